Source: an optimization exercise on an open RTL-to-GDS flow (aim: small area and a short achievable clock period). Production flows keep margins and buffers that such runs may drop. The RTL was checked by simulation tests, not by an equivalence proof against the original design. Runs are listed by start time; runs that overlapped did not see each other's results, and the first one shown may already differ from the original design. The series may have gaps, and a smaller design here may also do less where the tests do not look. Power figures rest on the tool's default switching activity, not on a simulated workload.

[flow/config.mk]
export PLATFORM = sky130hd
export DESIGN_NAME = PipelineMips
export DESIGN_NICKNAME = PipelineMips
export VERILOG_FILES = /design/flow/design.v
export SDC_FILE = /design/flow/constraint.sdc
export NUM_CORES = 4
export LEC_CHECK = 0
export CAP_MARGIN = 20
export CORE_MARGIN = 2
export CORE_UTILIZATION = 30
export SLEW_MARGIN = 20
[flow/constraint.sdc]
create_clock -name core_clock -period 12.0 [get_ports {clk}]
set_input_delay 2.4000 -clock core_clock [delete_from_list [all_inputs] [get_ports {clk}]]
set_output_delay 2.4000 -clock core_clock [all_outputs]
set_load 0.01 [all_outputs]
[flow/design.v]
module Adder(a, b, y);
  input [31:0] a, b;
  output wire [31:0] y;
  wire cout;
  assign {cout, y} = a + b;
endmodule
module ALU(a, b, ALU_Operation, ALU_Result, Zero);
  input [31:0] a, b;
  input [2:0] ALU_Operation;
  output reg[31:0] ALU_Result;
  output wire Zero;
  always@(a, b , ALU_Operation)
  begin
    case(ALU_Operation)
      3'b000:ALU_Result = a & b;
      3'b001:ALU_Result = a | b;
      3'b010:ALU_Result = a + b;
      3'b011:ALU_Result = a - b;
      3'b111:begin if(a < b)
                      ALU_Result = 32'b00000000000000000000000000000001;
                  else
                    ALU_Result = 32'b0;
                  end
      default:ALU_Result = 32'b0;
    endcase
  end
  assign Zero = (ALU_Result == 32'b0) ?
                1'b1 : 1'b0;
endmodule
module AluController(aluOp, func, aluOperation);
  input [1:0] aluOp;
  input [5:0] func;
  output reg [2:0] aluOperation;
  always@ (aluOp or func)
  begin
    aluOperation = 3'b000;
    if(aluOp == 2'b00)
    	aluOperation = 3'b010;
   	else if(aluOp == 2'b01)
    	aluOperation = 3'b011;
    else if(aluOp == 2'b11)
    	aluOperation = 3'b000;
    else if(aluOp == 2'b10)
    begin
    	if(func == 6'b100100)
    		aluOperation = 3'b000;
    	if(func == 6'b100101)
    		aluOperation = 3'b001;
    	if(func == 6'b100000)
    		aluOperation = 3'b010;
    	if(func == 6'b100010)
    		aluOperation = 3'b011;
    	if(func == 6'b101010)
    		aluOperation = 3'b111;
    end
  end
endmodule
module Controller(opcode, EX, MEM, WB, Jump, Branch, BranchNot);
  input [5:0] opcode;
  output reg [1:0] MEM;
  output reg [1:0] WB;
  output reg [3:0] EX;
  output reg Jump,  Branch, BranchNot;
  always @(opcode)
      begin
      {Jump,  Branch, BranchNot} = 3'b000;
      MEM = 2'b00;
      WB = 2'b00;
      EX = 4'b0000;
      case(opcode)
        6'b000000: begin 
          EX = 4'b0101;
          WB = 2'b10;
        end
        6'b001000:begin
          EX = 4'b1000;
          WB = 2'b10;
        end
        6'b001100:begin
          EX = 4'b1110;
          WB = 2'b10;
        end
        6'b100011:begin
          EX = 4'b1000;
          MEM = 2'b10;
          WB = 2'b11;
        end
        6'b101011:begin
          EX = 4'b1000;
          MEM = 2'b01;
          WB = 2'b00;
        end
        6'b000100:begin
          EX = 4'b0010;
          WB = 2'b00;
          Branch = 1'b1;
        end
        6'b000101:begin
          EX = 4'b0010;
          WB = 2'b00;
          BranchNot = 1'b1;
        end
        6'b000010:begin
          EX = 4'b0000;
          WB = 2'b00;
          Jump = 1'b1;
        end
      endcase
  end
endmodule
module Equal(a, b, equal);
  input [31:0] a, b;
  output wire equal;
  assign equal = (a==b) ? 1'b1 : 1'b0;
endmodule
module ForwardingUnit(ID_EX_RegWrite, ID_EX_RegisterRd, ID_EX_RegisterRt, ID_EX_RegisterRs, MEM_WB_RegisterRd, MEM_WB_RegWrite, EX_MEM_RegisterRd, EX_MEM_RegWrite,
instruction, ForwardA, ForwardB, Sel1, Sel2);
  input [31:0]instruction;
  input [4:0] ID_EX_RegisterRd, ID_EX_RegisterRt, ID_EX_RegisterRs, MEM_WB_RegisterRd, EX_MEM_RegisterRd;
  input ID_EX_RegWrite, MEM_WB_RegWrite, EX_MEM_RegWrite;
  output reg [1:0] ForwardA, ForwardB;
  output reg Sel1, Sel2;
  wire tempA, tempB;
  assign tempA = (EX_MEM_RegWrite == 1'b1) & ((EX_MEM_RegisterRd == ID_EX_RegisterRs) || (EX_MEM_RegisterRd == ID_EX_RegisterRt)) & (EX_MEM_RegisterRd != 0); 
  assign tempB = (ID_EX_RegWrite == 1'b1) & ((ID_EX_RegisterRd == instruction[25:21]) ||(ID_EX_RegisterRd == instruction[20:16])) & (ID_EX_RegisterRd != 0);
  always @(instruction or ID_EX_RegWrite or ID_EX_RegisterRd or ID_EX_RegisterRt or ID_EX_RegisterRs or MEM_WB_RegisterRd or MEM_WB_RegWrite or EX_MEM_RegisterRd or EX_MEM_RegWrite)
      begin
          ForwardB = 2'b00;
          ForwardA = 2'b00;
          Sel1 = 1'b0;
          Sel2 = 1'b0;
          if((EX_MEM_RegWrite == 1'b1) && (EX_MEM_RegisterRd == ID_EX_RegisterRs) && (EX_MEM_RegisterRd != 0))
              ForwardA = 2'b01;
          else if((EX_MEM_RegWrite == 1'b1) && (EX_MEM_RegisterRd == ID_EX_RegisterRt) && (EX_MEM_RegisterRd != 0))
              ForwardB = 2'b01;
          else if((MEM_WB_RegWrite == 1'b1) && (MEM_WB_RegisterRd == ID_EX_RegisterRs) && (MEM_WB_RegisterRd != 0) && (!tempA))
              ForwardA = 2'b10;
          else if((MEM_WB_RegWrite == 1'b1) && (MEM_WB_RegisterRd == ID_EX_RegisterRt) && (MEM_WB_RegisterRd != 0) && (!tempA))
              ForwardB = 2'b10;
          else if((EX_MEM_RegWrite == 1'b1) && (EX_MEM_RegisterRd == instruction[25:21]) && (EX_MEM_RegisterRd != 0) && (!tempB))
              Sel1 = 1'b1;
          else if((EX_MEM_RegWrite == 1'b1) && (EX_MEM_RegisterRd == instruction[20:16]) && (EX_MEM_RegisterRd !=0) && (!tempB))
              Sel2 = 1'b1;
      end
endmodule
 module HazardUnit(Rs, Rt, ID_EX_MemRead, ID_EX_RegisterRt, ID_EX_RegisterRd, ID_EX_RegWrite, IF_ID_Write, Sel, PCWrite, EX_MEM_MemRead, Branch, BranchNot, EX_MEM_RegisterRt);
  input [4:0] Rs, Rt, ID_EX_RegisterRt, ID_EX_RegisterRd, EX_MEM_RegisterRt;
  input ID_EX_MemRead, ID_EX_RegWrite, EX_MEM_MemRead, Branch, BranchNot;
  output reg Sel, PCWrite, IF_ID_Write;
  always @(Rs or Rt or ID_EX_MemRead or ID_EX_RegisterRt or ID_EX_RegisterRd or EX_MEM_RegisterRt or ID_EX_RegWrite or EX_MEM_MemRead or Branch or BranchNot)
      begin
          {PCWrite, IF_ID_Write} = 2'b11;
          Sel = 1'b1;
          if((ID_EX_MemRead == 1'b1) && ((ID_EX_RegisterRt == Rs) || (ID_EX_RegisterRt == Rt)) && (ID_EX_RegisterRt !=0))begin
              Sel = 1'b0;
              PCWrite = 1'b0;
              IF_ID_Write = 1'b0;
          end
          else if((EX_MEM_MemRead == 1'b1) && ((Branch == 1'b1) || (BranchNot == 1'b1)) && ((EX_MEM_RegisterRt == Rs) || (EX_MEM_RegisterRt == Rt)) && (EX_MEM_RegisterRt !=0))begin
              Sel = 1'b0;
              PCWrite = 1'b0;
              IF_ID_Write = 1'b0;
          end
          else if((ID_EX_RegWrite == 1'b1) && ((Branch == 1'b1) || (BranchNot == 1'b1)) && ((ID_EX_RegisterRd == Rs) || (ID_EX_RegisterRd == Rt)) && (ID_EX_RegisterRd !=0))begin
              Sel = 1'b0;
              PCWrite = 1'b0;
              IF_ID_Write = 1'b0;
          end
    end
endmodule
module Mux32bits(a, b, sel, y);
  input [31:0] a, b;
  input sel;
  output wire [31:0] y;
  assign y = sel ? a : b;
endmodule
module Mux5bits(a, b, sel, y);
  input [4:0] a, b;
  input sel;
  output wire [4:0] y;
  assign y = sel ? a : b;
endmodule
module Mux3(a, b, c, sel, y);
  input [31:0] a, b, c;
  input [1:0] sel;
  output wire [31:0] y;
  assign y = (sel == 2'b00) ? a:
             (sel == 2'b01) ? b:
             (sel == 2'b10) ? c : a;
endmodule
module Mux8bits(controlSignalStage, zero, controlSel, EX, MEM, WB);
  input [7:0] controlSignalStage, zero;
  input controlSel;
  output wire [1:0] MEM;
  output wire [1:0] WB;
  output wire [3:0] EX;
  assign {MEM,WB,EX} = controlSel ? controlSignalStage : zero;
endmodule
module Shifter26bits(a, y);
  input [25:0] a;
  output wire [27:0] y;
  assign y = {a[25:0], 2'b00};
endmodule
module Shifter32bits(a, y);
  input [31:0] a;
  output wire [31:0] y;
  assign y = {a[29:0], 2'b00};
endmodule
module SignExtender(a, y);
  input [15:0] a;
  output wire [31:0] y;
  assign y = a[15] ? {16'b1111111111111111, a[15:0]} : 
                     {16'b0000000000000000, a[15:0]};
endmodule
module Reg2bits(clk, rst, a, w);
	input [1:0] a;
	input clk, rst;
	output reg [1:0] w;
	always @(posedge clk, posedge rst)
	begin
		if(rst == 1) w = 2'b0;
		else w <= a;
	end
endmodule
module Reg4bits(clk, rst, a, w);
	input [3:0] a;
	input clk, rst;
	output reg [3:0] w;
	always @(posedge clk, posedge rst)
	begin
		if(rst == 1) w = 4'b0;
		else w <= a;
	end
endmodule
module Reg5bits(clk, rst, a, w);
	input [4:0] a;
	input clk, rst;
	output reg [4:0] w;
	always @(posedge clk, posedge rst)
	begin
		if(rst == 1) w = 5'b0;
		else w <= a;
	end
endmodule
module Reg32bits(clk, rst, a, w);
	input [31:0] a;
	input clk, rst;
	output reg [31:0] w;
	always @(posedge clk, posedge rst)
	begin
		if(rst == 1) w = 32'b0;
		else w <= a;
	end
endmodule
module RegisterWithClear(clk, rst, controlSignal, clear, a, w);
  input [31:0] a;
  input clk, rst, controlSignal, clear;
  output reg [31:0] w;
  always @(posedge clk, posedge rst)
  begin
    if(rst == 1'b1)
      w <= 32'b0;
    else if(clear == 1'b1)
      w <= 32'b0;
    else if(controlSignal == 1'b1)
      w <= a;
  end
endmodule
module RegisterWithControl(clk, rst, controlSignal, a, w);
  input [31:0] a;
  input clk, rst, controlSignal;
  output reg [31:0] w;
  always @(posedge clk, posedge rst)
  begin
    if(rst == 1'b1)
      w <= 32'b0;
    else if(controlSignal == 1'b1)
      w <= a;
  end
endmodule
module IfIdReg(clk, rst, IfIdWrite, IfFlush, nextPCIn, instIn, nextPCOut, instOut);
	input clk, rst, IfIdWrite, IfFlush;
	input [31:0]nextPCIn, instIn;
	output wire[31:0]nextPCOut, instOut;
	RegisterWithControl nextPC(clk, rst, IfIdWrite, nextPCIn, nextPCOut);
	RegisterWithClear Inst(clk, rst, IfIdWrite, IfFlush, instIn, instOut);
endmodule
module IdExReg(clk, rst, wbIn, wbOut, mIn, mOut, exIn, exOut, readData1In, readData1Out, readData2In, readData2Out, rtIn, rtOut, rdIn, rdOut, rsIn, rsOut, extendedAdrIn, extendedAdrOut); 
  input clk, rst;
  input [1:0]wbIn, mIn;
  input [3:0]exIn;
  input [31:0]readData1In, readData2In, extendedAdrIn;
  input [4:0]rtIn, rdIn, rsIn;
  output wire[1:0]wbOut, mOut;
  output wire[3:0]exOut;
  output wire[31:0]readData1Out, readData2Out, extendedAdrOut;
  output wire[4:0]rtOut, rdOut, rsOut;
  Reg4bits EX(clk, rst, exIn, exOut);
  Reg2bits WB(clk, rst, wbIn, wbOut);
  Reg2bits M(clk, rst, mIn, mOut);
  Reg32bits ReadData1(clk, rst, readData1In, readData1Out);
  Reg32bits ReadData2(clk, rst, readData2In, readData2Out);
  Reg32bits ExtendedAdr(clk, rst, extendedAdrIn, extendedAdrOut);
  Reg5bits Rt(clk, rst, rtIn, rtOut);
  Reg5bits Rs(clk, rst, rsIn, rsOut);
  Reg5bits Rd(clk, rst, rdIn, rdOut);
endmodule
module ExMemReg(clk, rst, wbIn, wbOut, mIn, mOut, resultIn, resultOut, writeDataIn, writeDataOut, registerRdIn, registerRdOut, registerRtIn, registerRtOut);
input clk, rst;
input [1:0]wbIn, mIn;
input [31:0]resultIn, writeDataIn;
input [4:0]registerRdIn, registerRtIn;
output wire[1:0]wbOut, mOut;
output wire[31:0]resultOut, writeDataOut;
output wire[4:0]registerRdOut, registerRtOut;
Reg2bits WB(clk, rst, wbIn, wbOut);
Reg2bits M(clk, rst, mIn, mOut);
Reg32bits Result(clk, rst, resultIn, resultOut);
Reg32bits WriteData(clk, rst, writeDataIn, writeDataOut);
Reg5bits RegisterRd(clk, rst, registerRdIn, registerRdOut);
Reg5bits RegisterRt(clk, rst, registerRtIn, registerRtOut);
endmodule
module MemWbReg(clk, rst, wbIn, wbOut, readDataIn, readDataOut, resultIn, resultOut, registerRdIn, registerRdOut);
input clk, rst;
input [1:0]wbIn;
input [31:0]readDataIn, resultIn;
input [4:0]registerRdIn;
output wire[1:0]wbOut;
output wire[31:0]readDataOut ,resultOut;
output wire[4:0]registerRdOut;
Reg2bits WB(clk, rst, wbIn, wbOut);
Reg32bits Result(clk, rst, resultIn, resultOut);
Reg32bits ReadData(clk, rst, readDataIn, readDataOut);
Reg5bits RegisterRd(clk, rst, registerRdIn, registerRdOut);
endmodule
module PCRegister_with_control(a, clk, reset, Write, w);
  input [31:0] a;
  input clk, reset;
  input Write;
  output reg [31:0] w;
  wire four;
  assign four = 32'b00000000000000000000000000000100;
  always @(posedge clk, posedge reset)
  begin
    if(reset == 1'b1)
      w <= 32'b0;
    else if(Write == 1'b0)
      w <= a - four;
    else
      w <= a;
    end
endmodule
module RegisterFile(Read_Register1, Read_Register2, Write_Register, Write_Data,
RegWrite, clk, reset, Read_Data1, Read_Data2);
input [4:0] Read_Register1, Read_Register2, Write_Register;
input [31:0] Write_Data;
input clk, reset, RegWrite;
output wire [31:0] Read_Data1, Read_Data2;
reg [31:0] reg_File [0:31];
integer i;
always @(negedge clk, posedge reset)
  begin
    if(reset == 1'b1)begin
      for(i = 0; i < 32; i = i + 1)begin
        reg_File[i] <= 32'b0;
      end
    end
    else if(RegWrite == 1'b1)
            reg_File[Write_Register] <= Write_Data;
    end
assign Read_Data1 = reg_File[Read_Register1];
assign Read_Data2 = reg_File[Read_Register2];
endmodule
module DataPath(clk, reset, controlSignalStage, Jump, func, opcode, ALU_Operation, ALUOp, Branch, BranchNot,
  imem_addr, imem_data, dmem_we, dmem_re, dmem_addr, dmem_wdata, dmem_rdata);
  output wire [31:0] imem_addr;
  input [31:0] imem_data;
  output wire dmem_we, dmem_re;
  output wire [31:0] dmem_addr, dmem_wdata;
  input [31:0] dmem_rdata;
  input clk, reset, Jump, Branch, BranchNot;
  input [7:0] controlSignalStage;
  input [2:0] ALU_Operation;
  output wire [5:0] func, opcode;
  output wire [1:0] ALUOp;
  wire [31:0] Addr, Inst, nextPCIn, nextPCOut, instOut, writeData, readData1, readData2, resultOutEXMEM,
  readData1InIDEX, readData2InIDEX, extendedAdrIn, readData1OutIDEX, readData2OutIDEX, extendedAdrOut, muxA, b,
  resultInEXMEM, writeDataInEXMEM, writeDataOutEXMEM, readData, readDataOutMEMWB, resultOutMEMWB, addOut, shiftAdder,
  y, nextPC, four;
  wire IfIdWriteSignal, IfFlush, PCWrite, Sel1, Sel2, Zero, Sel, equal, PCSrc, c, d, controlSel;
  wire [4:0] rtOutIDEX, rdOutIDEX, rsOutIDEX, registerRdInEXMEM, registerRdOutEXMEM, registerRdOutMEMWB, registerRtOutEXMEM;
  wire [1:0] MEM , WB, wbOutIDEX, mOutIDEX, ForwardA, ForwardB, wbOutMEMWB, wbOutEXMEM, mOutEXMEM;
  wire [3:0] EX, exOutIDEX;
  wire [27:0] z;
  assign four = 32'b00000000000000000000000000000100;
	assign func = instOut[5:0];
	assign opcode = instOut[31:26];
	assign ALUOp = exOutIDEX[2:1];
  assign c = Branch & equal;
  assign d = BranchNot & ~equal;
  assign PCSrc = c | d;
  assign IfFlush = c | d;
  assign imem_addr = Addr;
  assign Inst = imem_data;
  Adder PCAdder(Addr, four, nextPCIn);
  PCRegister_with_control PC(nextPC, clk, reset, PCWrite, Addr);
  Shifter32bits Shifter32bits(extendedAdrIn, shiftAdder);
  Adder Adder(nextPCOut, shiftAdder, addOut);
  Mux32bits AdderMUX(addOut, nextPCOut, PCSrc, y);
  Shifter26bits Shifter26bits(instOut[25:0], z);
  Mux32bits jump({nextPCOut[31:28],z}, y, Jump, nextPC);
  assign controlSel = Sel & ~IfFlush;
  Mux8bits Mux8bits(controlSignalStage, 8'b00000000, controlSel, EX, MEM, WB);
  RegisterFile RegisterFile(instOut[25:21], instOut[20:16], registerRdOutMEMWB, writeData, wbOutMEMWB[1], clk, reset, readData1, readData2);
  Mux32bits MuxRegFile1(resultOutEXMEM, readData1, Sel1, readData1InIDEX);
  Mux32bits MuxRegFile2(resultOutEXMEM, readData2, Sel2, readData2InIDEX);
  Equal Equal(readData1InIDEX, readData2InIDEX, equal);
  IdExReg IdExReg(clk, reset, WB, wbOutIDEX, MEM, mOutIDEX, EX, exOutIDEX, readData1InIDEX, readData1OutIDEX, readData2InIDEX, readData2OutIDEX, instOut[20:16], rtOutIDEX, instOut[15:11], rdOutIDEX, instOut[25:21], rsOutIDEX, extendedAdrIn, extendedAdrOut);
  SignExtender SignExtender(instOut[15:0], extendedAdrIn);
  HazardUnit HazardUnit(instOut[25:21], instOut[20:16], mOutIDEX[1], rtOutIDEX, rdOutIDEX, wbOutIDEX[1], IfIdWriteSignal, Sel, PCWrite, mOutEXMEM[1], Branch, BranchNot, registerRtOutEXMEM);
  IfIdReg IfIdReg(clk, reset, IfIdWriteSignal, IfFlush, nextPCIn, Inst, nextPCOut, instOut);
  Mux3 Mux3_1(readData1OutIDEX, resultOutEXMEM, writeData, ForwardA, muxA);
  Mux3 Mux3_2(readData2OutIDEX, resultOutEXMEM, writeData, ForwardB, writeDataInEXMEM);
  Mux32bits Mux32bits_B (extendedAdrOut, writeDataInEXMEM, exOutIDEX[3], b);
  ALU ALU(muxA, b, ALU_Operation, resultInEXMEM, Zero);
  Mux5bits Mux5bits(rdOutIDEX, rtOutIDEX, exOutIDEX[0], registerRdInEXMEM);
  ExMemReg ExMemReg(clk, reset, wbOutIDEX, wbOutEXMEM, mOutIDEX, mOutEXMEM, resultInEXMEM, resultOutEXMEM, 
  writeDataInEXMEM, writeDataOutEXMEM, registerRdInEXMEM, registerRdOutEXMEM, rtOutIDEX, registerRtOutEXMEM);
  ForwardingUnit ForwardingUnit(wbOutIDEX[1], rdOutIDEX, rtOutIDEX, rsOutIDEX, registerRdOutMEMWB, wbOutMEMWB[1],
  registerRdOutEXMEM, wbOutEXMEM[1], instOut, ForwardA, ForwardB, Sel1, Sel2);
  assign dmem_we = mOutEXMEM[0];
  assign dmem_re = mOutEXMEM[1];
  assign dmem_addr = resultOutEXMEM;
  assign dmem_wdata = writeDataOutEXMEM;
  assign readData = mOutEXMEM[1] ? dmem_rdata : 32'b0;
  MemWbReg MemWbReg(clk, reset, wbOutEXMEM, wbOutMEMWB, readData, readDataOutMEMWB, resultOutEXMEM, resultOutMEMWB, registerRdOutEXMEM, registerRdOutMEMWB);
  Mux32bits Mux32bitsMEMWB(readDataOutMEMWB, resultOutMEMWB, wbOutMEMWB[0], writeData);
endmodule
module PipelineMips(clk, reset, imem_addr, imem_data, dmem_we, dmem_re, dmem_addr, dmem_wdata, dmem_rdata);
  input clk, reset;
  output wire [31:0] imem_addr;
  input [31:0] imem_data;
  output wire dmem_we, dmem_re;
  output wire [31:0] dmem_addr, dmem_wdata;
  input [31:0] dmem_rdata;
  wire [1:0] MEM, WB, ALUOp;
  wire [3:0] EX;
  wire Jump,  Branch, BranchNot;
  wire [5:0] opcode, func;
  wire [7:0] controlSignalStage;
  wire [2:0] ALU_Operation;
  assign controlSignalStage[3:0] = EX;
  assign controlSignalStage[5:4] = WB;
  assign controlSignalStage[7:6] = MEM;
  DataPath DataPath(clk, reset, controlSignalStage, Jump, func, opcode, ALU_Operation, ALUOp, Branch, BranchNot,
    imem_addr, imem_data, dmem_we, dmem_re, dmem_addr, dmem_wdata, dmem_rdata);
  Controller Controller(opcode, EX, MEM, WB, Jump, Branch, BranchNot);
  AluController AluController(ALUOp, func, ALU_Operation);
endmodule
[flow/run.sh]
#!/bin/bash
# synth_recipe.tcl (not shown) runs the flow's synth.tcl, then flattens the netlist and writes it again
# the make line also repeats each setting of config.mk as NAME=value (left out here)
make -C /OpenROAD-flow-scripts/flow DESIGN_CONFIG=/design/flow/config.mk WORK_HOME=/design/flow/orfs CLKGATE_MAP_FILE= SYNTH_SCRIPT=/design/flow/synth_recipe.tcl finish
==> qor.yml, run 1 <==
first_pass_iters: 19
fin_skew_ns: 0.0984
ys_top_cells_by_area: "dfrtn_1, dfrtp_1, a21oi_1"
dp_hpwl_um: 233000
nets: 8204
core_um2: 238000
numCtsBuffers: 152
h-tree-depth: 4
gp_congestion: 1.00
start_kind: "flop"
layout_common_cells: "dfrtn_1, nor2_1, a21oi_1, nand2_1, o21ai_0"
regMostFlops: "DataPath.RegisterFile.reg_File"
hp-class: "flop to flop"
final_common_cell: "dfrtn_1"
synth_top_area_frac: 0.357
finalHoldViolCount: 0
ys_types: 99
place_area_um2: 77800
cts.path.max_buffers: 3
grt_antenna_before_repair: 42
powerDensity_nw_per_um2: 162
grtUsageMet1: 0.387
cts_tree: "done"
vias_per_cell: 6.41
cp_slowest_cell: "o22ai_1"
ys_ff_latch: 1367
grt_setup_unrepaired: "false"
use_met3: 0.119
cts_resized: 0
worstPathCellList: "and3_1, a2111oi_0, nand3_1, or3_1, o22ai_1, a221oi_1, o22ai_1, o21ai_1, nor4b_4, a21oi_1, nor2_4, o221ai_1"
die_h_um: 493
crit_type: "flop to flop"
finalSetupViolations: 0
fp.dieW_um: 493
status: "timing/DRC/antenna clean"
first_iter_violations: 13600
overflow: 0
gr-usage-all-layers: 0.299
layout-drive-gt1-share: 0.0964
clock-root-buffer: "clkbuf_16"
top_usage_layer: "met2"
crit_path_end_kind: "flop"
row_count: 179
maxCapViolations: 0
synth_ff_type: "dfrtn_1"
io_pins: 164
clk-insertion-delay-late_ns: 0.83
synth_edf_count: 0
max_slew_margin: 0.118
area_growth_pct: 16.4
netlist_area_um2: 71800
initial_core_util: 0.302
cts_setup_buffers: 0
clk_pin_slew_ns: 0.06
grt_use_met2: 0.406
synth_cells: 8112
worstMarginPinSlew_ns: 1.31
crit_required_ns: 12.66
largest_reg_flops: 1024
critPathMaxStageDelay_ns: 0.91
vias: 72600
crit_fanout: 18
timing.setup.tns_ns: 0
synth.avg_cell_area_um2: 8.85
async_flop_share: 1.00
seq_area_frac_synth: 0.476
ir_worst_vdd_mv: 0.128
detail-route-antenna-nets: 0
grt_pass1_wl_um: 525000
yosysWarningCount: 14
cts.sinks: 1367
io_buffer_count: 163
drc: 0
p_leak_nw: 37.8
die_area_um2: 243000
slew_viol_final: 0
grt_pass1_vias: 68800
path_common_cell: "o22ai_1"
crit_arrival_ns: 11.68
hold_buffers: 0
total_power_w: 0.0136
wirelength_um: 375000
avgRoutedWirePerCell_um: 33.1
grt_max_degree: 120
netlist.top_cell.by_area: "dfrtn_1"
final_area_um2: 83600
-- cells by family after synthesis --
group,after synthesis,synth area share
xor gates and xnor gates,153,0.0187
DFF,1367,0.476
adders and majority gates,141,0.0249
and+or+nand+nor,3050,0.204
AOI/OAI and AO/OA,2405,0.211
buffers and inverters,880,0.0483
muxes,116,0.0167
-- cell type report --
type | count | area, um^2
repair buffers | 451 | 4240
multi-input cells | 5865 | 35100
well taps | 3167 | 3960
inverters | 160 | 604
diodes | 34 | 85.1
fillers | 24200 | 154000
clock inverters | 65 | 983
flip-flops and latches | 1367 | 34200
clock buffers | 213 | 4420
-- worst max-delay path, delay by kind of cell (launching register included) --
| family | cells | cell delay [ns] |
|---|---|---|
| AO/OA/AOI/OAI | 7 | 2.62 |
| AND/OR/NAND/NOR | 5 | 1.94 |
| flip-flops | 1 | 0.35 |
-- through the flow --
step / util / cells / setup WS [ns] / hold slack, ns
floorplan: - / 8112 / -14.82 / 0.331
global placement: 0.327 / 11000 / 1.21 / 0.331
detailed placement: 0.327 / 11000 / 1.17 / 0.354
CTS: 0.350 / 11300 / 1.22 / 0.359
global route: 0.351 / 11300 / 0.668 / 0.372
finish: 0.351 / 11300 / 0.978 / 0.362
-- synthesized netlist by cell type, types with 89 or more instances --
cell type  instances
a221oi_1         108
clkbuf_1         610
and3_1           405
dfrtp_1          343
ha_1             138
inv_1            160
a2111oi_0        111
nand4_1          206
mux2i_1           89
a22oi_1          371
nand3_1          397
nand2_1          658
nor2_1          1004
dfrtn_1         1024
a21oi_1          861
o21ai_0          536
-- report_power, final --
| group | switching, W | internal [W] | total [W] |
|---|---|---|---|
| clock network | 0.00215 | 0.00302 | 0.00517 |
| registers | 0.000533 | 0.00510 | 0.00564 |
| logic | 0.00180 | 0.000962 | 0.00277 |
-- routing by layer --
| layer | wire length, um | vias up |
|---|---|---|
| li1 | - | 29100 |
| met5 | 153 | - |
| met2 | 147000 | 6319 |
| met4 | 31000 | 24 |
| met1 | 139000 | 35300 |
| met3 | 57100 | 1823 |
-- worst paths after layout --
check / cells after the start / slack, ns / from / to
setup / recovery: 12 / 0.98 / DataPath.RegisterFile.reg_File[6][11] / DataPath.PC.w[20]
hold / removal: 0 / 0.36 / DataPath.ExMemReg.WB.w[0] / DataPath.MemWbReg.WB.w[0]
setup reg to reg: 12 / 0.98 / DataPath.RegisterFile.reg_File[6][11] / DataPath.PC.w[20]
hold reg to reg: 0 / 0.36 / DataPath.ExMemReg.WB.w[0] / DataPath.MemWbReg.WB.w[0]
max in group asynchronous: 4 / 2.62 / reset / DataPath.RegisterFile.reg_File[0][13]
min in group asynchronous: 4 / 2.84 / reset / DataPath.IdExReg.ReadData1.w[24]
==> run 2: changes to the inputs <==
==> flow/design.v (replaced) <==
module PipelineMips(clk, reset, imem_addr, imem_data, dmem_we, dmem_re, dmem_addr, dmem_wdata, dmem_rdata);
  input clk, reset;
  output wire [31:0] imem_addr;
  input [31:0] imem_data;
  output wire dmem_we, dmem_re;
  output wire [31:0] dmem_addr, dmem_wdata;
  input [31:0] dmem_rdata;
  integer i;
  reg [31:0] pc;
  reg [31:0] if_pc4, if_inst;                
  reg        ex_alusrc, ex_regdst;           
  reg [1:0]  ex_aluop;
  reg        ex_mr, ex_mw, ex_rw;
  reg [31:0] ex_a, ex_b;                     
  reg [15:0] ex_imm;
  reg [4:0]  ex_rt;
  reg        fa_mem, fa_wb, fb_mem, fb_wb, f_any;  
  reg        mem_mr, mem_mw, mem_rw;         
  reg [31:0] mem_res, mem_wd;                
  reg [4:0]  mem_rd;
  reg        wb_rw;                          
  reg [31:0] wb_wd;
  reg [4:0]  wb_rd;
  reg [31:0] rf [0:31];
  reg [31:0] rf_v;
  wire [5:0] opcode = if_inst[31:26];
  wire [5:0] func   = if_inst[5:0];
  wire [4:0] rs     = if_inst[25:21];
  wire [4:0] rt     = if_inst[20:16];
  wire [15:0] imm   = if_inst[15:0];
  wire op_r    = (opcode == 6'b000000);
  wire op_addi = (opcode == 6'b001000);
  wire op_andi = (opcode == 6'b001100);
  wire op_lw   = (opcode == 6'b100011);
  wire op_sw   = (opcode == 6'b101011);
  wire op_beq  = (opcode == 6'b000100);
  wire op_bne  = (opcode == 6'b000101);
  wire op_j    = (opcode == 6'b000010);
  wire c_alusrc = op_addi | op_andi | op_lw | op_sw;
  wire c_aluop1 = op_r | op_andi;
  wire c_aluop0 = op_andi | op_beq | op_bne;
  wire c_regdst = op_r;
  wire c_mr     = op_lw;
  wire c_mw     = op_sw;
  wire c_rw     = op_r | op_addi | op_andi | op_lw;
  wire br       = op_beq | op_bne;
  wire [4:0] ex_rdf = ex_imm[15:11];         
  wire hz1 = ex_mr & ((ex_rt == rs) | (ex_rt == rt)) & (ex_rt != 5'd0);
  wire hz2 = mem_mr & br & ((mem_rd == rs) | (mem_rd == rt)) & (mem_rd != 5'd0);
  wire hz3 = ex_rw & br & ((ex_rdf == rs) | (ex_rdf == rt)) & (ex_rdf != 5'd0);
  wire stall = hz1 | hz2 | hz3;
  wire tempB = ex_rw & ((ex_rdf == rs) | (ex_rdf == rt)) & (ex_rdf != 5'd0);
  wire mem_ok = mem_rw & (mem_rd != 5'd0) & ~tempB & ~f_any;
  wire sel1 = mem_ok & (mem_rd == rs);
  wire sel2 = mem_ok & (mem_rd == rt) & ~(mem_rd == rs);
  wire byp1 = wb_rw & (wb_rd == rs);
  wire byp2 = wb_rw & (wb_rd == rt);
  reg [31:0] rd1, rd2;
  always @* begin
    rd1 = 32'd0;
    rd2 = 32'd0;
    for (i = 0; i < 32; i = i + 1) begin
      rd1 = rd1 | ({32{rf_v[i] & (rs == i)}} & rf[i]);
      rd2 = rd2 | ({32{rf_v[i] & (rt == i)}} & rf[i]);
    end
  end
  wire [31:0] op1 = sel1 ? mem_res : (byp1 ? wb_wd : rd1);
  wire [31:0] op2 = sel2 ? mem_res : (byp2 ? wb_wd : rd2);
  wire equal = (op1 == op2);
  wire pcsrc = (op_beq & equal) | (op_bne & ~equal);
  wire csel  = ~stall & ~pcsrc;
  wire [31:0] jt   = {if_pc4[31:28], if_inst[25:0], 2'b00};
  wire [31:0] bt   = if_pc4 + {{14{imm[15]}}, imm, 2'b00};
  wire [31:0] pc_next = op_j ? jt : (pcsrc ? bt : if_pc4);
  wire [4:0] n_exmem_rd = ex_regdst ? ex_rdf : ex_rt;
  wire c1 = ex_rw & (n_exmem_rd != 5'd0) & (n_exmem_rd == rs);
  wire c2 = ex_rw & (n_exmem_rd != 5'd0) & (n_exmem_rd == rt);
  wire c3 = mem_rw & (mem_rd != 5'd0) & (mem_rd == rs);
  wire c4 = mem_rw & (mem_rd != 5'd0) & (mem_rd == rt);
  reg [2:0] aluctl;
  always @* begin
    case (ex_aluop)
      2'b00: aluctl = 3'b010;
      2'b01: aluctl = 3'b011;
      2'b11: aluctl = 3'b000;
      default: case (func)
        6'b100101: aluctl = 3'b001;
        6'b100000: aluctl = 3'b010;
        6'b100010: aluctl = 3'b011;
        6'b101010: aluctl = 3'b111;
        default:   aluctl = 3'b000;
      endcase
    endcase
  end
  wire [31:0] fwd_a = fa_mem ? mem_res : (fa_wb ? wb_wd : ex_a);
  wire [31:0] fwd_b = fb_mem ? mem_res : (fb_wb ? wb_wd : ex_b);
  wire [31:0] alu_b = ex_alusrc ? {{16{ex_imm[15]}}, ex_imm} : fwd_b;
  wire sub = aluctl[0];
  wire [31:0] bx = alu_b ^ {32{sub}};
  wire [33:0] sum = {1'b0, fwd_a, 1'b1} + {1'b0, bx, sub};
  wire ltu = ~sum[33];
  reg [31:0] alu_res;
  always @* begin
    case (aluctl)
      3'b000: alu_res = fwd_a & alu_b;
      3'b001: alu_res = fwd_a | alu_b;
      3'b010: alu_res = sum[32:1];
      3'b011: alu_res = sum[32:1];
      3'b111: alu_res = {31'd0, ltu};
      default: alu_res = 32'd0;
    endcase
  end
  assign imem_addr  = pc;
  assign dmem_we    = mem_mw;
  assign dmem_re    = mem_mr;
  assign dmem_addr  = mem_res;
  assign dmem_wdata = mem_wd;
  always @(posedge clk or posedge reset) begin
    if (reset) begin
      pc <= 32'd0;
      if_pc4 <= 32'd0;
      if_inst <= 32'd0;
      ex_alusrc <= 1'b0; ex_regdst <= 1'b0; ex_aluop <= 2'b00;
      ex_mr <= 1'b0; ex_mw <= 1'b0; ex_rw <= 1'b0;
      fa_mem <= 1'b0; fa_wb <= 1'b0; fb_mem <= 1'b0; fb_wb <= 1'b0; f_any <= 1'b0;
      mem_mr <= 1'b0; mem_mw <= 1'b0; mem_rw <= 1'b0;
      wb_rw <= 1'b0;
      rf_v <= 32'd0;
    end else begin
      pc <= pc_next;
      if (~stall) if_pc4 <= pc + 32'd4;
      if (pcsrc) if_inst <= 32'd0;
      else if (~stall) if_inst <= imem_data;
      ex_alusrc <= csel & c_alusrc;
      ex_regdst <= csel & c_regdst;
      ex_aluop  <= {csel & c_aluop1, csel & c_aluop0};
      ex_mr <= csel & c_mr;
      ex_mw <= csel & c_mw;
      ex_rw <= csel & c_rw;
      fa_mem <= c1;
      fb_mem <= ~c1 & c2;
      fa_wb  <= ~c1 & ~c2 & c3;
      fb_wb  <= ~c1 & ~c2 & ~c3 & c4;
      f_any  <= c1 | c2 | c3 | c4;
      mem_mr <= ex_mr; mem_mw <= ex_mw; mem_rw <= ex_rw;
      wb_rw <= mem_rw;
      if (wb_rw) rf_v[wb_rd] <= 1'b1;
    end
  end
  always @(posedge clk) begin
    ex_a <= op1;
    ex_b <= op2;
    ex_imm <= imm;
    ex_rt <= rt;
    mem_res <= alu_res;
    mem_wd <= fwd_b;
    mem_rd <= n_exmem_rd;
    wb_wd <= mem_mr ? dmem_rdata : mem_res;
    wb_rd <= mem_rd;
    if (wb_rw) rf[wb_rd] <= wb_wd;
  end
endmodule
==> run 2 against run 1 <==
- the layout now fails its checks (max-capacitance violations, max-slew violations)
- setup slack improved by 3.0 ns
- sequential power grew 5.1%
- total power grew 3.0%
- synthesized area fell by 7.4%
- via count shrank 3.4%
- global-route usage rose by 13 points
- die area decreased by 7.3%
- worst hold slack lost 0.0075 ns
- utilization up 0.80 points
- routed wire length rose by 33%
- largest power group unchanged
==> qor.yml, run 2 <==
status: "failed layout checks"  # was timing/DRC/antenna clean
violations: "max-capacitance violations, max-slew violations"
die_area_um2: 225000  # was 243000 um^2
grt_pass1_wl_um: 633000  # was 525000 um
overflow: 0  # unchanged
nets: 6262  # was 8204
start_kind: "flop"  # unchanged
synth_top_area_frac: 0.463  # was 0.357
ys_types: 105  # was 99
wirelength_um: 499000  # was 375000 um
avgRoutedWirePerCell_um: 53.2  # was 33.1 um
min_from: "ex_mw"  # was DataPath.ExMemReg.WB.w[0]
timing.setup.tns_ns: 0  # unchanged
drc: 0  # unchanged
maxCapViolations: 1  # was 0
hold_path_depth: 0  # unchanged
max_slew_margin: -0.0322  # was 0.118
use_met3: 0.263  # was 0.119
total_power_w: 0.0140  # was 0.0136 W
worst_slack_ns: 3.98  # was 0.978 ns
cts.path.max_buffers: 3  # unchanged
dp_hpwl_um: 319000  # was 233000 um
finalSetupViolations: 0  # unchanged
area_growth_pct: 18.9  # was 16.4%
min_period_over_period: 0.668
ys_top_cells_by_area: "edfxtp_1, dfxtp_1, dfrtp_1"  # was dfrtn_1, dfrtp_1, a21oi_1
period_needed_ns: 8.02
grt_max_degree: 79  # was 120
cts.sinks: 1359  # was 1367
die_h_um: 475  # was 493 um
io_pins: 164  # unchanged
io_buffer_count: 163  # unchanged
grt_antenna_before_repair: 109  # was 42
switchingPower_w: 0.00469  # was 0.00448 W
async_flop_share: 0.106  # was 1.00
gp_congestion: 1.15  # was 1.00
crit_arrival_ns: 8.82  # was 11.68 ns
worstMarginPinSlew_ns: 1.51  # was 1.31 ns
layout_common_cells: "edfxtp_1, nand2_1, buf_4, nand3_1, nand4_1"  # was dfrtn_1, nor2_1, a21oi_1, nand2_1, o21ai_0
worst_r2r_path_depth: 15  # was 12
synth.avg_cell_area_um2: 11.3  # was 8.85 um^2
vias_per_cell: 7.48  # was 6.41
slew_viol_final: 2  # was 0
final_area_um2: 79100  # was 83600 um^2
clk-insertion-delay-late_ns: 0.92  # was 0.83 ns
powerDensity_nw_per_um2: 177  # was 162 nW/um^2
synth_ff_type: "edfxtp_1"  # was dfrtn_1
crit_type: "flop to flop"  # unchanged
clk_pin_slew_ns: 0.06  # about the same
dp_slack_ns: 4.65  # was 1.17 ns
largest_reg_flops: 1024  # unchanged
fin_skew_ns: 0.0627  # was 0.0984 ns
first_pass_iters: 12  # was 19
core_um2: 220000  # was 238000 um^2
crit_path_end_kind: "flop"  # unchanged
worstReg2RegEnd: "pc[24]"  # was DataPath.PC.w[20]
netlist.top_cell.by_area: "edfxtp_1"  # was dfrtn_1
hold_end: "mem_mw"  # was DataPath.MemWbReg.WB.w[0]
yosysMostFrequentCell: "edfxtp_1"  # was dfrtn_1
cts_tree: "done"  # unchanged
grt_setup_unrepaired: "false"  # unchanged
ys_top_cells_by_count: "edfxtp_1, nand2_1, nand3_1"  # was dfrtn_1, nor2_1, a21oi_1
r2r-start: "if_inst[24]"  # was DataPath.RegisterFile.reg_File[6][11]
p_int_w: 0.00929  # was 0.00909 W
ys_ff_latch: 1359  # was 1367
grt_pass1_vias: 60400  # was 68800
holdWs_ns: 0.355  # was 0.362 ns
p_leak_nw: 26.5  # was 37.8 nW
clkPwrFrac: 0.365  # was 0.381
top_usage_layer: "met2"  # unchanged
ff2ff_setup_slack_ns: 3.98  # was 0.98 ns
regMostFlops: "rf"  # was DataPath.RegisterFile.reg_File
max_freq_ghz: 0.125
ir_worst_vdd_mv: 0.144  # was 0.128 mV
netlist_area_um2: 66500  # was 71800 um^2
place_area_um2: 73200  # was 77800 um^2
crit_required_ns: 12.80  # was 12.66 ns
cts_resized: 0  # unchanged
detail-route-antenna-nets: 0  # unchanged
crit_fanout: 27  # was 18
seq_area_frac_synth: 0.574  # was 0.476
clock-root-buffer: "clkbuf_16"  # unchanged
final_common_cell: "edfxtp_1"  # was dfrtn_1
hold_buffers: 0  # unchanged
p_seq_frac: 0.424  # was 0.415
vias: 70100  # was 72600
synth_edf_count: 1024  # was 0
grt_use_met2: 0.559  # was 0.406
grtUsageMet1: 0.509  # was 0.387
first_iter_violations: 17000  # was 13600
fp.dieW_um: 475  # was 493 um
row_count: 172  # was 179
layout-drive-gt1-share: 0.135  # was 0.0964
yosysWarningCount: 1  # was 14
combPwrFrac: 0.211  # was 0.204
numCtsBuffers: 156  # was 152
synth_cells: 5904  # was 8112
cts_setup_buffers: 0  # unchanged
gr-usage-all-layers: 0.431  # was 0.299
p_sw_frac: 0.336  # was 0.330
h-tree-depth: 4  # unchanged
initial_core_util: 0.302  # about the same
hp-class: "flop to flop"  # unchanged
finalHoldViolCount: 0  # unchanged
==> run 2: cell types whose count changed after synthesis, sizes merged, moves of 199 or more <==
cell,change
dfrtn,-1024
edfxtp,+1024
a21oi,-757
nor2,-754
o21ai,-369
clkbuf,-329
and3,-246
a22oi,-207
dfrtp,-199
==> run 2: cell type report <==
class / instances / area [um^2]
Fill cell: 21600 / 141000
Sequential cell: 1359 / 38200
Multi-Input combinational cell: 4015 / 26800
Timing Repair Buffer: 518 / 4410
Clock buffer: 198 / 4300
Tap cell: 2958 / 3700
Clock inverter: 86 / 973
Antenna cell: 160 / 400
Inverter: 79 / 302
==> run 2: kinds of logic after synthesis <==
logic type / share of synthesized area
buffers and inverters: 0.0334
AO/OA/AOI/OAI: 0.151
multiplexers: 0.0275
flip-flops: 0.574
AND/OR/NAND/NOR: 0.171
adder cells (fa/ha/maj): 0.0174
XOR/XNOR: 0.0256
==> run 2: per-layer routing <==
layer	vias to the layer above	part of all wire
met5	-	0.0019
met4	40	0.10
met3	2808	0.17
met2	8708	0.37
met1	34800	0.35
li1	23800	-
==> run 2: worst max-delay path by stage <==
stage,to,from
final,pc[24],if_inst[24]
after floorplan,ex_aluop[0],reset
after global routing,pc[16],if_inst[24]
after CTS,pc[24],if_inst[24]
after global placement,pc[14],if_inst[24]
after detailed placement,pc[26],if_inst[24]
==> run 2: worst max-delay path: stages (launching register included) <==
cell,delay (ns)
dfrtp_1,1.12
nor3b_2,0.11
buf_4,0.31
buf_4,0.31
nand2_1,0.93
o2111ai_1,0.28
a2111oi_0,0.59
nand3_1,0.16
o32ai_1,1.02
a221oi_1,0.26
o22ai_1,0.42
nand4_1,0.24
nor4_4,0.50
a21boi_1,0.36
nor3_2,0.97
a221o_1,0.29
==> run 2: power by group through the flow <==
stage / logic, W / clock network, W / registers (W)
2_1_floorplan: 0.00114 / 0 / 0.00603
3_3_place_gp: 0.00270 / 0 / 0.00601
3_5_place_dp: 0.00272 / 0 / 0.00601
4_1_cts: 0.00273 / 0.00507 / 0.00591
5_1_grt: 0.00293 / 0.00525 / 0.00594
6_report: 0.00295 / 0.00510 / 0.00593
==> run 2: metrics by stage <==
stage,util,instances
6_report,0.359,9373
5_1_grt,0.358,9235
4_1_cts,0.357,9208
3_5_place_dp,0.333,8924
3_3_place_gp,0.332,8919
2_1_floorplan,-,5904
==> run 3: changes to the inputs <==
==> flow/design.v (replaced) <==
module PipelineMips(clk, reset, imem_addr, imem_data, dmem_we, dmem_re, dmem_addr, dmem_wdata, dmem_rdata);
  input clk, reset;
  output wire [31:0] imem_addr;
  input [31:0] imem_data;
  output wire dmem_we, dmem_re;
  output wire [31:0] dmem_addr, dmem_wdata;
  input [31:0] dmem_rdata;
  integer i;
  reg [31:2] pc;                             
  reg [31:2] if_pc4;                         
  reg [31:0] if_inst;
  reg        if_z;                           
  reg [31:0] if_g1, if_g2;                   
  reg        ex_regdst;                      
  reg        ex_sub, ex_r_and, ex_r_or, ex_r_sum, ex_r_slt;  
  reg        ex_mr, ex_mw, ex_rw;
  reg [31:0] ex_a, ex_b;                     
  reg [15:0] ex_imm;
  reg [4:0]  ex_rt;
  reg        as_mem, as_wb, as_reg;          
  reg        bs_imm, bs_mem, bs_wb, bs_reg;  
  reg        fb_mem, fb_wb;                  
  reg        id_sel1, id_sel2, id_byp1, id_byp2;  
  reg        id_byp0;                        
  reg        mem_mr, mem_mw, mem_rw;         
  reg        mem_mr2;
  reg [31:0] mem_res, mem_wd;                
  reg [4:0]  mem_rd;
  reg        wb_rw;                          
  reg [31:0] wb_wd;
  reg [4:0]  wb_rd;
  reg [31:0] rf [0:31];
  reg [31:0] rf_v;
  wire [31:0] inst  = if_inst & {32{~if_z}};
  wire [5:0] opcode = inst[31:26];
  wire [5:0] func   = inst[5:0];
  wire [4:0] rs     = inst[25:21];
  wire [4:0] rt     = inst[20:16];
  wire [15:0] imm   = inst[15:0];
  wire op_r    = (opcode == 6'b000000);
  wire op_addi = (opcode == 6'b001000);
  wire op_andi = (opcode == 6'b001100);
  wire op_lw   = (opcode == 6'b100011);
  wire op_sw   = (opcode == 6'b101011);
  wire op_beq  = (opcode == 6'b000100);
  wire op_bne  = (opcode == 6'b000101);
  wire op_j    = (opcode == 6'b000010);
  wire c_alusrc = op_addi | op_andi | op_lw | op_sw;
  wire c_aluop1 = op_r | op_andi;
  wire c_aluop0 = op_andi | op_beq | op_bne;
  wire c_regdst = op_r;
  wire c_mr     = op_lw;
  wire c_mw     = op_sw;
  wire c_rw     = op_r | op_addi | op_andi | op_lw;
  wire br       = op_beq | op_bne;
  wire [4:0] ex_rdf = ex_imm[15:11];         
  wire hz1 = ex_mr & ((ex_rt == rs) | (ex_rt == rt)) & (ex_rt != 5'd0);
  wire hz2 = mem_mr & br & ((mem_rd == rs) | (mem_rd == rt)) & (mem_rd != 5'd0);
  wire hz3 = ex_rw & br & ((ex_rdf == rs) | (ex_rdf == rt)) & (ex_rdf != 5'd0);
  wire stall = hz1 | hz2 | hz3;
  reg [31:0] rd1, rd2;
  always @* begin
    rd1 = 32'd0;
    rd2 = 32'd0;
    for (i = 0; i < 32; i = i + 1) begin
      rd1 = rd1 | ({32{if_g1[i]}} & rf[i]);
      rd2 = rd2 | ({32{if_g2[i]}} & rf[i]);
    end
  end
  wire byp0  = id_byp0;
  wire [31:0] rf0 = {32{rf_v[0]}} & rf[0];
  wire s1_mem = ~if_z & id_sel1;
  wire s1_wb  = if_z ? byp0 : (~id_sel1 & id_byp1);
  wire s1_r0  = if_z & ~byp0;
  wire s1_rf  = ~if_z & ~id_sel1 & ~id_byp1;
  wire s2_mem = ~if_z & id_sel2;
  wire s2_wb  = if_z ? byp0 : (~id_sel2 & id_byp2);
  wire s2_rf  = ~if_z & ~id_sel2 & ~id_byp2;
  wire [31:0] op1 = ({32{s1_mem}} & mem_res) | ({32{s1_wb}} & wb_wd) | ({32{s1_r0}} & rf0) | ({32{s1_rf}} & rd1);
  wire [31:0] op2 = ({32{s2_mem}} & mem_res) | ({32{s2_wb}} & wb_wd) | ({32{s1_r0}} & rf0) | ({32{s2_rf}} & rd2);
  wire equal = (op1 == op2);
  wire pcsrc = (op_beq & equal) | (op_bne & ~equal);
  wire csel  = ~stall & ~pcsrc;
  wire [31:0] rf_w = {31'd0, wb_rw} << wb_rd;
  wire [31:0] rf_vn = rf_v | rf_w;
  wire [4:0] h_rs = stall ? rs : imem_data[25:21];
  wire [4:0] h_rt = stall ? rt : imem_data[20:16];
  wire [31:0] g1_next = (32'd1 << h_rs) & rf_vn;
  wire [31:0] g2_next = (32'd1 << h_rt) & rf_vn;
  wire [31:2] jt   = {if_pc4[31:28], inst[25:0]};
  wire [31:2] bt   = if_pc4 + {{14{imm[15]}}, imm};
  wire [31:2] pc_nt = op_j ? jt : if_pc4;
  wire [31:2] pc_next = pcsrc ? bt : pc_nt;
  wire [4:0] n_exmem_rd = ex_regdst ? ex_rdf : ex_rt;
  wire c1 = ex_rw & (n_exmem_rd != 5'd0) & (n_exmem_rd == rs);
  wire c2 = ex_rw & (n_exmem_rd != 5'd0) & (n_exmem_rd == rt);
  wire c3 = mem_rw & (mem_rd != 5'd0) & (mem_rd == rs);
  wire c4 = mem_rw & (mem_rd != 5'd0) & (mem_rd == rt);
  wire n_fa_mem = c1;
  wire n_fb_mem = ~c1 & c2;
  wire n_fa_wb  = ~c1 & ~c2 & c3;
  wire n_fb_wb  = ~c1 & ~c2 & ~c3 & c4;
  wire [5:0] n_func = imem_data[5:0];
  reg [2:0] n_ctl;
  always @* begin
    case ({c_aluop1, c_aluop0})
      2'b00: n_ctl = 3'b010;
      2'b01: n_ctl = 3'b011;
      2'b11: n_ctl = 3'b000;
      default: case (n_func)
        6'b100101: n_ctl = 3'b001;
        6'b100000: n_ctl = 3'b010;
        6'b100010: n_ctl = 3'b011;
        6'b101010: n_ctl = 3'b111;
        default:   n_ctl = 3'b000;
      endcase
    endcase
  end
  wire [4:0] f_rs = imem_data[25:21];
  wire [4:0] f_rt = imem_data[20:16];
  wire [4:0] rdf  = inst[15:11];
  wire n_fany  = c1 | c2 | c3 | c4;
  wire nmem_ok = ex_rw & (n_exmem_rd != 5'd0) & ~n_fany;
  wire tempB_n = c_rw & ((rdf == f_rs) | (rdf == f_rt)) & (rdf != 5'd0);
  wire sel1_n = nmem_ok & ~tempB_n & (n_exmem_rd == f_rs);
  wire sel2_n = nmem_ok & ~tempB_n & (n_exmem_rd == f_rt) & ~(n_exmem_rd == f_rs);
  wire byp1_n = mem_rw & (mem_rd == f_rs);
  wire byp2_n = mem_rw & (mem_rd == f_rt);
  wire sel1_s = nmem_ok & (n_exmem_rd == rs);
  wire sel2_s = nmem_ok & (n_exmem_rd == rt) & ~(n_exmem_rd == rs);
  wire byp1_s = mem_rw & (mem_rd == rs);
  wire byp2_s = mem_rw & (mem_rd == rt);
  wire sel1_ns = stall ? sel1_s : sel1_n;
  wire sel2_ns = stall ? sel2_s : sel2_n;
  wire byp1_ns = stall ? byp1_s : byp1_n;
  wire byp2_ns = stall ? byp2_s : byp2_n;
  wire [31:0] ext = {{16{ex_imm[15]}}, ex_imm};
  wire [31:0] alu_a = ({32{as_mem}} & mem_res) | ({32{as_wb}} & wb_wd) | ({32{as_reg}} & ex_a);
  wire [31:0] alu_b = ({32{bs_imm}} & ext) | ({32{bs_mem}} & mem_res) | ({32{bs_wb}} & wb_wd) | ({32{bs_reg}} & ex_b);
  wire [31:0] fwd_b = fb_mem ? mem_res : (fb_wb ? wb_wd : ex_b);
  wire [31:0] bx = alu_b ^ {32{ex_sub}};
  wire [33:0] sum = {1'b0, alu_a, 1'b1} + {1'b0, bx, ex_sub};
  wire ltu = ~sum[33];
  wire [31:0] alu_res = ({32{ex_r_and}} & (alu_a & alu_b)) | ({32{ex_r_or}} & (alu_a | alu_b)) |
                        ({32{ex_r_sum}} & sum[32:1]) | {31'd0, ex_r_slt & ltu};
  assign imem_addr  = {pc, 2'b00};
  assign dmem_we    = mem_mw;
  assign dmem_re    = mem_mr;              
  assign dmem_addr  = mem_res;
  assign dmem_wdata = mem_wd;
  always @(posedge clk or posedge reset) begin
    if (reset) begin
      pc <= 30'd0;
      if_pc4 <= 30'd0;
      mem_mr2 <= 1'b0;
      if_z <= 1'b1;
      id_byp0 <= 1'b0;
      ex_mr <= 1'b0; ex_mw <= 1'b0; ex_rw <= 1'b0;
      mem_mr <= 1'b0; mem_mw <= 1'b0; mem_rw <= 1'b0;
      wb_rw <= 1'b0;
      rf_v <= 32'd0;
    end else begin
      pc <= pc_next;
      if (~stall) if_pc4 <= pc + 30'd1;
      mem_mr2 <= ex_mr;
      if_z <= pcsrc | (stall & if_z);
      id_byp0 <= mem_rw & (mem_rd == 5'd0);
      ex_mr <= csel & c_mr;
      ex_mw <= csel & c_mw;
      ex_rw <= csel & c_rw;
      mem_mr <= ex_mr; mem_mw <= ex_mw; mem_rw <= ex_rw;
      wb_rw <= mem_rw;
      rf_v <= rf_vn;
    end
  end
  always @(posedge clk) begin
    if (~stall) if_inst <= imem_data;
    if_g1 <= g1_next;
    if_g2 <= g2_next;
    id_sel1 <= sel1_ns;
    id_sel2 <= sel2_ns;
    id_byp1 <= byp1_ns;
    id_byp2 <= byp2_ns;
    ex_regdst <= csel & c_regdst;
    ex_a <= op1;
    ex_b <= op2;
    ex_imm <= imm;
    ex_rt <= rt;
    as_mem <= n_fa_mem;
    as_wb  <= n_fa_wb;
    as_reg <= ~(n_fa_mem | n_fa_wb);
    bs_imm <= c_alusrc;
    bs_mem <= ~c_alusrc & n_fb_mem;
    bs_wb  <= ~c_alusrc & n_fb_wb;
    bs_reg <= ~c_alusrc & ~(n_fb_mem | n_fb_wb);
    ex_sub   <= n_ctl[0];
    ex_r_and <= (n_ctl == 3'b000);
    ex_r_or  <= (n_ctl == 3'b001);
    ex_r_sum <= (n_ctl[2:1] == 2'b01);
    ex_r_slt <= n_ctl[2];
    fb_mem <= n_fb_mem;
    fb_wb  <= n_fb_wb;
    mem_res <= alu_res;
    mem_wd <= fwd_b;
    mem_rd <= n_exmem_rd;
    wb_wd <= mem_mr2 ? dmem_rdata : mem_res;
    wb_rd <= mem_rd;
    for (i = 0; i < 32; i = i + 1)
      if (rf_w[i]) rf[i] <= wb_wd;
  end
endmodule
==> flow/flow/run.sh (new file) <==
#!/bin/bash
# Layout flow: the standard ORFS flow (standard.sh) with
#  - plain buf_2 port buffers instead of delay buffers;
#  - a clock tree of clkbuf_16 with larger clusters and no dummy loads.
# The make output goes to flow.log here; ORFS writes each step's log under orfs/logs.
set -euo pipefail
export SETUP_SLACK_MARGIN=8.5
export TNS_END_PERCENT=10
export BUFFER_PORTS_ARGS="-buffer_cell sky130_fd_sc_hd__buf_2"
export CTS_ARGS="-sink_clustering_enable -repair_clock_nets -dont_use_dummy_load -buf_list sky130_fd_sc_hd__clkbuf_16 -sink_clustering_size 25 -sink_clustering_max_diameter 70"
bash standard.sh > flow.log 2>&1
==> flow/standard.sh (new file) <==
#!/bin/bash
# synth_recipe.tcl (not shown) runs the flow's synth.tcl, then flattens the netlist and writes it again
# the make line also repeats each setting of config.mk as NAME=value (left out here)
make -C /OpenROAD-flow-scripts/flow DESIGN_CONFIG=/design/flow/config.mk WORK_HOME=/design/flow/orfs CLKGATE_MAP_FILE= SYNTH_SCRIPT=/design/flow/synth_recipe.tcl "${@:-finish}"
==> flow/config.mk (replaced) <==
export PLATFORM = sky130hd
export DESIGN_NAME = PipelineMips
export DESIGN_NICKNAME = PipelineMips
export VERILOG_FILES = /design/flow/design.v
export SDC_FILE = /design/flow/constraint.sdc
export NUM_CORES = 4
export LEC_CHECK = 0
export CAP_MARGIN = 30
export CORE_MARGIN = 2
export CORE_UTILIZATION = 50
export SLEW_MARGIN = 30
removed: flow/run.sh
==> run 3 against run 2 <==
- now clean on timing, DRC and antenna
- synthesized area is 7.0% lower
- synthesized cell count is 18% lower
- register-to-register slack better by 3.6 ns
- combinational power is 44% lower
- total power is 24% lower
- non-clock buffer count is 84 lower
- worst hold slack worse by 0.019 ns
- routed wire length is 42% lower
- count of clock-buffer cells in the layout is 107 lower
- clock skew is 0.011 ns higher
- clock power is 42% lower
==> qor.yml, run 3 <==
first_pass_iters: 19  # was 12
area_growth_pct: 14.4  # was 18.9%
maxCapViolations: 0  # was 1
synth_cells: 4836  # was 5904
layout-drive-gt1-share: 0.171  # was 0.135
crit_path_end_kind: "flop"  # unchanged
ys_top_cells_by_area: "edfxtp_1, a22oi_1, dfxtp_1"  # was edfxtp_1, dfxtp_1, dfrtp_1
regMostFlops: "rf"  # unchanged
overflow: 0  # unchanged
io_pins: 164  # unchanged
vias: 52700  # was 70100
crit_arrival_ns: 5.03  # was 8.82 ns
crit_required_ns: 12.63  # was 12.80 ns
cts_tree: "done"  # unchanged
first_iter_violations: 14100  # was 17000
grt_pass1_vias: 49100  # was 60400
hold_buffers: 0  # unchanged
max_freq_ghz: 0.227  # was 0.125 GHz
timing.setup.tns_ns: 0  # unchanged
hp-class: "flop to flop"  # unchanged
h-tree-depth: 3  # was 4
largest_reg_flops: 1024  # unchanged
drc: 0  # unchanged
worstMarginPinSlew_ns: 1.11  # was 1.51 ns
ys_top_cells_by_count: "a22oi_1, edfxtp_1, dfxtp_1"  # was edfxtp_1, nand2_1, nand3_1
clock-root-buffer: "clkbuf_16"  # unchanged
die_h_um: 356  # was 475 um
grt_setup_unrepaired: "true"  # was false
yosysMostFrequentCell: "a22oi_1"  # was edfxtp_1
fp.dieW_um: 356  # was 475 um
die_area_um2: 126000  # was 225000 um^2
io_buffer_count: 161  # was 163
p_leak_nw: 24.2  # was 26.5 nW
ir_worst_vdd_mv: 0.157  # was 0.144 mV
powerDensity_nw_per_um2: 151  # was 177 nW/um^2
synth_edf_count: 1056  # was 1024
netlist_area_um2: 61800  # was 66500 um^2
fin_skew_ns: 0.0736  # was 0.0627 ns
period_needed_ns: 4.40  # was 8.02 ns
dp_hpwl_um: 164000  # was 319000 um
layout_common_cells: "a22oi_1, edfxtp_1, nand4_1, nand2_1, dfxtp_1"  # was edfxtp_1, nand2_1, buf_4, nand3_1, nand4_1
final_common_cell: "a22oi_1"  # was edfxtp_1
nets: 5171  # was 6262
synth_top_area_frac: 0.513  # was 0.463
crit_fanout: 24  # was 27
worst_slack_ns: 7.60  # was 3.98 ns
slew_viol_final: 0  # was 2
grt_pass1_wl_um: 389000  # was 633000 um
crit_type: "flop to flop"  # unchanged
initial_core_util: 0.506  # was 0.302
detail-route-antenna-nets: 0  # unchanged
seq_area_frac_synth: 0.643  # was 0.574
grt_max_degree: 65  # was 79
start_kind: "flop"  # unchanged
status: "timing/DRC/antenna clean"  # was failed layout checks
numCtsBuffers: 91  # was 156
yosysWarningCount: 2  # was 1
ys_types: 80  # was 105
grt_antenna_before_repair: 7  # was 109
core_um2: 122000  # was 220000 um^2
max_slew_margin: 0.258  # was -0.0322
async_flop_share: 0.0706  # was 0.106
finalHoldViolCount: 0  # unchanged
avgRoutedWirePerCell_um: 43.3  # was 53.2 um
synth.avg_cell_area_um2: 12.8  # was 11.3 um^2
vias_per_cell: 7.90  # was 7.48
netlist.top_cell.by_area: "edfxtp_1"  # unchanged
wirelength_um: 289000  # was 499000 um
num-fill-cells: 9760  # was 21600
clk-insertion-delay-late_ns: 0.76  # was 0.92 ns
clk_pin_slew_ns: 0.08  # was 0.06 ns
dp_slack_ns: 6.57  # was 4.65 ns
gr-usage-all-layers: 0.443  # was 0.431
ys_ff_latch: 1431  # was 1359
synth_ff_type: "edfxtp_1"  # unchanged
cts.sinks: 1431  # was 1359
row_count: 128  # was 172
gp_congestion: 1.05  # was 1.15
min_period_over_period: 0.367  # was 0.668
cts.path.max_buffers: 3  # unchanged
finalSetupViolations: 0  # unchanged
## run 3: cell count changes after synthesis, sizes merged, moves of 86 or more
cell	delta
nor2	-114
and3	-146
nand2	-413
nand3	-247
a22oi	+924
o22ai	-170
o2111ai	-86
buf	-89
## run 3: path summary, 6_finish.rpt
check / start / end / slack, ns / cells past startpoint
worst max-delay path: if_g1[10] / pc[6] / 7.60 / 16
worst min-delay path: ex_mw / mem_mw / 0.34 / 0
worst max register to register: if_g1[10] / pc[6] / 7.60 / 16
worst min register to register: ex_mw / mem_mw / 0.34 / 0
max in group asynchronous: reset / if_pc4[25] / 8.94 / 4
min in group asynchronous: reset / rf_v[6] / 1.90 / 3
## run 3: where the power goes
group	leakage (nW)	internal (W)	switching [W]
combinational	9.71	0.000578	0.00107
sequential	13.3	0.00575	0.000331
clock	1.12	0.00134	0.00162
## run 3: metal layers
metal / GRT usage / up-vias / wire [um]
li1: - / 19800 / -
met1: 0.570 / 25400 / 97900
met2: 0.604 / 5862 / 114000
met3: 0.205 / 1620 / 50700
met4: 0.276 / 17 / 26300
met5: 0.00302 / - / 274
## run 3: per-stage QoR
stage / utilization / power, W / instances / area (um^2) / hold slack [ns]
after floorplan: - / 0.00698 / 4837 / 61900 / 0.329
after CTS: 0.570 / 0.0106 / 6613 / 69600 / 0.337
after global routing: 0.579 / 0.0110 / 6665 / 70700 / 0.346
final: 0.579 / 0.0107 / 6670 / 70700 / 0.336
after detailed placement: 0.535 / 0.00767 / 6478 / 65400 / 0.340
after global placement: 0.534 / 0.00766 / 6478 / 65300 / 0.359
## run 3: worst max-delay path, cell delays in order (launching register included)
cell and delay (ns):
dfxtp_2 0.46, buf_8 0.29, a22oi_1 0.23, nand4_1 0.19, nor4_4 0.79, o21ai_1 0.22
xor2_1 0.23, nor4_1 0.32, nand4_1 0.20, nor3_4 0.38, mux2i_4 0.32, buf_12 0.16
buf_12 0.13, buf_12 0.10, buf_16 0.13, nand2_2 0.04, o21ai_1 0.07
## run 3: cells by family after synthesis
family          after synthesis  share of synthesized area
xor+xnor                    203                     0.0288
other cells                   1                  0.0000607
mux                         107                     0.0181
fa+ha+maj                    63                     0.0129
compound gates             1583                      0.185
flops                      1431                      0.643
simple gates               1056                     0.0880
buf+inv                     392                     0.0245
## run 3: layout make-up
class                      count  area (um^2)  share of cell area
antenna                        5         12.5            0.000177
clock buffer                  91         2280              0.0322
inverter                      67          259             0.00366
multi-input combinational   3016        22200               0.314
sequential                  1431        39900               0.564
tap                         1625         2030              0.0287
timing repair buffer         434         4030              0.0570
timing repair inverter         1         5.00           0.0000708
## run 3: what timing repair did
item,4_1_cts,5_1_grt
endpoints found under the setup margin,281,243
pin swaps,43,42
cloned,13,6
setup buffers,31,46
gates resized for setup,323,129
==> run 4: changes to the inputs <==
--- a/flow/design.v
+++ b/flow/design.v
@@ -79,8 +79,8 @@
   wire [31:0] op1 = ({32{s1_mem}} & mem_res) | ({32{s1_wb}} & wb_wd) | ({32{s1_r0}} & rf0) | ({32{s1_rf}} & rd1);
   wire [31:0] op2 = ({32{s2_mem}} & mem_res) | ({32{s2_wb}} & wb_wd) | ({32{s1_r0}} & rf0) | ({32{s2_rf}} & rd2);
   wire equal = (op1 == op2);
-  wire pcsrc = (op_beq & equal) | (op_bne & ~equal);
-  wire csel  = ~stall & ~pcsrc;
+  wire csel_eq = ~stall & ~op_beq;
+  wire csel_ne = ~stall & ~op_bne;
   wire [31:0] rf_w = {31'd0, wb_rw} << wb_rd;
   wire [31:0] rf_vn = rf_v | rf_w;
   wire [4:0] h_rs = stall ? rs : imem_data[25:21];
@@ -90,7 +90,11 @@
   wire [31:2] jt   = {if_pc4[31:28], inst[25:0]};
   wire [31:2] bt   = if_pc4 + {{14{imm[15]}}, imm};
   wire [31:2] pc_nt = op_j ? jt : if_pc4;
-  wire [31:2] pc_next = pcsrc ? bt : pc_nt;
+  wire [31:2] pc_eq = op_beq ? bt : pc_nt;
+  wire [31:2] pc_ne = op_bne ? bt : pc_nt;
+  wire [31:2] pc_next = equal ? pc_eq : pc_ne;
+  wire z_hold = stall & if_z;
+  wire z_next = equal ? (op_beq | z_hold) : (op_bne | z_hold);
   wire [4:0] n_exmem_rd = ex_regdst ? ex_rdf : ex_rt;
   wire c1 = ex_rw & (n_exmem_rd != 5'd0) & (n_exmem_rd == rs);
   wire c2 = ex_rw & (n_exmem_rd != 5'd0) & (n_exmem_rd == rt);
@@ -163,11 +167,11 @@
       pc <= pc_next;
       if (~stall) if_pc4 <= pc + 30'd1;
       mem_mr2 <= ex_mr;
-      if_z <= pcsrc | (stall & if_z);
+      if_z <= z_next;
       id_byp0 <= mem_rw & (mem_rd == 5'd0);
-      ex_mr <= csel & c_mr;
-      ex_mw <= csel & c_mw;
-      ex_rw <= csel & c_rw;
+      ex_mr <= equal ? (csel_eq & c_mr) : (csel_ne & c_mr);
+      ex_mw <= equal ? (csel_eq & c_mw) : (csel_ne & c_mw);
+      ex_rw <= equal ? (csel_eq & c_rw) : (csel_ne & c_rw);
       mem_mr <= ex_mr; mem_mw <= ex_mw; mem_rw <= ex_rw;
       wb_rw <= mem_rw;
       rf_v <= rf_vn;
@@ -181,7 +185,7 @@
     id_sel2 <= sel2_ns;
     id_byp1 <= byp1_ns;
     id_byp2 <= byp2_ns;
-    ex_regdst <= csel & c_regdst;
+    ex_regdst <= equal ? (csel_eq & c_regdst) : (csel_ne & c_regdst);
     ex_a <= op1;
     ex_b <= op2;
     ex_imm <= imm;
--- a/flow/config.mk
+++ b/flow/config.mk
@@ -7,5 +7,5 @@
 export LEC_CHECK = 0
 export CAP_MARGIN = 30
 export CORE_MARGIN = 2
-export CORE_UTILIZATION = 50
+export CORE_UTILIZATION = 55
 export SLEW_MARGIN = 30
==> run 4 against run 3 <==
- worst hold slack better by 0.0078 ns
- utilization up 5.8 points
- die area down 8.9%
- final area up 0.82%
- clock skew down 0.0047 ns
- largest power group unchanged
- cell count down 0.97%
- fmax up 4.0%
- critical endpoint is now pc[12]
- count of clock-buffer cells in the layout down 1
- global-route usage up 4.9 points
- synthesized area up 0.15%
- combinational power about the same
==> qor.yml, run 4 <==
p_leak_nw: 24.6  # was 24.2 nW
h-tree-depth: 3  # unchanged
gr-usage-all-layers: 0.493  # was 0.443
crit_fanout: 32  # was 24
ys_ff_latch: 1431  # unchanged
synth_edf_count: 1056  # unchanged
numCtsBuffers: 90  # was 91
finalHoldViolCount: 0  # unchanged
combPwrFrac: 0.152  # was 0.154
synth-adder-area-share: 0.0129  # about the same
layout-drive-gt1-share: 0.188  # was 0.171
fin_util: 0.636  # was 0.579
num-fill-cells: 8562  # was 9760
io_pins: 164  # unchanged
die_area_um2: 115000  # was 126000 um^2
max_slew_margin: 0.243  # was 0.258
overflow: 0  # unchanged
cts.sinks: 1431  # unchanged
p_seq_frac: 0.569  # about the same
first_iter_violations: 13400  # was 14100
synth_ff_type: "edfxtp_1"  # unchanged
synth.area.mux_share: 0.0153  # was 0.0181
gp_congestion: 0.966  # was 1.05
multi_input_area_um2: 22200  # about the same
clk-insertion-delay-late_ns: 0.74  # was 0.76 ns
vias_per_cell: 8.08  # was 7.90
wirelength_um: 294000  # was 289000 um
switchingPower_w: 0.00299  # was 0.00302 W
clock-root-buffer: "clkbuf_16"  # unchanged
synth_cells: 4842  # was 4836
cp_slowest_cell: "nor4_4"  # unchanged
io_buffer_count: 161  # unchanged
hp-class: "flop to flop"  # unchanged
max_freq_ghz: 0.236  # was 0.227 GHz
ys_top_cells_by_count: "a22oi_1, edfxtp_1, clkbuf_1"  # was a22oi_1, edfxtp_1, dfxtp_1
regArea_um2: 39900  # about the same
vias: 53300  # was 52700
first_pass_iters: 21  # was 19
powerDensity_nw_per_um2: 149  # was 151 nW/um^2
dp_hpwl_um: 155000  # was 164000 um
timing.setup.tns_ns: 0  # unchanged
synth_top_family_by_area: "compound AO/OA/AOI/OAI gates"  # unchanged
netlist_area_um2: 61900  # was 61800 um^2
grt_setup_unrepaired: "true"  # unchanged
row_count: 123  # was 128
worstPathCellList: "buf_6, a22oi_1, nand4_1, nor4_4, o21ai_2, xor2_1, nor4_2, nand4_1, buf_4, or3_4, a21o_4, buf_6, buf_6, buf_16, a21oi_2"  # was buf_8, a22oi_1, nand4_1, nor4_4, o21ai_1, xor2_1, nor4_1, nand4_1, nor3_4, mux2i_4, buf_12, buf_12, buf_12, buf_16, nand2_2, o21ai_1
finalSetupViolations: 0  # unchanged
die_h_um: 339  # was 356 um
p_sw_frac: 0.281  # was 0.282
avgRoutedWirePerCell_um: 44.4  # was 43.3 um
clk_pin_slew_ns: 0.10  # was 0.08 ns
netlist.top_cell.by_area: "edfxtp_1"  # unchanged
synth.avg_cell_area_um2: 12.8  # about the same
start_kind: "flop"  # unchanged
layout_common_cells: "a22oi_1, edfxtp_1, nand4_1, buf_4, nand2_1"  # was a22oi_1, edfxtp_1, nand4_1, nand2_1, dfxtp_1
status: "timing/DRC/antenna clean"  # unchanged
maxCapViolations: 0  # unchanged
hold_buffers: 0  # unchanged
worstMarginPinSlew_ns: 1.14  # was 1.11 ns
yosysMostFrequentCell: "a22oi_1"  # unchanged
cts.path.max_buffers: 3  # unchanged
path_common_cell: "buf_6"  # was buf_12
yosysWarningCount: 2  # unchanged
slew_viol_final: 0  # unchanged
nets: 5225  # was 5171
cts_tree: "done"  # unchanged
ir_worst_vdd_mv: 0.138  # was 0.157 mV
initial_core_util: 0.552  # was 0.506
crit_type: "flop to flop"  # unchanged
regMostFlops: "rf"  # unchanged
crit_arrival_ns: 4.85  # was 5.03 ns
grt_antenna_before_repair: 13  # was 7
ys_types: 83  # was 80
async_flop_share: 0.0706  # unchanged
fp.dieW_um: 339  # was 356 um
p_int_w: 0.00763  # was 0.00767 W
fin_skew_ns: 0.0689  # was 0.0736 ns
ys_top_cells_by_area: "edfxtp_1, a22oi_1, dfxtp_1"  # unchanged
min_period_over_period: 0.353  # was 0.367
grt_max_degree: 87  # was 65
drc: 0  # unchanged
crit_path_end_kind: "flop"  # unchanged
synth_compound_area_frac: 0.187  # was 0.185
crit_family: "simple AND/OR/NAND/NOR gates"  # unchanged
period_needed_ns: 4.23  # was 4.40 ns
final_common_cell: "a22oi_1"  # unchanged
clkPwrFrac: 0.278  # was 0.277
worst-path-buf-inv: 5  # unchanged
largest_reg_flops: 1024  # unchanged
grt_pass1_vias: 49000  # was 49100
grt_pass1_wl_um: 394000  # was 389000 um
synth_xor_area_frac: 0.0283  # was 0.0288
seq_area_frac_synth: 0.642  # was 0.643
area_growth_pct: 15.2  # was 14.4%
synth_top_area_frac: 0.512  # was 0.513
synth-simple-area-share: 0.0878  # was 0.0880
critPathMaxStageDelay_ns: 0.75  # was 0.79 ns
detail-route-antenna-nets: 0  # unchanged
crit_required_ns: 12.62  # was 12.63 ns
core_um2: 112000  # was 122000 um^2
[run 4: layer usage]
metal  track usage  vias up  wire, um
li1              -    20000         -
met1         0.642    25800     98600
met2         0.673     5944    116000
met3         0.217     1559     53300
met4         0.306        8     25900
met5       0.00654        -        52
[run 4: timing repair]
item                                    CTS  global route
gates cloned                             24             6
buffers inserted                         93            39
gates resized for setup                 407            99
pin swaps                                50            40
endpoints found under the setup margin  281           278
[run 4: path summary, 6_finish.rpt]
| path | from | slack, ns | cells after the start | endpoint |
|---|---|---|---|---|
| worst max-delay path | if_g2[26] | 7.77 | 15 | pc[12] |
| worst min-delay path | ex_mw | 0.34 | 0 | mem_mw |
| worst max register to register | if_g2[26] | 7.77 | 15 | pc[12] |
| worst min register to register | ex_mw | 0.34 | 0 | mem_mw |
| max in group asynchronous | reset | 9.15 | 3 | pc[8] |
| min in group asynchronous | reset | 1.70 | 2 | rf_v[8] |
[run 4: area by class of cell]
type | instances | share of cell area
flip-flops and latches | 1431 | 0.560
multi-input cells | 3002 | 0.312
repair buffers | 482 | 0.0649
clock buffers | 90 | 0.0316
well taps | 1500 | 0.0263
inverters | 89 | 0.00497
diodes | 11 | 0.000386
[run 4: kinds of logic (layout without fill, tap and decap cells)]
kind of cell / count (synthesis) / after routing
AO/OA/AOI/OAI: 1598 / 1600
XOR/XNOR: 200 / 200
adder cells (fa/ha/maj): 63 / 63
buffers and inverters: 420 / 661
flip-flops: 1431 / 1431
multiplexers: 90 / 90
other: 1 / 13
AND/OR/NAND/NOR: 1039 / 1047
[run 4: through the flow]
stage | instances | worst slack [ns] | cell area [um^2] | hold slack (ns) | power, W
4_1_cts | 6549 | 8.12 | 70400 | 0.350 | 0.0104
2_1_floorplan | 4843 | 7.52 | 61900 | 0.329 | 0.00688
3_3_place_gp | 6339 | 6.96 | 65000 | 0.368 | 0.00751
5_1_grt | 6594 | 7.87 | 71300 | 0.344 | 0.0109
6_report | 6605 | 7.77 | 71300 | 0.343 | 0.0106
3_5_place_dp | 6342 | 6.91 | 65100 | 0.358 | 0.00753
[run 4: power by group through the flow]
stage               Sequential (W)  Combinational, W  Clock [W]
finish                     0.00604           0.00162    0.00295
global route               0.00605           0.00170    0.00310
CTS                        0.00603           0.00149    0.00293
detailed placement         0.00614           0.00140          0
global placement           0.00613           0.00138          0
floorplan                  0.00615          0.000723          0
==> run 5: changes to the inputs <==
--- a/flow/design.v
+++ b/flow/design.v
@@ -53,11 +53,14 @@
   wire c_mw     = op_sw;
   wire c_rw     = op_r | op_addi | op_andi | op_lw;
   wire br       = op_beq | op_bne;
+  wire [4:0] rs_r = if_inst[25:21];
+  wire [4:0] rt_r = if_inst[20:16];
+  wire br_r = (if_inst[31:27] == 5'b00010);    
   wire [4:0] ex_rdf = ex_imm[15:11];         
-  wire hz1 = ex_mr & ((ex_rt == rs) | (ex_rt == rt)) & (ex_rt != 5'd0);
-  wire hz2 = mem_mr & br & ((mem_rd == rs) | (mem_rd == rt)) & (mem_rd != 5'd0);
-  wire hz3 = ex_rw & br & ((ex_rdf == rs) | (ex_rdf == rt)) & (ex_rdf != 5'd0);
-  wire stall = hz1 | hz2 | hz3;
+  wire hz1 = ex_mr & ((ex_rt == rs_r) | (ex_rt == rt_r)) & (ex_rt != 5'd0);
+  wire hz2 = mem_mr & br_r & ((mem_rd == rs_r) | (mem_rd == rt_r)) & (mem_rd != 5'd0);
+  wire hz3 = ex_rw & br_r & ((ex_rdf == rs_r) | (ex_rdf == rt_r)) & (ex_rdf != 5'd0);
+  wire stall = ~if_z & (hz1 | hz2 | hz3);
   reg [31:0] rd1, rd2;
   always @* begin
     rd1 = 32'd0;
@@ -83,8 +86,8 @@
   wire csel_ne = ~stall & ~op_bne;
   wire [31:0] rf_w = {31'd0, wb_rw} << wb_rd;
   wire [31:0] rf_vn = rf_v | rf_w;
-  wire [4:0] h_rs = stall ? rs : imem_data[25:21];
-  wire [4:0] h_rt = stall ? rt : imem_data[20:16];
+  wire [4:0] h_rs = stall ? rs_r : imem_data[25:21];
+  wire [4:0] h_rt = stall ? rt_r : imem_data[20:16];
   wire [31:0] g1_next = (32'd1 << h_rs) & rf_vn;
   wire [31:0] g2_next = (32'd1 << h_rt) & rf_vn;
   wire [31:2] jt   = {if_pc4[31:28], inst[25:0]};
@@ -93,13 +96,12 @@
   wire [31:2] pc_eq = op_beq ? bt : pc_nt;
   wire [31:2] pc_ne = op_bne ? bt : pc_nt;
   wire [31:2] pc_next = equal ? pc_eq : pc_ne;
-  wire z_hold = stall & if_z;
-  wire z_next = equal ? (op_beq | z_hold) : (op_bne | z_hold);
+  wire z_next = equal ? op_beq : op_bne;     
   wire [4:0] n_exmem_rd = ex_regdst ? ex_rdf : ex_rt;
-  wire c1 = ex_rw & (n_exmem_rd != 5'd0) & (n_exmem_rd == rs);
-  wire c2 = ex_rw & (n_exmem_rd != 5'd0) & (n_exmem_rd == rt);
-  wire c3 = mem_rw & (mem_rd != 5'd0) & (mem_rd == rs);
-  wire c4 = mem_rw & (mem_rd != 5'd0) & (mem_rd == rt);
+  wire c1 = ~if_z & ex_rw & (n_exmem_rd != 5'd0) & (n_exmem_rd == rs_r);
+  wire c2 = ~if_z & ex_rw & (n_exmem_rd != 5'd0) & (n_exmem_rd == rt_r);
+  wire c3 = ~if_z & mem_rw & (mem_rd != 5'd0) & (mem_rd == rs_r);
+  wire c4 = ~if_z & mem_rw & (mem_rd != 5'd0) & (mem_rd == rt_r);
   wire n_fa_mem = c1;
   wire n_fb_mem = ~c1 & c2;
   wire n_fa_wb  = ~c1 & ~c2 & c3;
@@ -130,10 +132,10 @@
   wire sel2_n = nmem_ok & ~tempB_n & (n_exmem_rd == f_rt) & ~(n_exmem_rd == f_rs);
   wire byp1_n = mem_rw & (mem_rd == f_rs);
   wire byp2_n = mem_rw & (mem_rd == f_rt);
-  wire sel1_s = nmem_ok & (n_exmem_rd == rs);
-  wire sel2_s = nmem_ok & (n_exmem_rd == rt) & ~(n_exmem_rd == rs);
-  wire byp1_s = mem_rw & (mem_rd == rs);
-  wire byp2_s = mem_rw & (mem_rd == rt);
+  wire sel1_s = nmem_ok & (n_exmem_rd == rs_r);
+  wire sel2_s = nmem_ok & (n_exmem_rd == rt_r) & ~(n_exmem_rd == rs_r);
+  wire byp1_s = mem_rw & (mem_rd == rs_r);
+  wire byp2_s = mem_rw & (mem_rd == rt_r);
   wire sel1_ns = stall ? sel1_s : sel1_n;
   wire sel2_ns = stall ? sel2_s : sel2_n;
   wire byp1_ns = stall ? byp1_s : byp1_n;
==> run 5 against run 4 <==
- still clean
- fmax up 2.9%
- sequential power up 1%
- synthesized area down 0.38%
- clock power down 4%
- utilization up 1.4 points
- total power down 0.34%
- flip-flop and latch count unchanged
==> qor.yml, run 5 <==
crit_type: "flop to flop"  # unchanged
finalHoldViolCount: 0  # unchanged
min_from: "ex_mw"  # unchanged
largest_reg_flops: 1024  # unchanged
grt_pass1_wl_um: 382000  # was 394000 um
synth.avg_cell_area_um2: 12.9  # was 12.8 um^2
cts.path.max_buffers: 3  # unchanged
start_kind: "flop"  # unchanged
hold_path_depth: 0  # unchanged
io_buffer_count: 161  # unchanged
p_leak_nw: 25.1  # was 24.6 nW
vias: 54100  # was 53300
wirelength_um: 298000  # was 294000 um
synth_edf_count: 1056  # unchanged
row_count: 122  # was 123
io_pins: 164  # unchanged
crit_arrival_ns: 4.72  # was 4.85 ns
seq_area_frac_synth: 0.644  # was 0.642
cp_slowest_cell: "nor4_4"  # unchanged
placed_cells_incl_taps: 6263  # was 6342
layout_common_cells: "edfxtp_1, a22oi_1, nand4_1, buf_4, nand2_1"  # was a22oi_1, edfxtp_1, nand4_1, buf_4, nand2_1
holdWs_ns: 0.408  # was 0.343 ns
period_needed_ns: 4.11  # was 4.23 ns
grt_max_degree: 65  # was 87
synth_cells: 4763  # was 4842
h-tree-depth: 3  # unchanged
worst-path-buf-inv: 3  # was 5
clk-insertion-delay-late_ns: 0.73  # was 0.74 ns
dr_wl_met2_um: 115000  # was 116000 um
routed.top_layer: "met5"  # unchanged
first_iter_violations: 13000  # was 13400
drc: 0  # unchanged
clk_pin_slew_ns: 0.10  # about the same
overflow: 0  # unchanged
hold_end: "mem_mw"  # unchanged
synth_top_area_frac: 0.514  # was 0.512
min_period_over_period: 0.343  # was 0.353
netlist.top_cell.by_area: "edfxtp_1"  # unchanged
gp_congestion: 1.00  # was 0.966
detail-route-antenna-nets: 0  # unchanged
worstMarginPinSlew_ns: 1.17  # was 1.14 ns
place_area_um2: 65000  # was 65100 um^2
hp-class: "flop to flop"  # unchanged
max_slew_margin: 0.217  # was 0.243
worst_slack_ns: 7.89  # was 7.77 ns
ys_top_cells_by_area: "edfxtp_1, a22oi_1, dfxtp_1"  # unchanged
first_pass_iters: 15  # was 21
worst-path-stages: 13  # was 15
numCtsBuffers: 83  # was 90
vias_per_cell: 8.18  # was 8.08
avgRoutedWirePerCell_um: 45.1  # was 44.4 um
grt_antenna_before_repair: 17  # was 13
ys_top_cells_by_count: "a22oi_1, edfxtp_1, clkbuf_1"  # unchanged
ff2ff_setup_slack_ns: 7.89  # was 7.77 ns
powerDensity_nw_per_um2: 147  # was 149 nW/um^2
met1_length_um: 98200  # was 98600 um
ir_worst_vdd_mv: 0.129  # was 0.138 mV
finalSetupViolations: 0  # unchanged
max_freq_ghz: 0.243  # was 0.236 GHz
regMostFlops: "rf"  # unchanged
fp.dieW_um: 339  # about the same
crit_required_ns: 12.61  # was 12.62 ns
ys_ff_latch: 1431  # unchanged
cts.sinks: 1431  # unchanged
layout-drive-gt1-share: 0.199  # was 0.188
crit_fanout: 8  # was 32
final_common_cell: "edfxtp_1"  # was a22oi_1
die_area_um2: 115000  # about the same
final_area_um2: 72200  # was 71300 um^2
ys_types: 70  # was 83
async_flop_share: 0.0706  # unchanged
fin_skew_ns: 0.0823  # was 0.0689 ns
netlist_area_um2: 61700  # was 61900 um^2
worstPathCellList: "buf_8, a22oi_2, nand4_1, nor4_4, o21ai_2, xor2_1, nor4_2, nand4_1, or3_4, a21oi_4, buf_12, buf_12, mux2i_2"  # was buf_6, a22oi_1, nand4_1, nor4_4, o21ai_2, xor2_1, nor4_2, nand4_1, buf_4, or3_4, a21o_4, buf_6, buf_6, buf_16, a21oi_2
dp_hpwl_um: 159000  # was 155000 um
synth_ff_type: "edfxtp_1"  # unchanged
critPathMaxStageDelay_ns: 0.74  # was 0.75 ns
gr-usage-all-layers: 0.478  # was 0.493
worst_r2r_path_depth: 13  # was 15
core_um2: 111000  # was 112000 um^2
crit_path_end_kind: "flop"  # unchanged
slew_viol_final: 0  # unchanged
timing.setup.tns_ns: 0  # unchanged
grt_pass1_vias: 48400  # was 49000
area_growth_pct: 17.1  # was 15.2%
nets: 5226  # was 5225
clock-root-buffer: "clkbuf_16"  # unchanged
dp_slack_ns: 7.03  # was 6.91 ns
grt_setup_unrepaired: "true"  # unchanged
r2r-start: "if_g2[3]"  # was if_g2[26]
maxCapViolations: 0  # unchanged
finalNonFillerCells: 6609  # was 6605
worstReg2RegEnd: "pc[10]"  # was pc[12]
status: "timing/DRC/antenna clean"  # unchanged
yosysWarningCount: 2  # unchanged
initial_core_util: 0.556  # was 0.552
wl_met3_um: 55000  # was 53300 um
die_h_um: 339  # about the same
crit_path_start: "if_g2[3]"  # was if_g2[26]
crit_family: "simple AND/OR/NAND/NOR gates"  # unchanged
cts_tree: "done"  # unchanged
yosysMostFrequentCell: "a22oi_1"  # unchanged
==> run 5: changes by cell type in the layout (fill, tap and decap cells not counted), sizes merged, moves of 13 or more <==
| cell | before | now |
|---|---|---|
| buf | 471 | 527 |
| mux2i | 54 | 95 |
| a21oi | 100 | 61 |
| nor2 | 161 | 126 |
| xor2 | 103 | 136 |
| xnor2 | 97 | 77 |
| clkbuf | 96 | 114 |
| a31oi | 29 | 12 |
| nand2b | 36 | 19 |
| diode | 11 | 26 |
| nand3 | 74 | 87 |
==> run 5: repair_timing <==
item                       in CTS  in global routing
pin swaps                      55                 57
setup endpoints to repair     194                184
cloned                          8                 30
hold buffers                    0                  0
resized for setup             342                150
buffers inserted              105                 93
==> run 5: per-stage QoR <==
| step | power, W | util |
|---|---|---|
| after global placement | 0.00766 | 0.584 |
| after CTS | 0.0104 | 0.629 |
| after global routing | 0.0108 | 0.650 |
| after floorplan | 0.00697 | - |
| final | 0.0106 | 0.650 |
| after detailed placement | 0.00768 | 0.586 |
==> run 5: layout make-up <==
cell class | count | area [um^2]
inverters | 75 | 285
repair buffers | 564 | 5920
flip-flops and latches | 1431 | 40000
fillers | 8241 | 38800
diodes | 26 | 65.1
well taps | 1488 | 1860
clock buffers | 83 | 2080
multi-input cells | 2942 | 21900
==> run 5: report_power, final <==
part / switching [W] / leakage, nW / internal (W)
registers: 0.000363 / 13.4 / 0.00577
clock network: 0.00159 / 1.02 / 0.00123
logic: 0.00103 / 10.8 / 0.000588
==> run 5: per-layer routing <==
layer / up-vias / global-route usage
met5: - / 0.00625
met4: 36 / 0.312
met3: 1884 / 0.203
met2: 6393 / 0.650
met1: 25900 / 0.622
li1: 19900 / -
==> run 5: worst max path at each step <==
| stage | slack [ns] | end |
|---|---|---|
| detailed placement | 7.03 | pc[30] |
| global placement | 7.05 | pc[30] |
| CTS | 8.23 | mem_res[31] |
| global route | 7.94 | pc[20] |
| finish | 7.89 | pc[10] |
| floorplan | 8.40 | ex_mr |
==> run 5: logic make-up after synthesis <==
logic type,after synthesis,synth area share
AOI/OAI and AO/OA,1544,0.182
muxes,134,0.0225
other,1,0.0000608
adders and majority gates,63,0.0129
buffers and inverters,391,0.0244
DFF,1431,0.644
xor gates and xnor gates,213,0.0303
and+or+nand+nor,986,0.0835
==> run 6: changes to the inputs <==
--- a/flow/design.v
+++ b/flow/design.v
@@ -18,7 +18,7 @@
   reg [15:0] ex_imm;
   reg [4:0]  ex_rt;
   reg        as_mem, as_wb, as_reg;          
-  reg        bs_imm, bs_mem, bs_wb, bs_reg;  
+  reg        bsp_imm, bsn_imm, bsp_mem, bsn_mem, bsp_wb, bsn_wb, bs_reg;
   reg        fb_mem, fb_wb;                  
   reg        id_sel1, id_sel2, id_byp1, id_byp2;  
   reg        id_byp0;                        
@@ -122,6 +122,7 @@
       endcase
     endcase
   end
+  wire n_sub = n_ctl[1] & n_ctl[0];          
   wire [4:0] f_rs = imem_data[25:21];
   wire [4:0] f_rt = imem_data[20:16];
   wire [4:0] rdf  = inst[15:11];
@@ -142,12 +143,13 @@
   wire byp2_ns = stall ? byp2_s : byp2_n;
   wire [31:0] ext = {{16{ex_imm[15]}}, ex_imm};
   wire [31:0] alu_a = ({32{as_mem}} & mem_res) | ({32{as_wb}} & wb_wd) | ({32{as_reg}} & ex_a);
-  wire [31:0] alu_b = ({32{bs_imm}} & ext) | ({32{bs_mem}} & mem_res) | ({32{bs_wb}} & wb_wd) | ({32{bs_reg}} & ex_b);
-  wire [31:0] fwd_b = fb_mem ? mem_res : (fb_wb ? wb_wd : ex_b);
-  wire [31:0] bx = alu_b ^ {32{ex_sub}};
+  wire [31:0] bx = ({32{bsp_imm}} & ext) | ({32{bsn_imm}} & ~ext) |
+                   ({32{bsp_mem}} & mem_res) | ({32{bsn_mem}} & ~mem_res) |
+                   ({32{bsp_wb}} & wb_wd) | ({32{bsn_wb}} & ~wb_wd) | ({32{bs_reg}} & ex_b);
+  wire [31:0] fwd_b = fb_mem ? mem_res : (fb_wb ? wb_wd : (ex_b ^ {32{ex_sub}}));
   wire [33:0] sum = {1'b0, alu_a, 1'b1} + {1'b0, bx, ex_sub};
   wire ltu = ~sum[33];
-  wire [31:0] alu_res = ({32{ex_r_and}} & (alu_a & alu_b)) | ({32{ex_r_or}} & (alu_a | alu_b)) |
+  wire [31:0] alu_res = ({32{ex_r_and}} & (alu_a & bx)) | ({32{ex_r_or}} & (alu_a | bx)) |
                         ({32{ex_r_sum}} & sum[32:1]) | {31'd0, ex_r_slt & ltu};
   assign imem_addr  = {pc, 2'b00};
   assign dmem_we    = mem_mw;
@@ -189,17 +191,20 @@
     id_byp2 <= byp2_ns;
     ex_regdst <= equal ? (csel_eq & c_regdst) : (csel_ne & c_regdst);
     ex_a <= op1;
-    ex_b <= op2;
+    ex_b <= op2 ^ {32{n_sub}};
     ex_imm <= imm;
     ex_rt <= rt;
     as_mem <= n_fa_mem;
     as_wb  <= n_fa_wb;
     as_reg <= ~(n_fa_mem | n_fa_wb);
-    bs_imm <= c_alusrc;
-    bs_mem <= ~c_alusrc & n_fb_mem;
-    bs_wb  <= ~c_alusrc & n_fb_wb;
+    bsp_imm <= c_alusrc & ~n_sub;
+    bsn_imm <= c_alusrc & n_sub;
+    bsp_mem <= ~c_alusrc & n_fb_mem & ~n_sub;
+    bsn_mem <= ~c_alusrc & n_fb_mem & n_sub;
+    bsp_wb  <= ~c_alusrc & n_fb_wb & ~n_sub;
+    bsn_wb  <= ~c_alusrc & n_fb_wb & n_sub;
     bs_reg <= ~c_alusrc & ~(n_fb_mem | n_fb_wb);
-    ex_sub   <= n_ctl[0];
+    ex_sub   <= n_sub;
     ex_r_and <= (n_ctl == 3'b000);
     ex_r_or  <= (n_ctl == 3'b001);
     ex_r_sum <= (n_ctl[2:1] == 2'b01);
==> run 6 against run 5 <==
- utilization down 1.3 points
- non-clock buffer count fell by 63
- highest routed layer unchanged
- synthesized area rose by 2.1%
- register-to-register slack worse by 0.27 ns
==> qor.yml, run 6 <==
status: "timing/DRC/antenna clean"  # unchanged
yosysMostFrequentCell: "edfxtp_1"  # was a22oi_1
regMostFlops: "rf"  # unchanged
synth_ff_type: "edfxtp_1"  # unchanged
largest_reg_flops: 1024  # unchanged
synth_top_area_frac: 0.504  # was 0.514
ys_top_cells_by_area: "edfxtp_1, dfxtp_1, a22oi_1"  # was edfxtp_1, a22oi_1, dfxtp_1
drc: 0  # unchanged
async_flop_share: 0.0704  # was 0.0706
maxCapViolations: 0  # unchanged
grt_use_met2: 0.685  # was 0.650
wirelength_um: 306000  # was 298000 um
h-tree-depth: 3  # unchanged
grt_antenna_before_repair: 10  # was 17
detail-route-antenna-nets: 0  # unchanged
synth_edf_count: 1056  # unchanged
io_pins: 164  # unchanged
crit_required_ns: 12.62  # was 12.61 ns
worstMarginPinSlew_ns: 1.17  # about the same
hp-class: "flop to flop"  # unchanged
first_iter_violations: 13000  # about the same
grtUsageMet1: 0.630  # was 0.622
clk_pin_slew_ns: 0.09  # was 0.10 ns
worstPathCellList: "a222oi_1, inv_1, fa_2, a21o_1, a211o_1, a21o_1, a2111o_1, a31oi_4, o31ai_4, nor4b_4, o21ai_1, buf_4, o21ai_4, o21ai_2, nand2_2, a21o_1, a21oi_2, xor2_1, o21ai_1"  # was buf_8, a22oi_2, nand4_1, nor4_4, o21ai_2, xor2_1, nor4_2, nand4_1, or3_4, a21oi_4, buf_12, buf_12, mux2i_2
ys_top_cells_by_count: "edfxtp_1, a22oi_1, dfxtp_1"  # was a22oi_1, edfxtp_1, clkbuf_1
max_freq_ghz: 0.228  # was 0.243 GHz
synth_top_family_by_area: "compound AO/OA/AOI/OAI gates"  # unchanged
netlist.top_cell.by_area: "edfxtp_1"  # unchanged
core_um2: 114000  # was 111000 um^2
start_kind: "flop"  # unchanged
max_slew_margin: 0.223  # was 0.217
vias_per_cell: 8.11  # was 8.18
finalSetupViolations: 0  # unchanged
vias: 53900  # was 54100
ir_worst_vdd_mv: 0.183  # was 0.129 mV
dp_hpwl_um: 164000  # was 159000 um
row_count: 124  # was 122
p_leak_nw: 25.3  # was 25.1 nW
timing.setup.tns_ns: 0  # unchanged
finalHoldViolCount: 0  # unchanged
cp_slowest_cell: "a222oi_1"  # was nor4_4
area_growth_pct: 15.3  # was 17.1%
cts.sinks: 1434  # was 1431
r2r-start: "mem_res[0]"  # was if_g2[3]
top_usage_layer: "met2"  # unchanged
min_period_over_period: 0.365  # was 0.343
crit_type: "flop to flop"  # unchanged
synth.area.mux_share: 0.0154  # was 0.0225
grt_max_degree: 65  # unchanged
crit_fanout: 8  # unchanged
final_area_um2: 72500  # was 72200 um^2
first_pass_iters: 17  # was 15
synth_cells: 4869  # was 4763
synth_xor_area_frac: 0.0338  # was 0.0303
netlist_area_um2: 62900  # was 61700 um^2
path_common_cell: "a21o_1"
numCtsBuffers: 90  # was 83
layout_common_cells: "edfxtp_1, a22oi_1, nand4_1, buf_4, dfxtp_1"  # was edfxtp_1, a22oi_1, nand4_1, buf_4, nand2_1
grt_pass1_wl_um: 408000  # was 382000 um
ys_types: 73  # was 70
gp_congestion: 0.998  # was 1.00
layout-drive-gt1-share: 0.189  # was 0.199
cts.path.max_buffers: 3  # unchanged
clk-insertion-delay-late_ns: 0.74  # was 0.73 ns
avgRoutedWirePerCell_um: 46.1  # was 45.1 um
initial_core_util: 0.553  # was 0.556
critPathMaxStageDelay_ns: 0.44  # was 0.74 ns
die_h_um: 342  # was 339 um
crit_path_start: "mem_res[0]"  # was if_g2[3]
synth_compound_area_frac: 0.189  # was 0.182
synth.avg_cell_area_um2: 12.9  # about the same
synth-adder-area-share: 0.0193  # was 0.0129
period_needed_ns: 4.38  # was 4.11 ns
crit_arrival_ns: 5.00  # was 4.72 ns
dp_slack_ns: 6.29  # was 7.03 ns
grt_setup_unrepaired: "true"  # unchanged
hold_buffers: 0  # unchanged
cts_tree: "done"  # unchanged
use_met3: 0.257  # was 0.203
seq_area_frac_synth: 0.632  # was 0.644
num-fill-cells: 8676  # was 8241
nets: 5294  # was 5226
die_area_um2: 117000  # was 115000 um^2
yosysWarningCount: 2  # unchanged
clock-root-buffer: "clkbuf_16"  # unchanged
powerDensity_nw_per_um2: 150  # was 147 nW/um^2
grt_pass1_vias: 50300  # was 48400
min_from: "ex_mw"  # unchanged
fin_skew_ns: 0.0548  # was 0.0823 ns
synth-simple-area-share: 0.0787  # was 0.0835
gr-usage-all-layers: 0.509  # was 0.478
final_common_cell: "edfxtp_1"  # unchanged
ys_ff_latch: 1434  # was 1431
fp.dieW_um: 342  # was 339 um
overflow: 0  # unchanged
io_buffer_count: 161  # unchanged
slew_viol_final: 0  # unchanged
place_area_um2: 66000  # was 65000 um^2
crit_path_end_kind: "flop"  # unchanged
worst_slack_ns: 7.62  # was 7.89 ns
## run 6: cell types whose count changed in the layout (fill, tap and decap cells not counted), sizes merged, moves of 33 or more
cell | before | now
a21oi | 61 | 94
a221oi | 6 | 205
a22o | 12 | 179
a22oi | 1084 | 677
buf | 527 | 488
inv | 74 | 142
mux2i | 95 | 62
nor3 | 98 | 135
nor4 | 81 | 26
xnor2 | 77 | 137
## run 6: power breakdown
group	internal (W)	switching (W)	total, W
Clock	0.00133	0.00165	0.00298
Combinational	0.000682	0.00113	0.00181
Sequential	0.00575	0.000325	0.00608
## run 6: final cells by class
cell class              count  area (um^2)  share of cell area
clock buffers              90         2250              0.0310
repair buffers            501         4830              0.0666
diodes                      6         15.0            0.000207
well taps                1512         1890              0.0261
flip-flops and latches   1434        40000               0.551
multi-input cells        2961        23000               0.317
inverters                 144          564             0.00778
## run 6: worst max-delay path, delay by kind of cell, from the launching register on
kind            cells  cell delay, ns
fa+ha+maj           1            0.39
xor+xnor            1            0.17
flops               1            0.42
buf+inv             2            0.31
simple gates        2            0.29
compound gates     13            2.70
## run 6: layer usage
| metal | routed length, um | vias up |
|---|---|---|
| li1 | - | 20000 |
| met1 | 98800 | 25900 |
| met2 | 119000 | 6140 |
| met3 | 56800 | 1857 |
| met4 | 31100 | 26 |
| met5 | 460 | - |
## run 6: cell families (layout without fill, tap and decap cells)
logic type / after synthesis / count (layout)
other: 1 / 9
buffers and inverters: 480 / 735
AOI/OAI and AO/OA: 1564 / 1567
xor gates and xnor gates: 243 / 243
DFF: 1434 / 1434
adders and majority gates: 96 / 96
and+or+nand+nor: 958 / 959
muxes: 93 / 93
## run 6: final timing paths
check | slack, ns | depth (start not counted) | endpoint
worst max-delay path | 7.62 | 19 | mem_res[31]
worst min-delay path | 0.39 | 0 | mem_mw
worst max register to register | 7.62 | 19 | mem_res[31]
worst min register to register | 0.39 | 0 | mem_mw
max in group asynchronous | 9.12 | 5 | if_z
min in group asynchronous | 1.68 | 2 | pc[30]
## run 6: stage by stage
stage	instances	total power [W]	utilization	hold slack (ns)
2_1_floorplan	4871	0.00701	-	0.329
3_3_place_gp	6370	0.00768	0.579	0.358
3_5_place_dp	6371	0.00770	0.579	0.342
4_1_cts	6573	0.0107	0.626	0.381
5_1_grt	6643	0.0111	0.637	0.389
6_report	6648	0.0109	0.637	0.385
## run 6: timing repair
item | in CTS | in global routing
hold endpoints to repair | 0 | 0
gates cloned | 18 | 5
setup buffers | 94 | 59
endpoints found under the setup margin | 284 | 282
pin swaps | 86 | 48
gates resized for setup | 413 | 126
==> run 7: changes to the inputs <==
--- a/flow/flow/run.sh
+++ b/flow/flow/run.sh
@@ -4,7 +4,7 @@
 #  - a clock tree of clkbuf_16 with larger clusters and no dummy loads.
 # The make output goes to flow.log here; ORFS writes each step's log under orfs/logs.
 set -euo pipefail
-export SETUP_SLACK_MARGIN=8.5
+export SETUP_SLACK_MARGIN=8
 export TNS_END_PERCENT=10
 export BUFFER_PORTS_ARGS="-buffer_cell sky130_fd_sc_hd__buf_2"
 export CTS_ARGS="-sink_clustering_enable -repair_clock_nets -dont_use_dummy_load -buf_list sky130_fd_sc_hd__clkbuf_16 -sink_clustering_size 25 -sink_clustering_max_diameter 70"
==> run 7 against run 6 <==
- still clean on timing, DRC and antenna
- cell count increased by 0.15%
- flip-flop and latch count unchanged
- routed wire length increased by 0.18%
- synthesized area unchanged
- fmax decreased by 1.2%
- first-iteration DRC count increased by 10%
- combinational power about the same
- largest cell class unchanged
==> qor.yml, run 7 <==
status: "timing/DRC/antenna clean"  # unchanged
area_growth_pct: 15.1  # was 15.3%
first_iter_violations: 14300  # was 13000
multi_input_area_um2: 22700  # was 23000 um^2
die_area_um2: 117000  # unchanged
slew_viol_final: 0  # unchanged
crit_fanout: 19  # was 8
dr_wl_met2_um: 119000  # about the same
seq_area_frac_synth: 0.632  # unchanged
wirelength_um: 307000  # was 306000 um
p_int_w: 0.00777  # was 0.00776 W
powerDensity_nw_per_um2: 149  # was 150 nW/um^2
nets: 5296  # was 5294
wl_met3_um: 58000  # was 56800 um
row_count: 124  # unchanged
synth_cells: 4869  # unchanged
dp_hpwl_um: 167000  # was 164000 um
period_needed_ns: 4.44  # was 4.38 ns
min_from: "ex_mw"  # unchanged
synth_ff_type: "edfxtp_1"  # unchanged
fin_util: 0.636  # was 0.637
clk-insertion-delay-late_ns: 0.72  # was 0.74 ns
clock-root-buffer: "clkbuf_16"  # unchanged
total_power_w: 0.0108  # was 0.0109 W
crit_path_end_kind: "flop"  # unchanged
critPathMaxStageDelay_ns: 0.45  # was 0.44 ns
die_h_um: 342  # unchanged
io_buffer_count: 161  # unchanged
core_um2: 114000  # unchanged
yosysMostFrequentCell: "edfxtp_1"  # unchanged
vias: 54300  # was 53900
fin_skew_ns: 0.0741  # was 0.0548 ns
netlist_area_um2: 62900  # unchanged
layout_common_cells: "edfxtp_1, a22oi_1, nand4_1, buf_4, dfxtp_1"  # unchanged
async_flop_share: 0.0704  # unchanged
min_period_over_period: 0.370  # was 0.365
grt_pass1_vias: 49600  # was 50300
crit_arrival_ns: 5.04  # was 5.00 ns
cts.sinks: 1434  # unchanged
cts_tree: "done"  # unchanged
routed.top_layer: "met5"  # unchanged
largest_reg_flops: 1024  # unchanged
synth_top_area_frac: 0.504  # unchanged
worst-path-stages: 18  # was 19
switchingPower_w: 0.00305  # was 0.00310 W
num-fill-cells: 8621  # was 8676
regMostFlops: "rf"  # unchanged
yosysWarningCount: 2  # unchanged
ys_ff_latch: 1434  # unchanged
hp-class: "flop to flop"  # unchanged
numCtsBuffers: 90  # unchanged
worst_r2r_path_depth: 18  # was 19
layout-drive-gt1-share: 0.183  # was 0.189
final_area_um2: 72500  # about the same
vias_per_cell: 8.16  # was 8.11
max_slew_margin: 0.231  # was 0.223
dp_slack_ns: 6.55  # was 6.29 ns
worst-path-buf-inv: 5  # was 2
clk_pin_slew_ns: 0.09  # about the same
ys_top_cells_by_area: "edfxtp_1, dfxtp_1, a22oi_1"  # unchanged
gr-usage-all-layers: 0.509  # about the same
worstMarginPinSlew_ns: 1.15  # was 1.17 ns
h-tree-depth: 3  # unchanged
synth.avg_cell_area_um2: 12.9  # unchanged
grt_pass1_wl_um: 407000  # was 408000 um
regArea_um2: 40000  # about the same
worstReg2RegEnd: "pc[20]"  # was mem_res[31]
drc: 0  # unchanged
p_sw_frac: 0.282  # was 0.285
max_freq_ghz: 0.225  # was 0.228 GHz
synth_edf_count: 1056  # unchanged
hold_path_depth: 0  # unchanged
hold_end: "mem_mw"  # unchanged
timing.setup.tns_ns: 0  # unchanged
grt_setup_unrepaired: "true"  # unchanged
first_pass_iters: 22  # was 17
final_common_cell: "edfxtp_1"  # unchanged
worstPathCellList: "buf_4, buf_8, a22o_1, a221oi_1, nand4_1, nor3_1, o21ai_1, xor2_1, o21ai_0, nor2_1, and4_4, nand2_4, a21oi_4, buf_12, clkinv_16, buf_4, nor3_1, o21bai_1"  # was a222oi_1, inv_1, fa_2, a21o_1, a211o_1, a21o_1, a2111o_1, a31oi_4, o31ai_4, nor4b_4, o21ai_1, buf_4, o21ai_4, o21ai_2, nand2_2, a21o_1, a21oi_2, xor2_1, o21ai_1
worst_slack_ns: 7.56  # was 7.62 ns
ys_top_cells_by_count: "edfxtp_1, a22oi_1, dfxtp_1"  # unchanged
fp.dieW_um: 342  # unchanged
p_leak_nw: 25.2  # was 25.3 nW
combPwrFrac: 0.165  # was 0.166
clkPwrFrac: 0.272  # was 0.274
ff2ff_setup_slack_ns: 7.56  # was 7.62 ns
finalSetupViolations: 0  # unchanged
ir_worst_vdd_mv: 0.159  # was 0.183 mV
ys_types: 73  # unchanged
overflow: 0  # unchanged
finalHoldViolCount: 0  # unchanged
crit_required_ns: 12.61  # was 12.62 ns
maxCapViolations: 0  # unchanged
cts.path.max_buffers: 3  # unchanged
crit_type: "flop to flop"  # unchanged
initial_core_util: 0.553  # unchanged
start_kind: "flop"  # unchanged
gp_congestion: 1.02  # was 0.998
avgRoutedWirePerCell_um: 46.1  # about the same
grt_antenna_before_repair: 20  # was 10
hold_buffers: 0  # unchanged
detail-route-antenna-nets: 0  # unchanged
r2r-start: "if_g1[26]"  # was mem_res[0]
io_pins: 164  # unchanged
grt_max_degree: 65  # unchanged
met1_length_um: 99300  # was 98800 um
place_area_um2: 66000  # about the same
netlist.top_cell.by_area: "edfxtp_1"  # unchanged
crit_family: "simple AND/OR/NAND/NOR gates"  # was compound AO/OA/AOI/OAI gates
cp_slowest_cell: "xor2_1"  # was a222oi_1
p_seq_frac: 0.564  # was 0.559
==> run 7: cell counts after synthesis <==
No cell type changed its count.
==> run 7: cells by family after synthesis <==
| logic type | share of synthesized area |
|---|---|
| compound gates | 0.189 |
| xor+xnor | 0.0338 |
| fa+ha+maj | 0.0193 |
| buf+inv | 0.0315 |
| flops | 0.632 |
| mux | 0.0154 |
| other cells | 0.0000596 |
| simple gates | 0.0787 |
==> run 7: worst max-delay path by stage <==
stage | from | slack (ns) | endpoint
after global routing | bsp_wb | 7.53 | mem_res[31]
final | if_g1[26] | 7.56 | pc[20]
after CTS | as_mem | 7.72 | mem_res[31]
after floorplan | if_z | 7.62 | pc[31]
after detailed placement | if_g2[31] | 6.55 | pc[31]
after global placement | if_g2[21] | 6.51 | pc[31]
==> run 7: power groups by stage <==
stage	clock network [W]	registers, W	logic [W]
4_1_cts	0.00291	0.00608	0.00165
3_3_place_gp	0	0.00619	0.00149
5_1_grt	0.00308	0.00612	0.00189
6_report	0.00294	0.00610	0.00178
3_5_place_dp	0	0.00619	0.00150
2_1_floorplan	0	0.00621	0.000790
==> run 7: worst reg2reg max path, delay by kind of cell (launching register included) <==
kind / cells / cell delay (ns)
compound gates: 6 / 1.26
xor+xnor: 1 / 0.45
buf+inv: 5 / 1.02
flops: 1 / 0.32
simple gates: 6 / 1.27
==> run 7: final cells by class <==
class,count,area share
clock buffers,90,0.0311
flip-flops and latches,1434,0.552
repair buffers,507,0.0691
inverters,144,0.00793
diodes,14,0.000484
multi-input cells,2957,0.313
well taps,1512,0.0261
==> run 7: repair_timing <==
action / in CTS / in global routing
pin swaps: 84 / 60
buffers inserted: 96 / 34
endpoints found under the setup margin: 70 / 129
gates resized for setup: 402 / 113
gates cloned: 21 / 6
==> run 7: stage by stage <==
step / std cells / hold WS [ns]
floorplan: 4871 / 0.329
global placement: 6395 / 0.337
detailed placement: 6395 / 0.335
CTS: 6602 / 0.356
global route: 6646 / 0.393
finish: 6658 / 0.356
==> run 7: metal layers <==
metal  global-route usage  vias to the layer above
li1                     -                    20000
met1                0.642                    26000
met2                0.684                     6342
met3                0.251                     1891
met4                0.341                       22
met5               0.0135                        -
==> run 8: changes to the inputs <==
==> flow/design.v: back to that of run 4 <==
==> run 8 against run 7 <==
- largest power group unchanged
- highest routed layer unchanged
- sequential power fell by 0.8%
- die area decreased by 1.6%
- total power decreased by 4.0%
- synthesized area decreased by 1.7%
- still clean on timing, DRC and antenna
- via count shrank 2.7%
- global-route usage decreased by 2.8 points
- synthesized cell count is 0.55% lower
- critical path type unchanged
- worst hold slack gained 0.0056 ns
- register-to-register slack better by 0.25 ns
==> qor.yml, run 8 <==
synth_top_area_frac: 0.512  # was 0.504
holdWs_ns: 0.361  # was 0.356 ns
synth.avg_cell_area_um2: 12.8  # was 12.9 um^2
row_count: 123  # was 124
final_common_cell: "a22oi_1"  # was edfxtp_1
die_area_um2: 115000  # was 117000 um^2
max_freq_ghz: 0.239  # was 0.225 GHz
status: "timing/DRC/antenna clean"  # unchanged
initial_core_util: 0.552  # was 0.553
synth_edf_count: 1056  # unchanged
critPathMaxStageDelay_ns: 0.40  # was 0.45 ns
overflow: 0  # unchanged
synth_ff_type: "edfxtp_1"  # unchanged
regMostFlops: "rf"  # unchanged
clk-insertion-delay-late_ns: 0.74  # was 0.72 ns
yosysWarningCount: 2  # unchanged
ir_worst_vdd_mv: 0.157  # was 0.159 mV
cts.path.max_buffers: 3  # unchanged
h-tree-depth: 3  # unchanged
vias: 52900  # was 54300
detail-route-antenna-nets: 0  # unchanged
grt_pass1_wl_um: 384000  # was 407000 um
fin_skew_ns: 0.0776  # was 0.0741 ns
cts.sinks: 1431  # was 1434
netlist_area_um2: 61900  # was 62900 um^2
layout-drive-gt1-share: 0.156  # was 0.183
vias_per_cell: 8.10  # was 8.16
nets: 5138  # was 5296
synth_top_family_by_area: "compound AO/OA/AOI/OAI gates"  # unchanged
numCtsBuffers: 85  # was 90
yosysMostFrequentCell: "a22oi_1"  # was edfxtp_1
worstMarginPinSlew_ns: 1.10  # was 1.15 ns
hp-class: "flop to flop"  # unchanged
cts_tree: "done"  # unchanged
first_iter_violations: 12600  # was 14300
ys_ff_latch: 1431  # was 1434
grt_setup_unrepaired: "true"  # unchanged
synth_xor_area_frac: 0.0283  # was 0.0338
min_period_over_period: 0.349  # was 0.370
finalHoldViolCount: 0  # unchanged
crit_path_start: "bs_wb"  # was if_g1[26]
cp-endpoint: "mem_res[30]"  # was pc[20]
crit_arrival_ns: 4.79  # was 5.04 ns
layout_common_cells: "a22oi_1, edfxtp_1, nand4_1, dfxtp_1, nand2_1"  # was edfxtp_1, a22oi_1, nand4_1, buf_4, dfxtp_1
crit_path_end_kind: "flop"  # unchanged
ys_top_cells_by_area: "edfxtp_1, a22oi_1, dfxtp_1"  # was edfxtp_1, dfxtp_1, a22oi_1
synth-simple-area-share: 0.0878  # was 0.0787
synth_cells: 4842  # was 4869
slew_viol_final: 0  # unchanged
period_needed_ns: 4.19  # was 4.44 ns
gp_congestion: 0.989  # was 1.02
total_power_w: 0.0104  # was 0.0108 W
core_um2: 112000  # was 114000 um^2
netlist.top_cell.by_area: "edfxtp_1"  # unchanged
synth.area.mux_share: 0.0153  # was 0.0154
worstReg2RegEnd: "mem_res[30]"  # was pc[20]
die_h_um: 339  # was 342 um
seq_area_frac_synth: 0.642  # was 0.632
worst_r2r_path_depth: 16  # was 18
grt_max_degree: 82  # was 65
avgRoutedWirePerCell_um: 44.5  # was 46.1 um
grt_antenna_before_repair: 16  # was 20
wirelength_um: 290000  # was 307000 um
io_pins: 164  # unchanged
r2r-start: "bs_wb"  # was if_g1[26]
powerDensity_nw_per_um2: 149  # about the same
gr-usage-all-layers: 0.480  # was 0.509
io_buffer_count: 161  # unchanged
grt_pass1_vias: 47800  # was 49600
clk_pin_slew_ns: 0.08  # was 0.09 ns
async_flop_share: 0.0706  # was 0.0704
clock-root-buffer: "clkbuf_16"  # unchanged
maxCapViolations: 0  # unchanged
first_pass_iters: 14  # was 22
fp.dieW_um: 339  # was 342 um
dp_hpwl_um: 158000  # was 167000 um
p_leak_nw: 24.0  # was 25.2 nW
ys_types: 83  # was 73
cp_slowest_cell: "a311o_1"  # was xor2_1
synth_compound_area_frac: 0.187  # was 0.189
hold_buffers: 0  # unchanged
max_slew_margin: 0.267  # was 0.231
drc: 0  # unchanged
largest_reg_flops: 1024  # unchanged
crit_type: "flop to flop"  # unchanged
finalSetupViolations: 0  # unchanged
ff2ff_setup_slack_ns: 7.81  # was 7.56 ns
area_growth_pct: 12.6  # was 15.1%
timing.setup.tns_ns: 0  # unchanged
crit_fanout: 32  # was 19
ys_top_cells_by_count: "a22oi_1, edfxtp_1, clkbuf_1"  # was edfxtp_1, a22oi_1, dfxtp_1
start_kind: "flop"  # unchanged
worstPathCellList: "buf_6, a22oi_2, nand2_2, xor2_1, ha_1, a21o_1, a21oi_1, nor2b_1, o21ai_2, a211oi_1, or2_2, a31o_2, a311o_1, a21oi_2, mux2_2, o21ai_0"  # was buf_4, buf_8, a22o_1, a221oi_1, nand4_1, nor3_1, o21ai_1, xor2_1, o21ai_0, nor2_1, and4_4, nand2_4, a21oi_4, buf_12, clkinv_16, buf_4, nor3_1, o21bai_1
crit_required_ns: 12.60  # was 12.61 ns
synth-adder-area-share: 0.0129  # was 0.0193
-- run 8: cell count changes after synthesis, sizes merged, moves of 40 or more --
cell and change:
a22oi +414, nor4 +66, a221oi -199, xnor2 -40
a22o -169, clkbuf +98, buf -103, inv -58
-- run 8: how the worst min path moves through the flow --
stage	start	endpoint	slack (ns)	cells after the start
3_3_place_gp	ex_mw	mem_mw	0.34	0
4_1_cts	ex_mw	mem_mw	0.36	0
2_1_floorplan	mem_rd[0]	wb_rd[0]	0.33	0
6_report	ex_mw	mem_mw	0.36	0
5_1_grt	ex_mw	mem_mw	0.37	0
3_5_place_dp	ex_mw	mem_mw	0.34	0
-- run 8: through the flow --
step	area [um^2]	std cells	util	setup slack, ns
final	69700	6526	0.622	7.81
after floorplan	61900	4843	-	7.38
after detailed placement	65100	6339	0.581	7.27
after global placement	65000	6336	0.580	7.07
after global routing	69700	6510	0.622	7.67
after CTS	68100	6437	0.608	7.92
-- run 8: per-layer routing --
| metal | GRT usage | part of all wire |
|---|---|---|
| met5 | 0.00368 | 0.00098 |
| met4 | 0.294 | 0.090 |
| met3 | 0.193 | 0.18 |
| met2 | 0.663 | 0.40 |
| met1 | 0.633 | 0.34 |
-- run 8: what timing repair did --
item	in CTS	in global routing
gates resized for setup	145	186
cloned	1	15
pin swaps	22	33
setup buffers	12	51
setup endpoints to repair	118	108
-- run 8: worst max-delay path, delay by kind of cell (launching register included) --
| kind | cells | cell delay [ns] |
|---|---|---|
| adders and majority gates | 1 | 0.35 |
| and+or+nand+nor | 3 | 0.59 |
| DFF | 1 | 0.31 |
| buffers and inverters | 1 | 0.20 |
| xor gates and xnor gates | 1 | 0.17 |
| AOI/OAI and AO/OA | 9 | 2.05 |
| muxes | 1 | 0.36 |
-- run 8: report_power, final --
part / switching, W / internal, W / total [W]
Combinational: 0.000948 / 0.000523 / 0.00147
Clock: 0.00161 / 0.00126 / 0.00286
Sequential: 0.000328 / 0.00572 / 0.00605
-- run 8: layout make-up --
type,count,area [um^2]
inverters,89,343
well taps,1500,1880
fillers,8776,42300
flip-flops and latches,1431,39900
repair buffers,403,3620
diodes,19,47.5
multi-input cells,2999,21800
clock buffers,85,2130
-- run 8: cell families (layout without fill, tap and decap cells) --
group	after synthesis	in the layout
xor+xnor	200	200
fa+ha+maj	63	63
buf+inv	420	577
simple gates	1039	1042
other cells	1	21
flops	1431	1431
mux	90	90
compound gates	1598	1602
==> run 9: changes to the inputs <==
==> flow/design.v: back to that of run 5 <==
==> run 9 against run 8 <==
- routed wire length decreased by 5.6%
- worst hold slack better by 0.062 ns
- critical path type unchanged
- utilization rose by 0.66 points
- total power is 2.0% higher
- critical endpoint is now pc[28]
- critical path depth is 2 lower
- combinational power increased by 5%
==> qor.yml, run 9 <==
ff2ff_setup_slack_ns: 7.80  # was 7.81 ns
yosysMostFrequentCell: "a22oi_1"  # unchanged
first_iter_violations: 11400  # was 12600
ys_top_cells_by_area: "edfxtp_1, a22oi_1, dfxtp_1"  # unchanged
cts_tree: "done"  # unchanged
die_area_um2: 115000  # about the same
p_sw_frac: 0.280  # was 0.277
maxCapViolations: 0  # unchanged
grt_max_degree: 65  # was 82
vias_per_cell: 7.92  # was 8.10
initial_core_util: 0.556  # was 0.552
min_period_over_period: 0.350  # was 0.349
p_seq_frac: 0.579  # was 0.583
h-tree-depth: 3  # unchanged
fin_skew_ns: 0.0768  # was 0.0776 ns
synth.avg_cell_area_um2: 12.9  # was 12.8 um^2
drc: 0  # unchanged
ys_ff_latch: 1431  # unchanged
crit_path_end_kind: "flop"  # unchanged
synth_edf_count: 1056  # unchanged
powerDensity_nw_per_um2: 152  # was 149 nW/um^2
clkPwrFrac: 0.275  # was 0.276
yosysWarningCount: 2  # unchanged
combPwrFrac: 0.146  # was 0.142
first_pass_iters: 14  # unchanged
wirelength_um: 274000  # was 290000 um
ys_top_cells_by_count: "a22oi_1, edfxtp_1, clkbuf_1"  # unchanged
die_h_um: 339  # about the same
worstMarginPinSlew_ns: 1.11  # was 1.10 ns
slew_viol_final: 0  # unchanged
layout-drive-gt1-share: 0.161  # was 0.156
max_freq_ghz: 0.238  # was 0.239 GHz
area_growth_pct: 13.2  # was 12.6%
numCtsBuffers: 89  # was 85
core_um2: 111000  # was 112000 um^2
timing.setup.tns_ns: 0  # unchanged
final_common_cell: "a22oi_1"  # unchanged
crit_arrival_ns: 4.77  # was 4.79 ns
clock-root-buffer: "clkbuf_16"  # unchanged
cts.path.max_buffers: 3  # unchanged
dp_hpwl_um: 160000  # was 158000 um
switchingPower_w: 0.00296  # was 0.00288 W
grt_pass1_vias: 47100  # was 47800
p_int_w: 0.00763  # was 0.00750 W
hold_path_depth: 0  # unchanged
largest_reg_flops: 1024  # unchanged
ir_worst_vdd_mv: 0.125  # was 0.157 mV
synth_ff_type: "edfxtp_1"  # unchanged
seq_area_frac_synth: 0.644  # was 0.642
io_buffer_count: 161  # unchanged
fp.dieW_um: 339  # about the same
regMostFlops: "rf"  # unchanged
nets: 5094  # was 5138
layout_common_cells: "a22oi_1, edfxtp_1, nand4_1, nand2_1, dfxtp_1"  # was a22oi_1, edfxtp_1, nand4_1, dfxtp_1, nand2_1
worst-path-buf-inv: 4  # was 1
clk-insertion-delay-late_ns: 0.74  # about the same
finalHoldViolCount: 0  # unchanged
ys_types: 70  # was 83
critPathMaxStageDelay_ns: 0.67  # was 0.40 ns
synth_top_area_frac: 0.514  # was 0.512
avgRoutedWirePerCell_um: 42.4  # was 44.5 um
detail-route-antenna-nets: 0  # unchanged
crit_required_ns: 12.57  # was 12.60 ns
netlist.top_cell.by_area: "edfxtp_1"  # unchanged
hp-class: "flop to flop"  # unchanged
netlist_area_um2: 61700  # was 61900 um^2
worstPathCellList: "buf_12, buf_12, buf_12, a22oi_2, nand4_1, nor4_4, o21ai_2, xor2_2, nor4_2, nand4_1, or3_4, a21oi_4, buf_12, mux2_2"  # was buf_6, a22oi_2, nand2_2, xor2_1, ha_1, a21o_1, a21oi_1, nor2b_1, o21ai_2, a211oi_1, or2_2, a31o_2, a311o_1, a21oi_2, mux2_2, o21ai_0
async_flop_share: 0.0706  # unchanged
worst_r2r_path_depth: 14  # was 16
status: "timing/DRC/antenna clean"  # unchanged
clk_pin_slew_ns: 0.09  # was 0.08 ns
worst-path-stages: 14  # was 16
grt_pass1_wl_um: 366000  # was 384000 um
path_common_cell: "buf_12"
cp_slowest_cell: "nor4_4"  # was a311o_1
finalSetupViolations: 0  # unchanged
p_leak_nw: 24.1  # was 24.0 nW
period_needed_ns: 4.20  # was 4.19 ns
vias: 51200  # was 52900
crit_family: "simple AND/OR/NAND/NOR gates"  # was compound AO/OA/AOI/OAI gates
holdWs_ns: 0.424  # was 0.361 ns
overflow: 0  # unchanged
gr-usage-all-layers: 0.455  # was 0.480
cts.sinks: 1431  # unchanged
grt_antenna_before_repair: 5  # was 16
row_count: 122  # was 123
io_pins: 164  # unchanged
crit_type: "flop to flop"  # unchanged
start_kind: "flop"  # unchanged
gp_congestion: 1.06  # was 0.989
crit_fanout: 8  # was 32
grt_setup_unrepaired: "true"  # unchanged
synth_cells: 4763  # was 4842
max_slew_margin: 0.255  # was 0.267
run 9: cell types whose count changed after synthesis, sizes merged, moves of 17 or more:
cell / before / now
a31oi: 29 / 12
mux2i: 54 / 95
xnor2: 97 / 77
nor2: 160 / 126
nand2b: 36 / 19
a21oi: 100 / 61
xor2: 103 / 136
run 9: logic make-up (layout without fill, tap and decap cells):
family,Yosys count,in the layout,synth area share
compound gates,1544,1545,0.182
xor+xnor,213,213,0.0303
fa+ha+maj,63,63,0.0129
buf+inv,391,589,0.0244
flops,1431,1431,0.644
mux,134,134,0.0225
other cells,1,10,0.0000608
simple gates,986,986,0.0835
run 9: routing by layer:
layer	part of all wire	wire length [um]	up-vias	GRT usage
met5	0.00028	78	-	0
met4	0.080	21900	9	0.267
met3	0.17	45300	1321	0.167
met2	0.41	111000	5415	0.637
met1	0.35	95300	24800	0.607
li1	-	-	19600	-
run 9: through the flow:
stage / total power, W / setup WS, ns / util / area, um^2 / cells
detailed placement: 0.00767 / 6.83 / 0.585 / 64900 / 6270
CTS: 0.0105 / 7.93 / 0.613 / 68100 / 6371
global route: 0.0109 / 7.84 / 0.629 / 69800 / 6452
floorplan: 0.00697 / 7.68 / - / 61700 / 4764
global placement: 0.00766 / 6.91 / 0.585 / 64900 / 6268
finish: 0.0106 / 7.80 / 0.629 / 69800 / 6459
run 9: repair_timing:
| item | in CTS | in global routing |
|---|---|---|
| gates cloned | 1 | 12 |
| endpoints found under the setup margin | 57 | 63 |
| hold buffers | 0 | 0 |
| pin swaps | 21 | 55 |
| resized for setup | 138 | 218 |
| setup buffers | 11 | 68 |
run 9: worst register-to-register path, delay by kind of cell (launching register included):
kind / cells / cell delay [ns]
AND/OR/NAND/NOR: 5 / 1.84
buffers and inverters: 4 / 0.63
AO/OA/AOI/OAI: 3 / 0.61
flip-flops: 1 / 0.36
multiplexers: 1 / 0.36
XOR/XNOR: 1 / 0.24
run 9: cell type report:
| type | instances | area [um^2] |
|---|---|---|
| fillers | 8540 | 41200 |
| clock buffers | 89 | 2230 |
| diodes | 8 | 20.0 |
| multi-input cells | 2943 | 21700 |
| inverters | 75 | 285 |
| flip-flops and latches | 1431 | 39900 |
| repair buffers | 425 | 3810 |
| well taps | 1488 | 1860 |
run 9: path summary, 6_finish.rpt:
path,start,to
setup reg to reg,if_g1[12],pc[28]
min in group asynchronous,reset,id_byp0
max in group asynchronous,reset,pc[23]
hold reg to reg,ex_mw,mem_mw
setup / recovery,if_g1[12],pc[28]
hold / removal,ex_mw,mem_mw
run 9: power by group through the flow:
stage	Combinational, W	Clock (W)	Sequential (W)
CTS	0.00148	0.00290	0.00613
finish	0.00155	0.00291	0.00613
detailed placement	0.00144	0	0.00624
global route	0.00165	0.00307	0.00615
global placement	0.00142	0	0.00623
floorplan	0.000750	0	0.00622

re-timing with driven ports:
The results above use ideal ports. As a check the final layouts listed here were re-extracted and re-timed, cells and wires unchanged. Step 1: set_driving_cell puts a clkbuf_16 on clk and a buf_2 on each other input, an assumption about the parent block. Step 2 also shifts input and output timing later by t, the mid clock arrival at the registers, as if the neighbouring blocks saw the same clock. a / b / c = ideal ports / drivers / drivers and shift; a / b = the first two.
run | shift t [ns] | slack for setup (ns) | worst setup path after step 2
run 2 | 0.972 | 3.984 / 3.984 / 3.984 | register to register
run 3 | 0.798 | 7.598 / 7.598 / 7.598 | register to register
run 4 | 0.780 | 7.768 / 7.768 / 7.768 | register to register
run 5 | 0.777 | 7.888 / 7.888 / 7.811 | input to register
run 6 | 0.802 | 7.616 / 7.616 / 7.365 | input to register
run 7 | 0.779 | 7.565 / 7.565 / 7.144 | input to register
run 8 | 0.776 | 7.814 / 7.814 / 7.814 | register to register
run 9 | 0.781 | 7.804 / 7.804 / 7.791 | input to register
For run 7, which loses most, drivers alone change the setup slack by 0.000 ns; drivers and shift together by -0.421 ns.
